From an optimization exercise on the open Yosys and OpenROAD flow, aimed at small area, a short achievable clock period and few clock cycles; shortcuts taken in it are not production practice. Only simulation tests tie the RTL to the original design; equivalence was not proved. The runs stand in the order in which they began. Some may have run side by side, so a run need not build on the results above it, and the first need not be the original design. Not every run is shown, and edits may drop behaviour that the tests do not exercise. Power and IR drop assume default switching activity.

==> design/flow/design.v <==
module ADD4 (
    input [31:0] pc,
    output reg [31:0] pc4 
);
    always @(*) begin
        pc4 = pc + 4;
    end
endmodule
module ALU(
    input [3:0] ALUop,
    input [31:0] A,
    input [31:0] B,
    output reg [31:0] AO
);
    always @(*) begin
        case(ALUop) 
			4'b0000: AO = A + B;
            4'b0001: AO = A - B;
            4'b0010: AO = A | B; 
            4'b0011: AO = A & B;
            4'b0100: AO = ($signed(A) < $signed(B)) ? $signed(1) : $signed(0);
            4'b0101: AO = ({1'b0, A} < {1'b0,B}) ? 32'd1 : 32'd0;
            default: AO = 0;
        endcase
    end
endmodule
module CMP(
    input [31:0] A,
    input [31:0] B,
    output reg nequal,
    output reg equal
);
    always @(*) begin
        equal = (A == B);
        nequal = (A != B);
    end
endmodule
module CTRL(																																															
    input [5:0] op,
    input [5:0] funct,
    input [4:0] a1,
    input [4:0] a2,
	input busy,
	input start_i,
    input [1:0] E_Tnew,
    input [4:0] E_a3,
    input  E_we,
    input [1:0] M_Tnew,
	input [4:0] M_a3,
	input M_we,
    output reg useImm,
    output reg [1:0] EXTop,
    output reg [3:0] ALUop,
	output reg [1:0] WBHop,
    output reg RegWE,
    output reg [1:0] a3_sel,
    output reg MemWE,
    output reg [1:0] Tnew,
    output reg [1:0] wd_sel,
    output reg stall,
	output reg [3:0] HILOop,
	output reg start_o,
	output reg [1:0] readHL,
	output reg [1:0] writeHL
);
    reg [1:0] Tuse_rs;
    reg [1:0] Tuse_rt;
    always @(*) begin
		useImm=0;
		EXTop=0;
		ALUop=0;
		WBHop=0;
		RegWE=0;
		a3_sel=0;
		MemWE=0;
		Tnew=0;
		wd_sel=0;
		Tuse_rs = 3;
		Tuse_rt = 3;
		WBHop = 0;
		HILOop=0;
		start_o=0;
		readHL=0;
		writeHL=0;
        case(op)
            6'b00_0000: begin
                case(funct)
                6'b10_0000 : begin
					useImm=0;
					EXTop=0;
					ALUop=4'b0000;
					WBHop=0;
					RegWE=1;
					a3_sel=1;
					MemWE=0;
					Tnew=1;
					wd_sel=0;
					Tuse_rs = 1;
					Tuse_rt = 1;
					wd_sel=1;
				end
                6'b10_0010 : begin
					useImm=0;
					EXTop=0;
					ALUop=4'b0001;
					WBHop=0;
					RegWE=1;
					a3_sel=1;
					MemWE=0;
					Tnew=1;
					wd_sel=0;
					Tuse_rs = 1;
					Tuse_rt = 1;
					wd_sel=1;
				end
				6'b00_1000 : begin
					useImm=0;
					EXTop=0;
					ALUop=0;
					WBHop = 0;
					RegWE=0;
					a3_sel=0;
					MemWE=0;
					Tnew=0;
					wd_sel=0;
					Tuse_rs = 0;
					Tuse_rt = 3;
					wd_sel=0;
				end
				6'b10_0100 : begin
					useImm=0;
					EXTop=0;
					ALUop=4'b0011;
					WBHop=0;
					RegWE=1;
					a3_sel=1;
					MemWE=0;
					Tnew=1;
					wd_sel=0;
					Tuse_rs = 1;
					Tuse_rt = 1;
					wd_sel=1;
				end
				6'b10_0101 : begin
					useImm=0;
					EXTop=0;
					ALUop=4'b0010;
					WBHop=0;
					RegWE=1;
					a3_sel=1;
					MemWE=0;
					Tnew=1;
					wd_sel=0;
					Tuse_rs = 1;
					Tuse_rt = 1;
					wd_sel=1;
				end
				6'b10_1010 : begin
					useImm=0;
					EXTop=0;
					ALUop=4'b0100;
					WBHop=0;
					RegWE=1;
					a3_sel=1;
					MemWE=0;
					Tnew=1;
					wd_sel=0;
					Tuse_rs = 1;
					Tuse_rt = 1;
					wd_sel=1;
				end
				6'b10_1011 : begin
					useImm=0;
					EXTop=0;
					ALUop=4'b0101;
					WBHop=0;
					RegWE=1;
					a3_sel=1;
					MemWE=0;
					Tnew=1;
					wd_sel=0;
					Tuse_rs = 1;
					Tuse_rt = 1;
					wd_sel=1;
				end
				6'b01_1000 : begin
					useImm=0;
					EXTop=0;
					ALUop=0;
					WBHop=0;
					RegWE=0;
					a3_sel=1;
					MemWE=0;
					Tnew=0;
					wd_sel=0;
					Tuse_rs = 1;
					Tuse_rt = 1;
					wd_sel=1;
					start_o=1;
					HILOop=4'b0000;
				end
				6'b01_1001 : begin
					useImm=0;
					EXTop=0;
					ALUop=0;
					WBHop=0;
					RegWE=0;
					a3_sel=1;
					MemWE=0;
					Tnew=0;
					wd_sel=0;
					Tuse_rs = 1;
					Tuse_rt = 1;
					wd_sel=1;
					start_o=1;
					HILOop=4'b0001;
				end
				6'b01_1010 : begin
					useImm=0;
					EXTop=0;
					ALUop=0;
					WBHop=0;
					RegWE=0;
					a3_sel=1;
					MemWE=0;
					Tnew=0;
					wd_sel=0;
					Tuse_rs = 1;
					Tuse_rt = 1;
					wd_sel=1;
					start_o=1;
					HILOop=4'b0010;
				end
				6'b01_1011 : begin
					useImm=0;
					EXTop=0;
					ALUop=0;
					WBHop=0;
					RegWE=0;
					a3_sel=1;
					MemWE=0;
					Tnew=0;
					wd_sel=0;
					Tuse_rs = 1;
					Tuse_rt = 1;
					wd_sel=1;
					start_o=1;
					HILOop=4'b0011;
				end
				6'b01_0000 : begin  
					useImm=0;
					EXTop=0;
					ALUop=0;
					WBHop=0;
					RegWE=1;
					a3_sel=1;
					MemWE=0;
					Tnew=1;
					Tuse_rs=1;
					Tuse_rt=3;
					wd_sel=1;
					start_o=0;
					HILOop=0;
					readHL=2'b01;
				end
				6'b01_0010 : begin  
					useImm=0;
					EXTop=0;
					ALUop=0;
					WBHop=0;
					RegWE=1;
					a3_sel=1;
					MemWE=0;
					Tnew=1;
					Tuse_rs=1;
					Tuse_rt=3;
					wd_sel=1;
					start_o=0;
					HILOop=0;
					readHL=2'b11;
				end
				6'b01_0001 : begin  
					useImm=0;
					EXTop=0;
					ALUop=0;
					WBHop=0;
					RegWE=0;
					a3_sel=0;
					MemWE=0;
					Tnew=0;
					wd_sel=0;
					Tuse_rs = 1;
					Tuse_rt = 3;
					start_o=0;
					HILOop=0;
					writeHL=2'b01;
				end
				6'b01_0011 : begin  
					useImm=0;
					EXTop=0;
					ALUop=0;
					WBHop=0;
					RegWE=0;
					a3_sel=1;
					MemWE=0;
					Tnew=0;
					wd_sel=0;
					Tuse_rs = 1;
					Tuse_rt = 3;
					wd_sel=1;
					start_o=0;
					HILOop=0;
					writeHL=2'b11;
				end
				default: begin
					useImm=0;
					EXTop=0;
					ALUop=0;
					WBHop=0;
					RegWE=0;
					a3_sel=0;
					MemWE=0;
					Tnew=0;
					wd_sel=0;
					Tuse_rs = 3;
					Tuse_rt = 3;
					WBHop = 0;
					HILOop=0;
					start_o=0;
					readHL=0;
					writeHL=0;
				end								
                endcase
            end
            6'b00_1101 : begin
				useImm=1;
				EXTop=2'b00;
				ALUop=4'b0010;
				WBHop = 0;
				RegWE=1;
				a3_sel=0;
				MemWE=0;
				Tnew=1;
				Tuse_rs = 1;
				Tuse_rt = 3;
				wd_sel=1;
			end
            6'b00_1111 : begin
				useImm=1;
				EXTop=2'b10;
				ALUop=4'b0000;
				WBHop = 0;
				RegWE=1;
				a3_sel=0;
				MemWE=0;
				Tnew=1;
				Tuse_rs = 3;
				Tuse_rt = 3;
				wd_sel=1;
			end
            6'b00_1000 : begin
				useImm=1;
				EXTop=2'b01;
				ALUop=4'b0000;
				WBHop = 0;
				RegWE=1;
				a3_sel=0;
				MemWE=0;
				Tnew=1;
				Tuse_rs = 1;
				Tuse_rt = 3;
				wd_sel=1;
			end			
            6'b00_1100 : begin
				useImm=1;
				EXTop=2'b00;
				ALUop=4'b0011;
				WBHop=0;
				RegWE=1;
				a3_sel=0;
				MemWE=0;
				Tnew=1;
				Tuse_rs = 1;
				Tuse_rt = 3;
				wd_sel=1;
			end				
            6'b10_0011 : begin
				useImm=1;
				EXTop=2'b01;
				ALUop=4'b0000;
				WBHop = 2'b00;
				RegWE=1;
				a3_sel=0;
				MemWE=0;
				Tnew=2;
				Tuse_rs = 1;
				Tuse_rt = 3;
				wd_sel=0;
			end
            6'b10_1011 : begin
				useImm=1;
				EXTop=2'b01;
				ALUop=4'b0000;
				WBHop=2'b00;
				RegWE=0;
				a3_sel=0;
				MemWE=1;
				Tnew=0;
				Tuse_rs = 1;
				Tuse_rt = 2;
				wd_sel=0;
			end
            6'b10_0000 : begin
				useImm=1;
				EXTop=2'b01;
				ALUop=4'b0000;
				WBHop = 2'b01;
				RegWE=1;
				a3_sel=0;
				MemWE=0;
				Tnew=2;
				Tuse_rs = 1;
				Tuse_rt = 3;
				wd_sel=0;
			end
			6'b10_1000 : begin
				useImm=1;
				EXTop=2'b01;
				ALUop=4'b0000;
				WBHop = 2'b01;
				RegWE=0;
				a3_sel=0;
				MemWE=1;
				Tnew=0;
				Tuse_rs = 1;
				Tuse_rt = 2;
				wd_sel=0;
			end
            6'b10_0001 : begin
				useImm=1;
				EXTop=2'b01;
				ALUop=4'b0000;
				WBHop = 2'b10;
				RegWE=1;
				a3_sel=0;
				MemWE=0;
				Tnew=2;
				Tuse_rs = 1;
				Tuse_rt = 3;
				wd_sel=0;
			end
			6'b10_1001 : begin
				useImm=1;
				EXTop=2'b01;
				ALUop=4'b0000;
				WBHop = 2'b10;
				RegWE=0;
				a3_sel=0;
				MemWE=1;
				Tnew=0;
				Tuse_rs = 1;
				Tuse_rt = 2;
				wd_sel=0;
			end
            6'b00_0100 : begin
				useImm=0;
				EXTop=0;
				ALUop=0;
				WBHop=0;
				RegWE=0;
				a3_sel=0;
				MemWE=0;
				Tnew=0;
				Tuse_rs=0;
				Tuse_rt=0;
				wd_sel=1;
			end
			6'b00_0101 : begin
				useImm=0;
				EXTop=0;
				ALUop=0;
				WBHop=0;
				RegWE=0;
				a3_sel=0;
				MemWE=0;
				Tnew=0;
				Tuse_rs=0;
				Tuse_rt=0;
				wd_sel=1;
			end
            6'b00_0011 : begin
				useImm=0;
				EXTop=0;
				ALUop=0;
				RegWE=1;
				a3_sel=2'b10;
				MemWE=0;
				Tnew=2;
				Tuse_rs = 3;
				Tuse_rt = 3;
				wd_sel=2'b10;
			end
			default: begin
				useImm=0;
				EXTop=0;
				ALUop=0;
				WBHop=0;
				RegWE=0;
				a3_sel=0;
				MemWE=0;
				Tnew=0;
				wd_sel=0;
				Tuse_rs = 3;
				Tuse_rt = 3;
				WBHop = 0;
				HILOop=0;
				start_o=0;
				readHL=0;
				writeHL=0;
			end
        endcase
    end
    always @(*) begin
        if ((Tuse_rs == 2'b00 && (E_Tnew == 2'b01 || E_Tnew == 2'b10) || Tuse_rs == 2'b01 && E_Tnew == 2'b10) && E_we == 1 && a1 == E_a3 && a1 != 0) begin
            stall = 1;
		end else if ((Tuse_rs == 2'b00 && (M_Tnew == 2'b01 || M_Tnew == 2'b10) || Tuse_rs == 2'b01 && M_Tnew == 2'b10) && M_we == 1 && a1 == M_a3 && a1 != 0) begin
			stall = 1;
		end else if ((Tuse_rt == 2'b00 && (E_Tnew == 2'b01 || E_Tnew == 2'b10) || Tuse_rt == 2'b01 && E_Tnew == 2'b10) && E_we == 1 && a2 == E_a3 && a2 != 0) begin
            stall = 1;
        end else if ((Tuse_rt == 2'b00 && (M_Tnew == 2'b01 || M_Tnew == 2'b10) || Tuse_rt == 2'b01 && M_Tnew == 2'b10) && M_we == 1 && a2 == M_a3 && a2 != 0) begin
            stall = 1;
        end else if ((busy == 1 || start_i == 1) && (op == 6'b00_0000 && (funct == 6'b01_1000 || funct == 6'b01_1001 || funct == 6'b01_1010 || funct == 6'b01_1011 || funct == 6'b01_0000 || funct == 6'b01_0010 || funct == 6'b01_0001 || funct == 6'b01_0011))) begin
			stall = 1;
		end else begin
            stall = 0;
        end
    end
endmodule
module D(
	input [31:0] pc_i,
    input clk,
    input reset,
    input Dstall,
    input Dclear,
    input [31:0] instr_i,
    input [31:0] pc4_i,
	output reg [31:0] pc_o,
    output reg [31:0] instr_o,
    output reg [31:0] pc4_o
);
    always @(posedge clk) begin
        if (reset == 1) begin
            instr_o <= 0;
            pc4_o <= 0;
			pc_o <= 0;
        end else begin
            if (Dstall == 1) begin
                instr_o <= instr_o;
                pc4_o <= pc4_o;
				pc_o <= pc_o;
            end else if (Dclear == 1) begin
                instr_o <= 0;
                pc4_o <= 0;
				pc_o <= 0;
            end else begin
                instr_o <= instr_i;
                pc4_o <= pc4_i;
				pc_o <= pc_i;
            end
        end
    end
endmodule
module DATAEXT(
    input [1:0] A,
    input [31:0] Din,
    input [2:0] Op,
    output reg [31:0] Dout
);
    always @(*) begin
        if (Op == 3'b000) begin
            Dout = Din;
        end else if (Op == 3'b001) begin  
            if (A[1] == 1'b1) begin
                Dout = {{16{Din[31]}}, Din[31:16]};
            end else begin
                Dout = {{16{Din[15]}}, Din[15:0]};
            end
        end else if (Op == 3'b010) begin  
            if (A == 2'b00) begin
                Dout = {{24{Din[7]}}, Din[7:0]};
            end else if (A == 2'b01) begin
                Dout = {{24{Din[15]}}, Din[15:8]};
            end else if (A == 2'b10) begin
                Dout = {{24{Din[23]}}, Din[23:16]};
            end else begin
                Dout = {{24{Din[31]}}, Din[31:24]};
            end
        end else begin
            Dout = Din;
        end
    end
endmodule
module E(
    input Eclear,
	input [31:0] pc_i,
    input [4:0] a1_i,
    input [4:0] a2_i,
    input clk,
    input reset,
    input useImm_i,
    input [3:0] ALUop_i,
	input [1:0] WBHop_i,
    input RegWE_i,
    input [1:0] a3_sel_i,
    input MemWE_i,
    input [1:0] Tnew_i,
    input [31:0] RD1_i,
    input [31:0] RD2_i,
    input [1:0] wd_sel_i,
    input [31:0] ext32_i,
    input [4:0] rt_i,
    input [4:0] rd_i,
    input [31:0] pc8_i,
    input [3:0] HILOop_i,
    input start_i,
    input [1:0] readHL_i,
    input [1:0] writeHL_i,
	output reg [31:0] pc_o,
    output reg [4:0] a1_o,
    output reg [4:0] a2_o,
    output reg useImm_o,
    output reg [3:0] ALUop_o,
	output reg [1:0] WBHop_o,
    output reg RegWE_o,
    output reg [1:0] a3_sel_o,
    output reg MemWE_o,
    output reg [1:0] Tnew_o,
    output reg [31:0] RD1_o,
    output reg [31:0] RD2_o,
    output reg [1:0] wd_sel_o,
    output reg [31:0] ext32_o,
    output reg [4:0] rt_o,
    output reg [4:0] rd_o,
    output reg [31:0] pc8_o,
    output reg [3:0] HILOop_o,
    output reg start_o,
    output reg [1:0] readHL_o,
    output reg [1:0] writeHL_o
);
always @(posedge clk) begin
    if (reset == 1 || Eclear == 1) begin
        useImm_o <= 0;
        ALUop_o <= 0;
        RegWE_o <= 0;
        a3_sel_o <= 0;
        MemWE_o <= 0;
        Tnew_o <= 0;
        RD1_o <= 0;
        RD2_o <= 0;
        wd_sel_o <= 0;
        ext32_o <= 0;
        rt_o <= 0;
        rd_o <= 0;
        pc8_o <= 0;
		pc_o <= 0;
        a1_o <= 0;
        a2_o <= 0;
		WBHop_o <= 0;
        HILOop_o <= 0;
        start_o <= 0;
        readHL_o <= 0;
        writeHL_o <= 0;
    end else begin
            useImm_o <= useImm_i;
            ALUop_o <= ALUop_i;
			WBHop_o <= WBHop_i;
            RegWE_o <= RegWE_i;
            a3_sel_o <= a3_sel_i;
            MemWE_o <= MemWE_i;
            Tnew_o <= Tnew_i;
            RD1_o <= RD1_i;
            RD2_o <= RD2_i;
            wd_sel_o <= wd_sel_i;
            ext32_o <= ext32_i;
            rt_o <= rt_i;
            rd_o <= rd_i;
            pc8_o <= pc8_i;
			pc_o <= pc_i;
            a1_o <= a1_i;
            a2_o <= a2_i;
            HILOop_o <= HILOop_i;
            start_o <= start_i;
            readHL_o <= readHL_i;
            writeHL_o <= writeHL_i;
    end
end
endmodule
module EXT(
    input [15:0] imm16,
    input [1:0] extop,
    output reg [31:0] ext32
); 
    always @(*) begin
        case(extop)
            2'b00 : ext32 = {{16{1'b0}}, imm16};
            2'b01 : ext32 = {{16{imm16[15]}}, imm16};
            2'b10  : ext32 = {imm16, {16{1'b0}}};
            default : ext32 = 0;
        endcase
    end
endmodule
module FWD(
    input [4:0] a1,
    input [4:0] a2,
	input [4:0] M_a3,
	input M_we,
	input [4:0] W_a3,
	input W_we,
    output reg [1:0] v1_sel,
    output reg [1:0] v2_sel
);
    always @(*) begin
        if (a1 == M_a3 && M_we == 1 && M_a3 != 0 && a1 != 0) begin
            v1_sel = 2;
        end else if (a1 == W_a3 && W_we == 1 && W_a3 != 0 && a1 != 0) begin
            v1_sel = 1;
        end else begin
            v1_sel = 0;
        end
    end
     always @(*) begin
        if (a2 == M_a3 && M_we == 1 && M_a3 != 0 && a2 != 0) begin
            v2_sel = 2;
        end else if (a2 == W_a3 && W_we == 1 && W_a3 != 0 && a2 != 0) begin
            v2_sel = 1;
        end else begin
            v2_sel = 0;
        end
    end
endmodule
module GRF(
	input [31:0] pc,
    input clk,
    input reset,
    input [4:0] a1,
    input [4:0] a2,
    input [4:0] a3,
    input [31:0]wd,
    input we,
    output reg [31:0] RD1,
    output reg [31:0] RD2
);
    reg [31:0] regs [0:31];
    always @(*) begin
        if (a1 == a3 && we == 1 && a1 != 0) begin
            RD1 = wd;
        end else begin
            RD1 = regs[a1];
        end
        if (a2 == a3 && we == 1 && a2 != 0) begin
            RD2 = wd;
        end else begin
            RD2 = regs[a2];
        end
    end
    integer i;
    always @(posedge clk) begin
        if (reset == 1) begin
            for (i = 0 ; i < 32; i = i + 1) begin
                regs[i] <= 0;
            end
        end else begin
            if (we == 1 && a3 != 0) begin
                regs[a3] <= wd;
            end else begin
                regs[a3] <= regs[a3];
            end
        end
    end
endmodule
module HILO(
    input clk,
    input reset,
    input start_i,
    input [3:0] op,
    input [31:0] D1,
    input [31:0] D2,
    input [1:0] we,
    input [31:0] wd,
    output reg [31:0] HI,
    output reg [31:0] LO,
    output reg busy,
    output reg start_o
);
    reg [3:0] timer;
    reg [63:0] temp;
    always @(*) begin
        start_o=start_i;
    end
    always @(posedge clk) begin
        if (reset == 1) begin
            HI <= 0;
            LO <= 0;
            busy <= 0;
            timer <= 0;
            temp <= 0;
        end else begin
            if (timer == 0) begin
                if (start_i == 1) begin
                    busy <= 1;
                    if (op == 4'b0000) begin
                        temp <= $signed(D1) * $signed(D2);
                        timer <= 5;
                    end else if (op == 4'b0001) begin
                        temp <= D1 *  D2;    
                        timer <= 5;       
                    end else if (op == 4'b0010) begin
                        temp[63:32] <= $signed(D1) % $signed(D2);
                        temp[31:0] <= $signed(D1) / $signed(D2);
                        timer <= 10;
                    end else if (op == 4'b0011) begin
                        temp[63:32] <= D1 % D2;
                        temp[31:0] <= D1 / D2;           
                        timer <= 10;       
                    end
                end else if (we[0] == 1) begin
                    if  (we[1] == 1) begin 
                        LO <= wd; 
                    end else begin 
                        HI <= wd; 
                    end
                end else begin
                    timer <= 0;
                end
            end else begin
                if (timer == 1) begin
                    HI <= temp[63:32];
                    LO <= temp[31:0];
                    busy <= 1'b0;
                    timer <= 1'b0;
                end else begin
                    HI <= HI;
                    LO <= LO;
                    timer <= timer - 1;
                end
            end
        end
    end
endmodule
module M(
	input [31:0] pc_i,
    input clk,
    input reset,
    input [31:0] AO_i,
    input [31:0] RD2_i,
    input [4:0] a2_i,
    input [4:0] a3_i, 
    input RegWE_i,
    input [1:0] Tnew_i,
    input [31:0] pc8_i,
    input MemWE_i,
    input [1:0] wd_sel_i,
	input [1:0] WBHop_i,
	output reg [31:0] pc_o,
    output reg [31:0] AO_o,  
    output reg [31:0] RD2_o,
    output reg [4:0] a2_o,
    output reg [4:0] a3_o,  
    output reg RegWE_o,  
    output reg [1:0] Tnew_o,  
    output reg [31:0] pc8_o,
    output reg MemWE_o,
    output reg [1:0] wd_sel_o,
	output reg [1:0] WBHop_o
);
    always @(posedge clk) begin
        if (reset == 1) begin
            AO_o <= 0;
            RD2_o <= 0;
            a3_o <= 0;
            RegWE_o <= 0;
            Tnew_o <= 0;
            pc8_o <= 0;
            MemWE_o <= 0;
            wd_sel_o <= 0;
			pc_o <= 0;
            a2_o <= 0;
			WBHop_o <=0 ;
        end else begin
            AO_o <= AO_i;
            RD2_o <= RD2_i;
            a3_o <= a3_i;
            RegWE_o <= RegWE_i;
            Tnew_o <= Tnew_i - 2'd1;
            pc8_o <= pc8_i;
            MemWE_o <= MemWE_i;
            wd_sel_o <= wd_sel_i;
			pc_o <= pc_i;
            a2_o <= a2_i;
			WBHop_o <= WBHop_i;
		end
    end
endmodule
module NPC(
    input equal,
    input nequal,
    input [5:0] op,
    input [5:0] funct,
    input [31:0] pc4,
    input [25:0] dst,
    input [31:0] regdst,
    input [15:0] offset,
    output reg [31:0] npc,
    output reg Dclear,
    output reg [31:0] pc8,
    output reg branch
);
    wire [31:0] beq;
    wire [31:0] j;
	wire [31:0] pc;
    assign beq = {{14{offset[15]}}, offset, {2{1'b0}}} + pc4;
    assign pc = pc4-32'd4;
	assign j = {pc[31:28], dst, 1'b0, 1'b0};
    always @(*) begin
        Dclear = 0;
        pc8 = pc4 + 4;
        branch = 0;
        npc =  32'h00003000;
        case (op)
        6'b00_0000 : begin
            case (funct)
                6'b00_1000 : begin
                    Dclear = 0;
                    npc = regdst;
                    branch = 1;
                end
            endcase
        end
        6'b00_0100 : begin
            if (equal == 1) begin
                Dclear = 0;
                npc = beq;
                branch =  1;
            end
        end
        6'b00_0011 : begin
            Dclear = 0;
            npc = j;
            branch = 1;
        end
        6'b00_0101 : begin
            if (nequal == 1) begin
                Dclear = 0;
                npc = beq;
                branch =  1;
            end
        end
        default : begin
            Dclear = 0;
            npc = 0;
            branch =  0;
        end
        endcase
    end
endmodule
module PC(
    input clk,
    input reset,
    input PCstall,
    input [31:0] npc,
    output reg [31:0] pc
);
    always @(posedge clk) begin
        if (reset == 1) begin
            pc <= 32'h00003000;
        end else begin 
            if (PCstall == 1) begin
                pc <= pc;
            end else begin
                pc <= npc;
            end    
        end
    end
endmodule
module W(
	input [31:0] pc_i,
    input clk,
    input reset,
    input [1:0]  Tnew_i,
    input [31:0] mrd_i,
    input [31:0] ao_i,
    input [31:0] pc8_i,
    input RegWE_i,
    input [1:0] wd_sel_i,
    input [4:0] a3_i,
	output reg [31:0] pc_o,
    output reg RegWE_o,  
    output reg [31:0] wd_o,
    output reg [4:0] a3_o  
);
    always @(posedge clk) begin
        if (reset == 1) begin
            RegWE_o <= 0;
            wd_o <= 0;
            a3_o <= 0;
			pc_o <= 0;
        end else begin
            RegWE_o <= RegWE_i;
            a3_o <= a3_i;
			pc_o <= pc_i;
            case(wd_sel_i) 
                2'b00: wd_o <= mrd_i;
                2'b01: wd_o <= ao_i;
                2'b10: wd_o <= pc8_i;
                default : wd_o <= 0;
            endcase
        end
    end
endmodule
module mips(
    input clk,
    input reset,
    input [31:0] i_inst_rdata,
    input [31:0] m_data_rdata,
    output [31:0] i_inst_addr,
    output [31:0] m_data_addr,
    output [31:0] m_data_wdata,
    output [3 :0] m_data_byteen,
    output [31:0] m_inst_addr,
    output w_grf_we,
    output [4:0] w_grf_addr,
    output [31:0] w_grf_wdata,
    output [31:0] w_inst_addr
);
    assign i_inst_addr = PC_pc;
    assign m_data_addr = M_AO;
    assign m_data_wdata =  (M_MemWE == 1 && M_WBHop == 2'b00)                       ?  RD2 : 
                           (M_MemWE == 1 && M_WBHop == 2'b10 && M_AO[1] == 1'b1)    ? {RD2[15:0],RD2[15:0]} :
						   (M_MemWE == 1 && M_WBHop == 2'b10 && M_AO[1] == 1'b0)    ? {RD2[15:0],RD2[15:0]} : 
                           (M_MemWE == 1 && M_WBHop == 2'b01 && M_AO[1:0] == 2'b00) ? {RD2[7:0],RD2[7:0],RD2[7:0],RD2[7:0]} :
                           (M_MemWE == 1 && M_WBHop == 2'b01 && M_AO[1:0] == 2'b01) ? {RD2[7:0],RD2[7:0],RD2[7:0],RD2[7:0]} :
                           (M_MemWE == 1 && M_WBHop == 2'b01 && M_AO[1:0] == 2'b10) ? {RD2[7:0],RD2[7:0],RD2[7:0],RD2[7:0]} :
                           (M_MemWE == 1 && M_WBHop == 2'b01 && M_AO[1:0] == 2'b11) ? {RD2[7:0],RD2[7:0],RD2[7:0],RD2[7:0]} : 0;
    assign m_data_byteen = (M_MemWE == 1 && M_WBHop == 2'b00)                       ? 4'b1111 : 
                           (M_MemWE == 1 && M_WBHop == 2'b10 && M_AO[1] == 1'b1)    ? 4'b1100 :
						   (M_MemWE == 1 && M_WBHop == 2'b10 && M_AO[1] == 1'b0)    ? 4'b0011 : 
                           (M_MemWE == 1 && M_WBHop == 2'b01 && M_AO[1:0] == 2'b00) ? 4'b0001 :
                           (M_MemWE == 1 && M_WBHop == 2'b01 && M_AO[1:0] == 2'b01) ? 4'b0010 :
                           (M_MemWE == 1 && M_WBHop == 2'b01 && M_AO[1:0] == 2'b10) ? 4'b0100 :
                           (M_MemWE == 1 && M_WBHop == 2'b01 && M_AO[1:0] == 2'b11) ? 4'b1000 : 4'd0;
    assign m_inst_addr = M_pc;
    assign w_grf_we = W_RegWE;
    assign w_grf_addr = W_a3;
    assign w_grf_wdata = W_wd;
    assign w_inst_addr = W_pc;
	wire stall;
    wire [31:0] PC_pc, IM_instr, ADD4_pc4, D_instr, D_pc4, GRF_RD1_0, GRF_RD2_0, EXT_ext32, 
                E_RD1, E_RD2, E_ext32, ALU_AO, M_AO, M_RD2, M_pc8, DM_RD, W_wd, NPC_npc, NPC_pc8, 
                E_pc8, D_pc, E_pc, M_pc, W_pc, GRF_RD1, GRF_RD2, HILO_HI, HILO_LO, next_pc, A, B, 
                AO, RD2_0, RD2, rdata;
    wire CTRL_useimm, CTRL_RegWE, CTRL_MemWE, E_useImm, E_RegWE, E_MemWE, M_RegWE, M_MemWE, 
         W_RegWE, CMP_equal, CMP_nequal, NPC_Dclear, HILO_busy, HILO_start_o, CTRL_start, NPC_branch;
    wire [1:0] CTRL_EXTop, CTRL_a3_sel, CTRL_Tnew, FWD_v1_sel, FWD_v2_sel, CTRL_wd_sel, E_a3_sel, 
               E_Tnew, E_wd_sel, M_Tnew, M_wd_sel, grf_v1_sel, grf_v2_sel, dm_v2_sel, 
               CTRL_WBHop, E_WBHop, M_WBHop, CTRL_writeHL, CTRL_readHL, E_writeHL, E_readHL;
    wire [3:0] CTRL_ALUop, E_ALUop, CTRL_HILOop, E_HILOop;
    wire [4:0] E_rt, E_rd, M_a3, W_a3, E_a1, E_a2, M_a2, a3;
    wire [2:0] deop;
    assign next_pc = (NPC_branch == 1) ? NPC_npc : ADD4_pc4;
    PC pc0(
        .clk(clk),
        .reset(reset),
        .PCstall(stall),
        .npc(next_pc),
        .pc(PC_pc)
    );
    ADD4 add4(
        .pc(PC_pc),
        .pc4(ADD4_pc4)
    );
    D d0(
        .pc_i(PC_pc),
        .clk(clk),
        .reset(reset),
        .Dstall(stall),
        .Dclear(NPC_Dclear),
        .instr_i(i_inst_rdata),
        .pc4_i(ADD4_pc4),
        .instr_o(D_instr),
        .pc4_o(D_pc4),
        .pc_o(D_pc)
    );
    CTRL ctrl0(
        .op(D_instr[31:26]),
        .funct(D_instr[5:0]),
        .a1(D_instr[25:21]),
        .a2(D_instr[20:16]),
        .busy(HILO_busy),
        .start_i(HILO_start_o),
        .E_Tnew(E_Tnew),
        .E_a3(a3),
        .E_we(E_RegWE),
        .M_Tnew(M_Tnew),
        .M_a3(M_a3),
        .M_we(M_RegWE),
        .useImm(CTRL_useimm),
        .EXTop(CTRL_EXTop),
        .ALUop(CTRL_ALUop),
        .WBHop(CTRL_WBHop),
        .RegWE(CTRL_RegWE),
        .a3_sel(CTRL_a3_sel),
        .MemWE(CTRL_MemWE),
        .Tnew(CTRL_Tnew),
        .wd_sel(CTRL_wd_sel),
        .stall(stall),
        .HILOop(CTRL_HILOop),
        .start_o(CTRL_start),
        .readHL(CTRL_readHL),
        .writeHL(CTRL_writeHL)
    );
    GRF grf0(
        .pc(W_pc),
        .clk(clk),
        .reset(reset),
        .a1(D_instr[25:21]),
        .a2(D_instr[20:16]),
        .a3(W_a3),
        .wd(W_wd),
        .we(W_RegWE),
        .RD1(GRF_RD1_0),
        .RD2(GRF_RD2_0)
    );
    FWD fwd0(
        .a1(D_instr[25:21]),
        .a2(D_instr[20:16]),
        .M_a3(M_a3),
        .M_we(M_RegWE),
        .W_a3(W_a3),
        .W_we(W_RegWE),
        .v1_sel(grf_v1_sel),
        .v2_sel(grf_v2_sel)
    );
    assign GRF_RD1 = (grf_v1_sel == 2'b00) ? GRF_RD1_0 :
                     (grf_v1_sel == 2'b01) ? W_wd      :
                     (grf_v1_sel == 2'b10) ? M_AO      : 0 ;
    assign GRF_RD2 = (grf_v2_sel == 2'b00) ? GRF_RD2_0 :
                     (grf_v2_sel == 2'b01) ? W_wd      :
                     (grf_v2_sel == 2'b10) ? M_AO      : 0 ;
    EXT ext0(
        .imm16(D_instr[15:0]),
        .extop(CTRL_EXTop),
        .ext32(EXT_ext32)
    );
    CMP cmp0(
        .A(GRF_RD1),
        .B(GRF_RD2),
        .equal(CMP_equal),
        .nequal(CMP_nequal)
    );
    NPC npc0(
        .equal(CMP_equal),
        .nequal(CMP_nequal),
        .op(D_instr[31:26]),
        .funct(D_instr[5:0]),
        .pc4(D_pc4),
        .dst(D_instr[25:0]),
        .offset(D_instr[15:0]),
        .npc(NPC_npc),
        .Dclear(NPC_Dclear),
        .pc8(NPC_pc8),
        .branch(NPC_branch),
        .regdst(GRF_RD1)
    );
    E e0(
        .Eclear(stall),
        .a1_i(D_instr[25:21]),
        .a2_i(D_instr[20:16]),
        .pc_i(D_pc),
        .clk(clk),
        .reset(reset),
        .useImm_i(CTRL_useimm),
        .ALUop_i(CTRL_ALUop),
        .WBHop_i(CTRL_WBHop),
        .RegWE_i(CTRL_RegWE),
        .a3_sel_i(CTRL_a3_sel),
        .MemWE_i(CTRL_MemWE),
        .Tnew_i(CTRL_Tnew),
        .RD1_i(GRF_RD1),
        .RD2_i(GRF_RD2),
        .wd_sel_i(CTRL_wd_sel),
        .ext32_i(EXT_ext32),
        .rt_i(D_instr[20:16]),
        .rd_i(D_instr[15:11]),
        .pc8_i(NPC_pc8),
        .HILOop_i(CTRL_HILOop),
        .start_i(CTRL_start),
        .readHL_i(CTRL_readHL),
        .writeHL_i(CTRL_writeHL),
        .a1_o(E_a1),
        .a2_o(E_a2),
        .useImm_o(E_useImm),
        .ALUop_o(E_ALUop),
        .WBHop_o(E_WBHop),
        .RegWE_o(E_RegWE),
        .a3_sel_o(E_a3_sel),
        .MemWE_o(E_MemWE),
        .Tnew_o(E_Tnew),
        .RD1_o(E_RD1),
        .RD2_o(E_RD2),
        .wd_sel_o(E_wd_sel),
        .ext32_o(E_ext32),
        .rt_o(E_rt),
        .rd_o(E_rd),
        .pc8_o(E_pc8),
        .pc_o(E_pc),
        .HILOop_o(E_HILOop),
        .start_o(E_start),
        .readHL_o(E_readHL),
        .writeHL_o(E_writeHL)
    );
    FWD fwd1(
        .a1(E_a1),
        .a2(E_a2),
        .M_a3(M_a3),
        .M_we(M_RegWE),
        .W_a3(W_a3),
        .W_we(W_RegWE),
        .v1_sel(FWD_v1_sel),
        .v2_sel(FWD_v2_sel)
    );
    assign A = (FWD_v1_sel == 2'b00) ? E_RD1 :
               (FWD_v1_sel == 2'b01) ? W_wd  :
               (FWD_v1_sel == 2'b10) ? M_AO  : 0 ;
    assign B = (E_useImm == 1'b1)  ? E_ext32 : 
               (E_useImm == 0 && FWD_v2_sel == 2'b00) ? E_RD2 :
               (E_useImm == 0 && FWD_v2_sel == 2'b01) ? W_wd  :
               (E_useImm == 0 && FWD_v2_sel == 2'b10) ? M_AO: 0 ;
    HILO hilo0(
        .clk(clk),
        .reset(reset),
        .start_i(E_start),
        .op(E_HILOop),
        .D1(A),
        .D2(B),
        .we(E_writeHL),
        .wd(A),
        .HI(HILO_HI),
        .LO(HILO_LO),
        .busy(HILO_busy),
        .start_o(HILO_start_o)
    );
    ALU alu0(
        .ALUop(E_ALUop),
        .A(A),
        .B(B),
        .AO(ALU_AO)
    );
    assign AO = (E_readHL == 2'b00)   ? ALU_AO  :
                (E_readHL == 2'b01) ? HILO_HI :
                (E_readHL == 2'b11) ? HILO_LO : 0 ;
    assign a3 = (E_a3_sel == 2'b00) ? E_rt :
                (E_a3_sel == 2'b01) ? E_rd :
                (E_a3_sel == 2'b10) ? 5'd31 : 5'd0;
    assign RD2_0 = (FWD_v2_sel == 2'b00) ? E_RD2 :
                    (FWD_v2_sel == 2'b01)    ? W_wd  :
                    (FWD_v2_sel == 2'b10)    ? M_AO  : 0 ;
    M m0(
        .pc_i(E_pc),
        .clk(clk),
        .reset(reset),
        .a2_i(E_a2),
        .AO_i(AO),
        .RD2_i(RD2_0),
        .a3_i(a3),
        .WBHop_i(E_WBHop),
        .RegWE_i(E_RegWE),
        .Tnew_i(E_Tnew),
        .pc8_i(E_pc8),
        .MemWE_i(E_MemWE),
        .wd_sel_i(E_wd_sel),
        .WBHop_o(M_WBHop),
        .a2_o(M_a2),
        .AO_o(M_AO),  
        .RD2_o(M_RD2),
        .a3_o(M_a3),  
        .RegWE_o(M_RegWE),  
        .Tnew_o(M_Tnew),  
        .pc8_o(M_pc8),
        .MemWE_o(M_MemWE),
        .wd_sel_o(M_wd_sel),
        .pc_o(M_pc)
    );
    assign RD2 = (dm_v2_sel == 2'b00) ? M_RD2 : 
                 (dm_v2_sel == 2'b10) ? M_AO  :                 
                 (dm_v2_sel == 2'b01) ? W_wd  : 0 ;
    FWD fwd2(
        .a1(5'd0),
        .a2(M_a2),
        .M_a3(5'd0),
        .M_we(1'd0),
        .W_a3(W_a3),
        .W_we(W_RegWE),
        .v2_sel(dm_v2_sel)
    );
    assign deop = (M_WBHop == 2'b00) ?  3'b000 : 
                  (M_WBHop == 2'b10) ?  3'b001 :
                  (M_WBHop == 2'b01) ?  3'b010 : 3'd0 ;
    DATAEXT dataext(
        .A(M_AO[1:0]),
        .Din(m_data_rdata),
        .Op(deop),
        .Dout(rdata)
    );
    W w0(
        .pc_i(M_pc),
        .clk(clk),
        .reset(reset),
        .Tnew_i(M_Tnew),
        .mrd_i(rdata),
        .ao_i(M_AO),
        .pc8_i(M_pc8),
        .RegWE_i(M_RegWE),
        .wd_sel_i(M_wd_sel),
        .a3_i(M_a3),
        .RegWE_o(W_RegWE),  
        .wd_o(W_wd),  
        .a3_o(W_a3),  
        .pc_o(W_pc)
    );
endmodule
==> design/flow/run.sh <==
#!/bin/bash
# synth_recipe.tcl (not shown) runs the flow's synth.tcl, then flattens the netlist and writes it again
# the make line also repeats each setting of config.mk as NAME=value (left out here)
make -C /OpenROAD-flow-scripts/flow DESIGN_CONFIG=/design/flow/config.mk WORK_HOME=/design/flow/orfs CLKGATE_MAP_FILE= SYNTH_SCRIPT=/design/flow/synth_recipe.tcl finish
==> design/flow/config.mk <==
export PLATFORM = sky130hd
export DESIGN_NAME = mips
export DESIGN_NICKNAME = mips
export VERILOG_FILES = /design/flow/design.v
export SDC_FILE = /design/flow/constraint.sdc
export NUM_CORES = 4
export LEC_CHECK = 0
export CAP_MARGIN = 20
export CORE_MARGIN = 2
export CORE_UTILIZATION = 40
export SLEW_MARGIN = 20
==> design/flow/constraint.sdc <==
create_clock -name core_clock -period 100.0 [get_ports {clk}]
set_input_delay 20.0000 -clock core_clock [delete_from_list [all_inputs] [get_ports {clk}]]
set_output_delay 20.0000 -clock core_clock [all_outputs]
set_load 0.01 [all_outputs]
==> reports/results.md, run 1 <==
| Step | Quantity | Value |
|:---|:---|:---|
| outcome | Run status | complete, no violations |
| layout | Count of placed standard cells in the final layout, fillers left out | 30500 |
| place | Count of buffers inserted at the top-level ports | 267 |
| synthesis | Dominant cells by area after synthesis | sky130_fd_sc_hd__edfxtp_1 (15%), sky130_fd_sc_hd__fa_1 (15%), sky130_fd_sc_hd__ha_1 (10%) |
| place | Pre-CTS setup slack | 0.0159 ns |
| layout | Number of inserted filler cells in the final layout | 47900 |
| synthesis | Largest area contributor in the netlist | sky130_fd_sc_hd__edfxtp_1 |
| route | Antenna Violating Nets Remaining | 0 |
| setup path | Type of the worst setup path | flop to flop |
| route | Routed via count | 190000 |
| synthesis | Async set-or-reset flop fraction in the synthesized netlist | 0% |
| timing | Shortest period the worst path allows | 95.49 ns |
| layout | Register with the most flip-flops | grf0.regs |
| synthesis | Post-synth top area share | 15.4% |
| setup path | Required time reported for the critical path endpoint | 100.77 ns |
| synthesis | Cell with the most instances after synthesis | sky130_fd_sc_hd__nand2_1 |
| grt | Wire length of the first global-routing pass | 1360000 µm |
| timing | Final hold viol count | 0 |
| place | Routability Congestion | 1.07 |
| route | First-pass iteration count of the detailed router | 24 |
| setup path | Sort of element at the end of the critical path | flop |
| cts | Hold-fix buffers, CTS | 0 |
| layout | Nets | 26800 |
| timing | Worst rel slew slack | 11.3% |
| cts | CTS tree | built |
| timing | Final worst clock skew | 0.121 ns |
| layout | Area Overhead vs Synth | 15.8% |
| setup path | CP startpoint kind | flop |
| grt | Gr usage total | 37.7% |
| synthesis | FF+latch count, synth | 1716 |
| floorplan | Number of core rows | 259 |
| route | Sum of routed wire length over all layers | 977000 µm |
| floorplan | Number of top-level pins | 268 |
| timing | Ratio of final minimum period to clock period | 95.5% |
| setup path | Register-to-register setup slack | 4.51 ns |
| setup path | Cell family contributing the most delay on the critical path | compound AO/OA/AOI/OAI gates |
| grt | Via count of the first global-routing pass | 182000 |
| cts | Clk sink count | 1716 |
| cts | Maximum number of buffers from clock root to sink | 4 |
| route | Final routed DRC violation total | 0 |
| synthesis | Number of library cell types mapped by synthesis | 111 |
| setup path | Crit path top cell by count | sky130_fd_sc_hd__buf_4 |
| setup path | Worst Path Max Fanout | 25 |
| cts | Clock buffers created by TritonCTS | 191 |
| timing | Worst slew pin tran | 1.32 ns |
| cts | Master cell of the clock root buffer | sky130_fd_sc_hd__clkbuf_16 |
| layout | Layout cells sized above 1 | 16.5% |
| floorplan | Die width | 710 µm |
| timing | Fmax | 10.5 MHz |
| synthesis | Post-synthesis cell count | 22200 |
| layout | Max reg flops | 1024 |
| timing | Total Neg Setup Slack | 0 ns |
| synthesis | Portion of the post-synthesis area used by sequential elements | 22.4% |
| cts | Later-pin clock latency in the skew report | 0.92 ns |
| synthesis | Mean Syn Cell Area | 8.97 µm² |
| job | Maximum capacitance violations | 0 |
| timing | Endpoints failing setup | 0 |
| min path | Class of the worst hold path | flop to flop |
| grt | Pin count of the biggest net entering global routing | 143 |
| cts | Clk pin slew, worst setup/hold paths | 0.07 ns |
| floorplan | Vert. Die Dim | 710 µm |
| route | Detail-routed net length per standard cell | 32.0 µm |
| setup path | Max stage delay cell, worst path | sky130_fd_sc_hd__xnor2_1 |
| synthesis | Number of warnings reported in the yosys synthesis log | 16 |
| setup path | Count of buffering cells on the critical path with inverters included | 62 |
| place | HPWL after detailed placement | 737000 µm |
| timing | Max-slew violation count | 0 |
| layout | Register Area | 44700 µm² |
| floorplan | Initial Util | 40.1% |
| setup path | Critical path data arrival time | 96.26 ns |
| synthesis | EDFF count, synth | 1024 |
| route | Vias per inst | 6.21 |
| route | Number of violations reported at the end of detailed-routing iteration 0 | 23600 |
| timing | Smallest setup slack after layout | 4.51 ns |
| place | Inst Count DP | 30100 |
| layout | Largest registers ranked by flip-flop count | grf0.regs (1024), hilo0.temp (64) |
| floorplan | Core footprint | 497000 µm² |
| synthesis | Most frequent cells after synthesis | sky130_fd_sc_hd__nand2_1 (2218), sky130_fd_sc_hd__nor2_1 (2059), sky130_fd_sc_hd__inv_1 (1888) |
| grt | Initial antenna violation count | 92 |
| floorplan | Area enclosed by the die boundary | 505000 µm² |
| synthesis | Top flip-flop cell by instance count after synthesis | sky130_fd_sc_hd__edfxtp_1 |
| layout | Area occupied by multi-input gates | 145000 µm² |
| grt | Overflow left after global routing | 0 |
| setup path | Stage delay of the slowest cell on the critical path | 0.73 ns |
| synthesis | Synthesized cell area | 200000 µm² |
| cts | # H-tree levels | 4 |
-- area by class of cell --
class                      count  share of cell area (%)
antenna                       75                  0.0812
clock buffer                 264                    2.33
inverter                    1915                    3.11
tap                         6655                    3.60
sequential                  1716                    19.3
clock inverter                81                   0.328
multi-input combinational  17300                    62.7
timing repair buffer        2503                    8.53
-- cell families (layout without fill, tap and decap cells) --
group / Yosys count / count (layout) / synth area share (%)
DFF: 1716 / 1716 / 22.4
adders and majority gates: 3072 / 3072 / 24.8
xor gates and xnor gates: 1057 / 1057 / 4.64
other: 1 / 107 / 0.00188
and+or+nand+nor: 7599 / 7601 / 17.9
buffers and inverters: 3228 / 4763 / 6.13
AOI/OAI and AO/OA: 4529 / 4531 / 14.8
muxes: 1040 / 1040 / 9.34
-- cells in the final DEF, fill, tap and decap left out, types with 103 or more instances in the layout --
master,netlist,final
sky130_fd_sc_hd__a211oi_1,231,214
sky130_fd_sc_hd__a21o_1,388,385
sky130_fd_sc_hd__a21oi_1,1308,1280
sky130_fd_sc_hd__a31oi_1,200,181
sky130_fd_sc_hd__and2_1,760,759
sky130_fd_sc_hd__and3_1,159,156
sky130_fd_sc_hd__buf_4,8,2210
sky130_fd_sc_hd__clkbuf_16,0,194
sky130_fd_sc_hd__clkdlybuf4s50_1,0,266
sky130_fd_sc_hd__dfxtp_1,692,654
sky130_fd_sc_hd__edfxtp_1,1024,1024
sky130_fd_sc_hd__fa_1,1477,1476
sky130_fd_sc_hd__ha_1,1595,1592
sky130_fd_sc_hd__inv_1,1888,1873
sky130_fd_sc_hd__mux2_2,153,153
sky130_fd_sc_hd__mux2i_1,244,242
sky130_fd_sc_hd__mux4_2,641,641
sky130_fd_sc_hd__nand2_1,2218,2213
sky130_fd_sc_hd__nand2b_1,134,133
sky130_fd_sc_hd__nand3_1,304,296
sky130_fd_sc_hd__nand4_1,165,165
sky130_fd_sc_hd__nor2_1,2059,2029
sky130_fd_sc_hd__nor2b_1,283,282
sky130_fd_sc_hd__nor3_1,905,882
sky130_fd_sc_hd__nor4_1,127,110
sky130_fd_sc_hd__o211ai_1,107,107
sky130_fd_sc_hd__o21a_1,386,375
sky130_fd_sc_hd__o21ai_0,774,735
sky130_fd_sc_hd__o31ai_1,120,103
sky130_fd_sc_hd__or2_2,138,139
sky130_fd_sc_hd__or3_1,153,146
sky130_fd_sc_hd__xnor2_1,667,644
sky130_fd_sc_hd__xor2_1,390,389
-- final timing paths --
kind | from | endpoint | cells past startpoint
worst max-delay path | m0.a3_o[3] | hilo0.temp[63] | 445
worst min-delay path | e0.Tnew_o[0] | m0.Tnew_o[0] | 1
worst max register to register | m0.a3_o[3] | hilo0.temp[63] | 445
worst min register to register | e0.Tnew_o[0] | m0.Tnew_o[0] | 1
-- per-layer routing --
| layer | vias to the layer above | GRT usage, % | share of wire (%) |
|---|---|---|---|
| li1 | 81100 | - | - |
| met1 | 93100 | 46.2 | 37 |
| met2 | 12200 | 56.3 | 42 |
| met3 | 3131 | 11.6 | 12 |
| met4 | 57 | 27.0 | 9.0 |
| met5 | - | 0.190 | 0.069 |
-- stage by stage --
stage / cell area, µm² / hold slack [ns] / util [%]
floorplan: 200000 / 0.393 / -
global placement: 223000 / 0.416 / 44.9
detailed placement: 223000 / 0.412 / 44.9
CTS: 230000 / 0.418 / 46.2
global route: 231000 / 0.441 / 46.4
finish: 231000 / 0.417 / 46.5
-- timing repair --
action,in CTS,in global routing
gates cloned,0,4
buffers inserted,0,28
pin swaps,0,36
setup endpoints to repair,21,64
resized for setup,4,229
Testbench counts, summed over its fixed seeds: cycles 125,233.
Power of run 1 is not shown: default switching activity piles up to over one toggle a cycle in this logic, so the estimate is an artifact.
==> run 2, diff against run 1 <==
==> design/flow/design.v (replaced) <==
module mips(
    input clk,
    input reset,
    input [31:0] i_inst_rdata,
    input [31:0] m_data_rdata,
    output [31:0] i_inst_addr,
    output [31:0] m_data_addr,
    output [31:0] m_data_wdata,
    output [3 :0] m_data_byteen,
    output [31:0] m_inst_addr,
    output w_grf_we,
    output [4:0] w_grf_addr,
    output [31:0] w_grf_wdata,
    output [31:0] w_inst_addr
);
    reg [31:0] pc;                        
    reg [31:0] ir, x_pc;                  
    reg [31:0] m_pc, m_res, m_wd;         
    reg [3:0]  m_be;
    reg [4:0]  m_rd;
    reg        m_we, m_ld;
    reg [1:0]  m_lt;                      
    reg [31:0] w_pc, w_wd;                
    reg [4:0]  w_rd;
    reg        w_we;
    assign i_inst_addr   = pc;
    assign m_data_addr   = m_res;
    assign m_data_wdata  = m_wd;
    assign m_data_byteen = m_be;
    assign m_inst_addr   = m_pc;
    assign w_grf_we      = w_we;
    assign w_grf_addr    = w_rd;
    assign w_grf_wdata   = w_wd;
    assign w_inst_addr   = w_pc;
    wire [5:0]  op = ir[31:26];
    wire [5:0]  fn = ir[5:0];
    wire [4:0]  rs = ir[25:21];
    wire [4:0]  rt = ir[20:16];
    wire [4:0]  rd = ir[15:11];
    wire [15:0] imm = ir[15:0];
    wire rtype  = (op == 6'h00);
    wire i_add  = rtype & (fn == 6'h20);
    wire i_sub  = rtype & (fn == 6'h22);
    wire i_and  = rtype & (fn == 6'h24);
    wire i_or   = rtype & (fn == 6'h25);
    wire i_slt  = rtype & (fn == 6'h2a);
    wire i_sltu = rtype & (fn == 6'h2b);
    wire i_jr   = rtype & (fn == 6'h08);
    wire i_mult = rtype & (fn == 6'h18);
    wire i_multu= rtype & (fn == 6'h19);
    wire i_div  = rtype & (fn == 6'h1a);
    wire i_divu = rtype & (fn == 6'h1b);
    wire i_mfhi = rtype & (fn == 6'h10);
    wire i_mthi = rtype & (fn == 6'h11);
    wire i_mflo = rtype & (fn == 6'h12);
    wire i_mtlo = rtype & (fn == 6'h13);
    wire i_ori  = (op == 6'h0d);
    wire i_andi = (op == 6'h0c);
    wire i_addi = (op == 6'h08);
    wire i_lui  = (op == 6'h0f);
    wire i_lw   = (op == 6'h23);
    wire i_lh   = (op == 6'h21);
    wire i_lb   = (op == 6'h20);
    wire i_sw   = (op == 6'h2b);
    wire i_sh   = (op == 6'h29);
    wire i_sb   = (op == 6'h28);
    wire i_beq  = (op == 6'h04);
    wire i_bne  = (op == 6'h05);
    wire i_jal  = (op == 6'h03);
    wire r_alu  = i_add | i_sub | i_and | i_or | i_slt | i_sltu;
    wire load   = i_lw | i_lh | i_lb;
    wire store  = i_sw | i_sh | i_sb;
    wire md_op  = i_mult | i_multu | i_div | i_divu;
    wire hl_op  = md_op | i_mfhi | i_mflo | i_mthi | i_mtlo;
    wire use_rs = r_alu | i_jr | md_op | i_mthi | i_mtlo | i_ori | i_andi | i_addi |
                  load | store | i_beq | i_bne;
    wire use_rt = r_alu | md_op | store | i_beq | i_bne;
    wire [4:0] dst = (r_alu | i_mfhi | i_mflo) ? rd :
                     (i_ori | i_andi | i_addi | i_lui | load) ? rt :
                     i_jal ? 5'd31 : 5'd0;
    wire [31:0] rf_rs, rf_rt;
    reg reset_q;
    always @(posedge clk) reset_q <= reset;
    regfile rf (.clk(clk), .reset(reset_q), .ra1(rs), .ra2(rt),
                .we(w_we), .wa(w_rd), .wd(w_wd), .rd1(rf_rs), .rd2(rf_rt));
    wire m_fwd_rs = m_we & (m_rd != 5'd0) & (m_rd == rs);
    wire m_fwd_rt = m_we & (m_rd != 5'd0) & (m_rd == rt);
    wire w_fwd_rs = w_we & (w_rd != 5'd0) & (w_rd == rs);
    wire w_fwd_rt = w_we & (w_rd != 5'd0) & (w_rd == rt);
    wire [31:0] vs = m_fwd_rs ? m_res : w_fwd_rs ? w_wd : rf_rs;
    wire [31:0] vt = m_fwd_rt ? m_res : w_fwd_rt ? w_wd : rf_rt;
    wire md_busy;
    wire ld_haz = m_ld & ((use_rs & m_fwd_rs) | (use_rt & m_fwd_rt));
    wire stall  = ld_haz | ((i_mfhi | i_mflo | i_mthi | i_mtlo) & md_busy);
    wire        imm_z = i_ori | i_andi;
    wire [31:0] ext   = {{16{imm[15] & ~imm_z}}, imm};
    wire [31:0] b     = (r_alu | store & 1'b0) ? vt : ext;
    wire        sub   = i_sub | i_slt | i_sltu;
    wire [32:0] sum   = {1'b0, vs} + {1'b0, sub ? ~b : b} + {32'd0, sub};
    wire        lt_s  = (vs[31] ^ b[31]) ? vs[31] : sum[31];
    wire        lt_u  = ~sum[32];
    wire [31:0] hl_val;
    wire [31:0] res = (i_and | i_andi) ? (vs & b) :
                      (i_or  | i_ori)  ? (vs | b) :
                      i_slt  ? {31'd0, lt_s} :
                      i_sltu ? {31'd0, lt_u} :
                      i_lui  ? {imm, 16'd0} :
                      (i_mfhi | i_mflo) ? hl_val :
                      i_jal  ? pc4 :
                      sum[31:0];
    wire        eq     = (vs == vt);
    wire        taken  = (i_beq & eq) | (i_bne & ~eq) | i_jal | i_jr;
    wire [31:0] pc4, btgt;
    wire        pc4_co, btgt_co;
    assign pc4[1:0]  = pc[1:0];
    assign btgt[1:0] = pc[1:0];
    rc_add #(.W(30)) pc_inc (.a(pc[31:2]), .b(30'd0), .ci(1'b1), .s(pc4[31:2]), .co(pc4_co));
    rc_add #(.W(30)) br_add (.a(pc[31:2]), .b({{14{imm[15]}}, imm}), .ci(1'b0), .s(btgt[31:2]), .co(btgt_co));
    wire [31:0] target = i_jr ? vs : i_jal ? {x_pc[31:28], ir[25:0], 2'b00} : btgt;
    wire go = ~stall;
    muldiv md (.clk(clk), .reset(reset_q),
               .start_mul(go & (i_mult | i_multu)), .start_div(go & (i_div | i_divu)),
               .sgn(i_mult | i_div), .a(vs), .b(vt),
               .wr_hi(go & i_mthi), .wr_lo(go & i_mtlo),
               .rd_hi(i_mfhi), .busy(md_busy), .rdata(hl_val));
    wire [1:0] al = sum[1:0];
    wire [3:0] be = i_sw ? 4'b1111 :
                    i_sh ? (al[1] ? 4'b1100 : 4'b0011) :
                    i_sb ? (4'b0001 << al) : 4'b0000;
    wire [31:0] sdat = i_sw ? vt : i_sh ? {2{vt[15:0]}} : {4{vt[7:0]}};
    reg [31:0] ldat;
    always @(*) begin
        case (m_lt)
            2'd1: ldat = m_res[1] ? {{16{m_data_rdata[31]}}, m_data_rdata[31:16]}
                                  : {{16{m_data_rdata[15]}}, m_data_rdata[15:0]};
            2'd2: case (m_res[1:0])
                      2'd0: ldat = {{24{m_data_rdata[7]}},  m_data_rdata[7:0]};
                      2'd1: ldat = {{24{m_data_rdata[15]}}, m_data_rdata[15:8]};
                      2'd2: ldat = {{24{m_data_rdata[23]}}, m_data_rdata[23:16]};
                      default: ldat = {{24{m_data_rdata[31]}}, m_data_rdata[31:24]};
                  endcase
            default: ldat = m_data_rdata;
        endcase
    end
    always @(posedge clk) begin
        if (reset) begin
            pc <= 32'h00003000;
            ir[31:26] <= 6'd0;
            ir[5:0] <= 6'd0;
            m_we <= 1'b0; m_ld <= 1'b0; m_be <= 4'd0;
            w_we <= 1'b0;
        end else begin
            if (!stall) begin
                pc   <= taken ? target : pc4;
                ir   <= i_inst_rdata;
                x_pc <= pc;
            end
            m_we <= ~stall & (dst != 5'd0);
            m_ld <= ~stall & load;
            m_be <= stall ? 4'd0 : be;
            w_we <= m_we;
        end
        m_pc  <= x_pc;
        m_res <= res;
        m_wd  <= sdat;
        m_rd  <= dst;
        m_lt  <= i_lh ? 2'd1 : i_lb ? 2'd2 : 2'd0;
        w_pc  <= m_pc;
        w_rd  <= m_rd;
        w_wd  <= m_ld ? ldat : m_res;
    end
endmodule
module regfile(
    input clk,
    input reset,
    input [4:0] ra1,
    input [4:0] ra2,
    input we,
    input [4:0] wa,
    input [31:0] wd,
    output [31:0] rd1,
    output [31:0] rd2
);
    wire [31:0] q [0:31];
    wire [31:0] wdz = reset ? 32'd0 : wd;
    assign q[0] = 32'd0;
    genvar i;
    generate for (i = 1; i < 32; i = i + 1) begin : r
        reg [31:0] v;
        always @(posedge clk)
            if (reset | (we & (wa == i))) v <= wdz;
        assign q[i] = v;
    end endgenerate
    assign rd1 = q[ra1];
    assign rd2 = q[ra2];
endmodule
module muldiv #(parameter MW = 8) (
    input clk,
    input reset,
    input start_mul,
    input start_div,
    input sgn,
    input [31:0] a,
    input [31:0] b,
    input wr_hi,
    input wr_lo,
    input rd_hi,
    output busy,
    output [31:0] rdata
);
    reg [31:0] hi, lo, ma, mb;
    reg neg_hi, neg_lo, msgn, mfirst, mbusy, dbusy;
    reg [4:0] mk;
    reg [4:0] dcnt;
    assign busy = mbusy | dbusy;
    wire [31:0] rv = rd_hi ? hi : lo;
    wire        rn = rd_hi ? neg_hi : neg_lo;
    cneg rneg (.x(rv), .n(rn), .y(rdata));
    localparam NC = 32 / MW;
    function [4:0] nch(input [31:0] x, input s);
        integer c;
        reg [31:0] hs, hz;
        begin
            nch = NC - 1;
            for (c = NC - 2; c >= 0; c = c - 1) begin
                hs = $signed(x) >>> (MW * (c + 1) - 1);
                hz = x >> (MW * (c + 1));
                if (s ? (&hs | ~|hs) : ~|hz) nch = c;
            end
        end
    endfunction
    wire [4:0] na = nch(a, sgn);
    wire [4:0] nb = nch(b, sgn);
    wire       swp = na < nb;
    wire [MW-1:0] ch = mb[mk*MW +: MW];
    wire        cs = msgn & mfirst;
    wire signed [32:0] sma = {msgn & ma[31], ma};
    wire signed [MW:0] sch = {cs & ch[MW-1], ch};
    wire signed [63:0] sma64 = sma;
    wire signed [63:0] sch64 = sch;
    wire [63:0] acc_in = mfirst ? 64'd0 : {hi, lo};
    wire [63:0] acc    = (acc_in << MW) + sma64 * sch64;
    wire sn = sgn & a[31];
    wire sd = sgn & b[31];
    wire [31:0] an, ad;
    cneg aneg (.x(a), .n(sn), .y(an));
    cneg bneg (.x(b), .n(sd), .y(ad));
    function [5:0] clz(input [31:0] x);
        integer i;
        begin
            clz = 6'd32;
            for (i = 0; i < 32; i = i + 1)
                if (x[i]) clz = 6'd31 - i;
        end
    endfunction
    wire [6:0] sh   = {1'b0, clz(ad)} - {1'b0, clz(an)};
    wire       dnow = sh[6];                   
    wire       bz   = ~|b;
    wire [31:0] dsh = ad << sh[4:0];
    wire [31:0] df;
    wire        dge;                           
    rc_add #(.W(32)) dsub (.a(hi), .b(~ma), .ci(1'b1), .s(df), .co(dge));
    always @(posedge clk) begin
        if (reset) begin
            hi <= 32'd0; lo <= 32'd0;
            neg_hi <= 1'b0; neg_lo <= 1'b0;
            mbusy <= 1'b0; dbusy <= 1'b0;
        end else if (start_mul) begin
            ma <= swp ? b : a;
            mb <= swp ? a : b;
            mk <= swp ? na : nb;
            msgn <= sgn; mfirst <= 1'b1; mbusy <= 1'b1; dbusy <= 1'b0;
            neg_hi <= 1'b0; neg_lo <= 1'b0;
        end else if (start_div) begin
            if (dnow | bz) begin
                hi <= bz ? 32'd0 : a; lo <= 32'd0;
                mbusy <= 1'b0; dbusy <= 1'b0;
                neg_hi <= 1'b0; neg_lo <= 1'b0;
            end else begin
                hi <= an; lo <= 32'd0;
                ma <= dsh;
                dcnt <= sh[4:0];
                dbusy <= 1'b1; mbusy <= 1'b0;
                neg_hi <= sn; neg_lo <= sn ^ sd;
            end
        end else if (mbusy) begin
            {hi, lo} <= acc;
            mfirst <= 1'b0;
            mk <= mk - 5'd1;
            if (mk == 5'd0) mbusy <= 1'b0;
        end else if (dbusy) begin
            if (dge) hi <= df;
            lo <= {lo[30:0], dge};
            ma <= {1'b0, ma[31:1]};
            dcnt <= dcnt - 5'd1;
            if (dcnt == 5'd0) dbusy <= 1'b0;
        end else begin
            if (wr_hi) begin hi <= a; neg_hi <= 1'b0; end
            if (wr_lo) begin lo <= a; neg_lo <= 1'b0; end
        end
    end
endmodule
module rc_add #(parameter W = 32) (
    input [W-1:0] a,
    input [W-1:0] b,
    input ci,
    output [W-1:0] s,
    output co
);
    wire [W:0] c;
    assign c[0] = ci;
    genvar i;
    generate for (i = 0; i < W; i = i + 1) begin : gb
        assign s[i]   = a[i] ^ b[i] ^ c[i];
        assign c[i+1] = (a[i] & b[i]) | (c[i] & (a[i] ^ b[i]));
    end endgenerate
    assign co = c[W];
endmodule
module cneg (
    input [31:0] x,
    input n,
    output [31:0] y
);
    wire [31:0] low;
    assign low[0] = 1'b0;
    genvar i;
    generate for (i = 1; i < 32; i = i + 1) begin : gb
        assign low[i] = low[i-1] | x[i-1];
    end endgenerate
    assign y = x ^ ({32{n}} & low);
endmodule
==> design/flow/flow/run.sh (new file) <==
#!/bin/bash
# The standard layout (standard.sh, standard synthesis), except that
# the input and output ports are buffered with buf_2 cells rather than the
# placer's default choice. Each tool's output is in standard_flow.log.
set -euo pipefail
export BUFFER_PORTS_ARGS="-buffer_cell sky130_fd_sc_hd__buf_2"
bash standard.sh "BUFFER_PORTS_ARGS=-buffer_cell sky130_fd_sc_hd__buf_2" finish > standard_flow.log 2>&1
==> design/flow/standard.sh (new file) <==
#!/bin/bash
# synth_recipe.tcl (not shown) runs the flow's synth.tcl, then flattens the netlist and writes it again
# the make line also repeats each setting of config.mk as NAME=value (left out here)
make -C /OpenROAD-flow-scripts/flow DESIGN_CONFIG=/design/flow/config.mk WORK_HOME=/design/flow/orfs CLKGATE_MAP_FILE= SYNTH_SCRIPT=/design/flow/synth_recipe.tcl "${@:-finish}"
--- a/design/flow/config.mk
+++ b/design/flow/config.mk
@@ -7,5 +7,9 @@
 export LEC_CHECK = 0
-export CAP_MARGIN = 20
+export CAP_MARGIN = 30
+export CELL_PAD_IN_SITES_DETAIL_PLACEMENT = 1
+export CELL_PAD_IN_SITES_GLOBAL_PLACEMENT = 2
 export CORE_MARGIN = 2
 export CORE_UTILIZATION = 40
-export SLEW_MARGIN = 20
+export CTS_CLUSTER_DIAMETER = 100
+export CTS_CLUSTER_SIZE = 16
+export SLEW_MARGIN = 40
removed: design/flow/run.sh
==> run 2 against run 1 <==
Against the previous run:
- sequential share of layout area grew 21 points
- via count shrank 56%
- first-iteration DRC count shrank 46%
- non-clock buffer count shrank 1830
- fmax grew to 4.3 times the previous value
- design area shrank 58%
- critical path depth shrank 444
- sequential cell count shrank 304
- count of clock-buffer cells in the layout shrank 123
- critical path type is now flop to primary output
==> reports/results.md, run 2 <==
| Step | Quantity | Value |
|:---|:---|:---|
| layout | Top library cells by usage in the layout, fill and taps aside | sky130_fd_sc_hd__edfxtp_1 (1120), sky130_fd_sc_hd__nand3_1 (657), sky130_fd_sc_hd__nand2_1 (563) |
| floorplan | Vert. Die Dim | 471 µm |
| pwr | Leakage dissipation | 37.7 nW |
| synthesis | Number of library cell types mapped by synthesis | 101 |
| route | Sum of routed wire length over all layers | 509000 µm |
| cts | Clk pin slew, worst setup/hold paths | 0.08 ns |
| place | Count of buffers inserted at the top-level ports | 267 |
| cts | # H-tree levels | 3 |
| route | Antenna Violating Nets Remaining | 0 |
| synthesis | Async set-or-reset flop fraction in the synthesized netlist | 0% |
| synthesis | Mean Syn Cell Area | 10.2 µm² |
| timing | Shortest period the worst path allows | 22.05 ns |
| pwr | Part of the total power dissipated in combinational logic | 34.9% |
| cts | Clock buffers created by TritonCTS | 108 |
| pwr | Total power consumption of the routed design | 0.00197 W |
| cts | CTS-repair resized insts | 0 |
| grt | Pin count of the biggest net entering global routing | 77 |
| route | Routed via count | 83000 |
| grt | Wire length of the first global-routing pass | 689000 µm |
| setup path | Path depth of the worst reg2reg path | 43 |
| setup path | Origin of the critical flop-to-flop path | md.ma[0] |
| setup path | Required time reported for the critical path endpoint | 80.00 ns |
| min path | Cell depth of the worst hold path | 0 |
| floorplan | Die width | 471 µm |
| grt | Overflow left after global routing | 0 |
| route | First-pass iteration count of the detailed router | 7 |
| min path | Worst hold path endpoint | m_pc[13] |
| layout | Max reg flops | 992 |
| timing | Final worst clock skew | 0.0915 ns |
| synthesis | Most frequent cells after synthesis | sky130_fd_sc_hd__edfxtp_1 (1120), sky130_fd_sc_hd__nand3_1 (659), sky130_fd_sc_hd__nor2_1 (602) |
| place | Routability Congestion | 0.982 |
| floorplan | Initial Util | 40.2% |
| floorplan | Core footprint | 217000 µm² |
| route | Number of violations reported at the end of detailed-routing iteration 0 | 12700 |
| setup path | Sort of element at the end of the critical path | primary output |
| setup path | Launching instance or port of the critical path | w_wd[9] |
| timing | Worst rel slew slack | 33.4% |
| pwr | Sequential power share | 42.5% |
| layout | Number of inserted filler cells in the final layout | 23700 |
| floorplan | Area enclosed by the die boundary | 222000 µm² |
| cts | Post-CTS Setup Inserts | 0 |
| pwr | Pint | 0.00116 W |
| outcome | Run status | complete, no violations |
| synthesis | Post-synth top area share | 38.5% |
| floorplan | Number of core rows | 171 |
| setup path | Max stage delay cell, worst path | sky130_fd_sc_hd__dfxtp_1 |
| cts | Hold-fix buffers, CTS | 0 |
| layout | Register Area | 39500 µm² |
| route | Detail-routed net length per standard cell | 43.8 µm |
| grt | Gr usage total | 44.6% |
| setup path | Worst Path Max Fanout | 6 |
| cts | Master cell of the clock root buffer | sky130_fd_sc_hd__clkbuf_16 |
| pwr | Power density relative to cell area | 20.2 nW/µm² |
| setup path | Register-to-register setup slack | 85.24 ns |
| layout | Layout cells sized above 1 | 13.3% |
| cts | Later-pin clock latency in the skew report | 0.89 ns |
| grt | Initial antenna violation count | 62 |
| place | HPWL after detailed placement | 335000 µm |
| layout | Nets | 9278 |
| setup path | Cell family contributing the most delay on the critical path | flip-flops |
| layout | Register with the most flip-flops | rf.r.v |
| pwr | Net switching component of the power | 0.000807 W |
| setup path | Count of buffering cells on the critical path with inverters included | 1 |
| cts | Clk sink count | 1412 |
| synthesis | Dominant cells by area after synthesis | sky130_fd_sc_hd__edfxtp_1 (39%), sky130_fd_sc_hd__fa_1 (6.9%), sky130_fd_sc_hd__dfxtp_1 (6.7%) |
| timing | Fmax | 45.4 MHz |
| timing | Final hold viol count | 0 |
| timing | Worst slew pin tran | 0.998 ns |
| setup path | Worst reg2reg endpoint | md.hi[31] |
| min path | Worst Hold Launch | x_pc[13] |
| synthesis | Number of warnings reported in the yosys synthesis log | 3 |
| job | Maximum capacitance violations | 0 |
| timing | Ratio of final minimum period to clock period | 22.0% |
| pwr | Share of total power in the clock network | 22.6% |
| route | Vias per inst | 7.13 |
| cts | Maximum number of buffers from clock root to sink | 3 |
| layout | Area occupied by multi-input gates | 44900 µm² |
| route | Final routed DRC violation total | 0 |
| synthesis | Top flip-flop cell by instance count after synthesis | sky130_fd_sc_hd__edfxtp_1 |
| place | Placement Cell Area | 93900 µm² |
| layout | Non-Filler Cell Area, Final | 97300 µm² |
| layout | Most common cell after layout, fill and taps aside | sky130_fd_sc_hd__edfxtp_1 |
| pwr | Worst ir drop on vdd | 19.0 µV |
| setup path | Stage delay of the slowest cell on the critical path | 0.92 ns |
| timing | Endpoints failing setup | 0 |
| synthesis | Post-synthesis cell count | 8591 |
| synthesis | EDFF count, synth | 1120 |
| timing | Max-slew violation count | 0 |
| grt | Via count of the first global-routing pass | 80900 |
| synthesis | Portion of the post-synthesis area used by sequential elements | 45.2% |
| floorplan | Number of top-level pins | 268 |
| min path | Class of the worst hold path | flop to flop |
| synthesis | Largest area contributor in the netlist | sky130_fd_sc_hd__edfxtp_1 |
| timing | Setup repair after global routing missed its margin | no |
| layout | Area Overhead vs Synth | 11.5% |
| setup path | CP startpoint kind | flop |
| timing | Total Neg Setup Slack | 0 ns |
| synthesis | Cell with the most instances after synthesis | sky130_fd_sc_hd__edfxtp_1 |
| cts | CTS tree | built |
| setup path | Critical path data arrival time | 2.05 ns |
| synthesis | FF+latch count, synth | 1412 |
| pwr | Switching share of total power | 41.0% |
| synthesis | Synthesized cell area | 87300 µm² |
| setup path | Type of the worst setup path | flop to primary output |
| setup path | Crit path cell chain | buf_2 |
## run 2: cell count changes after synthesis, moves of 479 or more
cell	before	now
sky130_fd_sc_hd__clkbuf_1	1016	502
sky130_fd_sc_hd__o21ai_0	774	217
sky130_fd_sc_hd__fa_1	1477	301
sky130_fd_sc_hd__a21oi_1	1308	426
sky130_fd_sc_hd__nor2_1	2059	602
sky130_fd_sc_hd__nor3_1	905	177
sky130_fd_sc_hd__inv_1	1888	349
sky130_fd_sc_hd__nand2_1	2218	564
sky130_fd_sc_hd__and2_1	760	42
sky130_fd_sc_hd__ha_1	1595	216
sky130_fd_sc_hd__mux4_2	641	25
sky130_fd_sc_hd__xnor2_1	667	188
## run 2: cell families (layout without fill, tap and decap cells)
logic type                 after synthesis  count (layout)  share of synthesized area (%)
buffers and inverters                 1051            1210                           4.73
other                                    0              36                              0
DFF                                   1412            1412                           45.2
muxes                                  177             177                           2.42
and+or+nand+nor                       3071            3071                           17.9
adders and majority gates              517             517                           10.0
AOI/OAI and AO/OA                     2058            2058                           16.7
xor gates and xnor gates               305             305                           3.06
## run 2: how the worst max path moves through the flow
stage	end	slack [ns]	depth (start not counted)
floorplan	ir[10]	78.19	3
global placement	ir[10]	77.82	5
detailed placement	ir[6]	77.74	5
CTS	w_grf_wdata[9]	78.01	1
global route	w_grf_wdata[9]	77.98	1
finish	w_grf_wdata[9]	77.95	1
## run 2: cell type report
class | instances | area share [%]
Timing Repair Buffer | 673 | 4.82
Clock inverter | 24 | 0.356
Sequential cell | 1412 | 40.6
Inverter | 372 | 1.44
Clock buffer | 141 | 2.95
Antenna cell | 36 | 0.0926
Multi-Input combinational cell | 6128 | 46.1
Tap cell | 2854 | 3.67
## run 2: power groups by stage
stage | registers, W | logic (W) | clock network [W]
3_3_place_gp | 0.000838 | 0.000650 | 0
3_5_place_dp | 0.000842 | 0.000658 | 0
5_1_grt | 0.000840 | 0.000703 | 0.000462
6_report | 0.000836 | 0.000687 | 0.000446
4_1_cts | 0.000829 | 0.000661 | 0.000445
2_1_floorplan | 0.000817 | 0.000336 | 0
## run 2: metrics by stage
stage | setup slack (ns) | cells | utilization (%) | hold slack, ns
after floorplan | 78.19 | 8591 | - | 0.323
after detailed placement | 77.74 | 11400 | 43.3 | 0.330
final | 77.95 | 11600 | 44.9 | 0.347
after CTS | 78.01 | 11600 | 44.8 | 0.346
after global placement | 77.82 | 11400 | 43.0 | 0.329
after global routing | 77.98 | 11600 | 44.8 | 0.353
## run 2: per-layer routing
metal	GRT usage [%]	part of all wire, %
met5	0.368	0.075
met3	12.5	11
met4	35.2	9.6
met2	67.2	43
met1	53.6	36
Testbench counts for the RTL of run 2, summed over its fixed seeds: cycles 98,879.
==> run 3, diff against run 2 <==
--- a/design/flow/design.v
+++ b/design/flow/design.v
@@ -25,4 +25,7 @@
     reg        w_we;
-    assign i_inst_addr   = pc;
-    assign m_data_addr   = m_res;
+    reg [31:0] pc_o, m_res_o, w_wd_o;
+    reg [4:0]  w_rd_o;
+    reg        w_we_o;
+    assign i_inst_addr   = pc_o;
+    assign m_data_addr   = m_res_o;
     assign m_data_wdata  = m_wd;
@@ -30,5 +33,5 @@
     assign m_inst_addr   = m_pc;
-    assign w_grf_we      = w_we;
-    assign w_grf_addr    = w_rd;
-    assign w_grf_wdata   = w_wd;
+    assign w_grf_we      = w_we_o;
+    assign w_grf_addr    = w_rd_o;
+    assign w_grf_wdata   = w_wd_o;
     assign w_inst_addr   = w_pc;
@@ -147,2 +150,3 @@
             pc <= 32'h00003000;
+            pc_o <= 32'h00003000;
             ir[31:26] <= 6'd0;
@@ -151,5 +155,7 @@
             w_we <= 1'b0;
+            w_we_o <= 1'b0;
         end else begin
+            pc   <= stall ? pc_o : taken ? target : pc4;
+            pc_o <= stall ? pc   : taken ? target : pc4;
             if (!stall) begin
-                pc   <= taken ? target : pc4;
                 ir   <= i_inst_rdata;
@@ -160,3 +166,4 @@
             m_be <= stall ? 4'd0 : be;
-            w_we <= m_we;
+            w_we <= m_we & (m_rd != 5'd0);
+            w_we_o <= m_we;
         end
@@ -164,2 +171,3 @@
         m_res <= res;
+        if (!stall & (load | store)) m_res_o <= res;
         m_wd  <= sdat;
@@ -169,3 +177,5 @@
         w_rd  <= m_rd;
+        if (m_we) w_rd_o <= m_rd;
         w_wd  <= m_ld ? ldat : m_res;
+        if (m_we) w_wd_o <= m_ld ? ldat : m_res;
     end
==> design/flow/run.sh (new file) <==
#!/bin/bash
# synth_recipe.tcl (not shown) runs the flow's synth.tcl, then flattens the netlist and writes it again
# the make line also repeats each setting of config.mk as NAME=value (left out here)
make -C /OpenROAD-flow-scripts/flow DESIGN_CONFIG=/design/flow/config.mk WORK_HOME=/design/flow/orfs CLKGATE_MAP_FILE= SYNTH_SCRIPT=/design/flow/synth_recipe.tcl finish
removed: design/flow/flow/run.sh
removed: design/flow/standard.sh
==> run 3 against run 2 <==
Against the previous run:
- still clean on timing, DRC and antenna
- global-route usage is 0.94 points lower
- cell count is 2.1% higher
- non-clock buffer count is 24 lower
- count of clock-buffer cells in the layout is 4 higher
- combinational power is 27% higher
- worst setup slack better by 0.21 ns
- synthesized cell count is 1.1% higher
- worst hold slack worse by 0.0035 ns
- critical endpoint is now i_inst_addr[27]
- highest routed layer unchanged
==> reports/results.md, run 3 <==
| Step | Quantity | Value |
|:---|:---|:---|
| outcome | Run status | complete, no violations |
| route | Final routed DRC violation total | 0 |
| timing | Total Neg Setup Slack | 0 ns |
| layout | Max reg flops | 992 |
| layout | Nets | 9363 |
| synthesis | FF+latch count, synth | 1514 |
| floorplan | Initial Util | 40.2% |
| layout | Most common cell after layout, fill and taps aside | sky130_fd_sc_hd__edfxtp_1 |
| pwr | Net switching component of the power | 0.000971 W |
| pwr | Share of total power in the clock network | 20.4% |
| cts | Clk sink count | 1514 |
| pwr | Part of the total power dissipated in combinational logic | 38.8% |
| timing | Worst slew pin tran | 1.07 ns |
| timing | Max-slew violation count | 0 |
| synthesis | Mean Syn Cell Area | 10.4 µm² |
| place | HPWL after detailed placement | 341000 µm |
| route | First-pass iteration count of the detailed router | 8 |
| pwr | Worst ir drop on vdd | 30.7 µV |
| cts | Clk pin slew, worst setup/hold paths | 0.08 ns |
| cts | Hold-fix buffers, CTS | 0 |
| setup path | Critical path data arrival time | 1.83 ns |
| setup path | Crit path cell chain | clkdlybuf4s50_1 |
| synthesis | Async set-or-reset flop fraction in the synthesized netlist | 0% |
| pwr | Sequential power share | 40.8% |
| setup path | CP startpoint kind | flop |
| setup path | Max stage delay cell, worst path | sky130_fd_sc_hd__clkdlybuf4s50_1 |
| pwr | Power density relative to cell area | 22.0 nW/µm² |
| floorplan | Vert. Die Dim | 479 µm |
| route | Length of routed met3 wiring | 58100 µm |
| synthesis | Number of warnings reported in the yosys synthesis log | 3 |
| timing | Fmax | 45.8 MHz |
| min path | Cell depth of the worst hold path | 0 |
| setup path | Sort of element at the end of the critical path | primary output |
| timing | Ratio of final minimum period to clock period | 21.8% |
| place | Count of buffers inserted at the top-level ports | 267 |
| route | Top Metal Used | met5 |
| grt | Overflow left after global routing | 0 |
| pwr | Leakage dissipation | 39.6 nW |
| synthesis | Cell with the most instances after synthesis | sky130_fd_sc_hd__edfxtp_1 |
| route | Number of violations reported at the end of detailed-routing iteration 0 | 13300 |
| floorplan | Core footprint | 225000 µm² |
| grt | Initial antenna violation count | 78 |
| setup path | Type of the worst setup path | flop to primary output |
| layout | Area Overhead vs Synth | 13.1% |
| route | Antenna Violating Nets Remaining | 0 |
| route | Routed via count | 84400 |
| timing | Final worst clock skew | 0.146 ns |
| setup path | Cell family contributing the most delay on the critical path | buffers and inverters |
| timing | Worst rel slew slack | 28.4% |
| grt | Pin count of the biggest net entering global routing | 83 |
| min path | Class of the worst hold path | flop to flop |
| setup path | Register-to-register setup slack | 85.53 ns |
| timing | Endpoints failing setup | 0 |
| timing | Smallest setup slack after layout | 78.17 ns |
| timing | Shortest period the worst path allows | 21.83 ns |
| grt | Gr usage total | 43.7% |
| route | Sum of routed wire length over all layers | 516000 µm |
| cts | Master cell of the clock root buffer | sky130_fd_sc_hd__clkbuf_16 |
| cts | Post-CTS Setup Inserts | 0 |
| timing | Final hold viol count | 0 |
| pwr | Total power consumption of the routed design | 0.00224 W |
| setup path | Stage delay of the slowest cell on the critical path | 0.66 ns |
| synthesis | Post-synthesis cell count | 8686 |
| grt | Via count of the first global-routing pass | 82400 |
| setup path | Path depth of the worst reg2reg path | 42 |
| layout | Register with the most flip-flops | rf.r.v |
| route | Vias per inst | 7.10 |
| route | Detail-routed net length per standard cell | 43.4 µm |
| layout | Top library cells by usage in the layout, fill and taps aside | sky130_fd_sc_hd__edfxtp_1 (1189), sky130_fd_sc_hd__and3_1 (700), sky130_fd_sc_hd__nor2_1 (596) |
| cts | CTS-repair resized insts | 0 |
| synthesis | Dominant cells by area after synthesis | sky130_fd_sc_hd__edfxtp_1 (40%), sky130_fd_sc_hd__dfxtp_1 (7.2%), sky130_fd_sc_hd__fa_1 (6.7%) |
| setup path | Required time reported for the critical path endpoint | 80.00 ns |
| synthesis | Portion of the post-synthesis area used by sequential elements | 46.7% |
| floorplan | Die width | 479 µm |
| min path | Worst hold path endpoint | m_pc[6] |
| place | Pre-CTS setup slack | 77.96 ns |
| synthesis | Post-synth top area share | 39.5% |
| place | Routability Congestion | 0.947 |
| synthesis | Synthesized cell area | 90300 µm² |
| cts | # H-tree levels | 3 |
| route | Length of routed met2 wiring | 227000 µm |
| setup path | Count of buffering cells on the critical path with inverters included | 1 |
| setup path | Origin of the critical flop-to-flop path | md.ma[1] |
| min path | Worst Hold Launch | x_pc[6] |
| grt | Wire length of the first global-routing pass | 698000 µm |
| synthesis | Most frequent cells after synthesis | sky130_fd_sc_hd__edfxtp_1 (1189), sky130_fd_sc_hd__and3_1 (703), sky130_fd_sc_hd__nor2_1 (673) |
| synthesis | Number of library cell types mapped by synthesis | 102 |
| synthesis | Largest area contributor in the netlist | sky130_fd_sc_hd__edfxtp_1 |
| route | Routed metal-1 wirelength | 184000 µm |
| floorplan | Area enclosed by the die boundary | 230000 µm² |
| timing | Setup repair after global routing missed its margin | no |
| cts | Maximum number of buffers from clock root to sink | 3 |
| pwr | Switching share of total power | 43.3% |
| cts | Clock buffers created by TritonCTS | 111 |
| floorplan | Number of core rows | 174 |
| job | Maximum capacitance violations | 0 |
| pwr | Pint | 0.00127 W |
| cts | CTS tree | built |
| synthesis | Top flip-flop cell by instance count after synthesis | sky130_fd_sc_hd__edfxtp_1 |
| layout | Layout cells sized above 1 | 10.1% |
| cts | Later-pin clock latency in the skew report | 0.91 ns |
| synthesis | EDFF count, synth | 1189 |
| floorplan | Number of top-level pins | 268 |
| setup path | Worst Path Max Fanout | 2 |
| setup path | Worst reg2reg endpoint | md.hi[30] |
-- run 3: cell types whose count changed after synthesis, sizes merged, moves of 32 or more --
cell / delta
xnor2: +46
a22o: -90
a211oi: +32
and3: +348
nand4: -92
nor2: +72
edfxtp: +69
a2111oi: +101
nand3: -462
xor2: -43
a31oi: -35
a22oi: +157
dfxtp: +33
a21oi: +34
-- run 3: worst max-delay path by stage --
| stage | startpoint | to | slack (ns) | cells past startpoint |
|---|---|---|---|---|
| 3_3_place_gp | m_data_rdata[7] | w_wd_o[11] | 77.98 | 6 |
| 6_report | pc_o[27] | i_inst_addr[27] | 78.17 | 1 |
| 3_5_place_dp | m_data_rdata[7] | w_wd_o[10] | 77.96 | 6 |
| 4_1_cts | pc_o[25] | i_inst_addr[25] | 78.16 | 1 |
| 5_1_grt | pc_o[27] | i_inst_addr[27] | 78.10 | 1 |
| 2_1_floorplan | reset | ir[10] | 77.31 | 1 |
-- run 3: power by group through the flow --
| stage | Combinational, W | Clock (W) | Sequential, W |
|---|---|---|---|
| floorplan | 0.000434 | 0 | 0.000871 |
| global placement | 0.000812 | 0 | 0.000920 |
| detailed placement | 0.000827 | 0 | 0.000920 |
| CTS | 0.000831 | 0.000458 | 0.000908 |
| global route | 0.000891 | 0.000476 | 0.000917 |
| finish | 0.000871 | 0.000457 | 0.000917 |
-- run 3: metrics by stage --
| stage | hold WS, ns | cell area (µm²) | std cells | util [%] |
|---|---|---|---|---|
| after floorplan | 0.323 | 90300 | 8686 | - |
| after global placement | 0.326 | 98000 | 11600 | 43.6 |
| after detailed placement | 0.329 | 98700 | 11700 | 43.9 |
| after CTS | 0.344 | 102000 | 11800 | 45.4 |
| after global routing | 0.359 | 102000 | 11800 | 45.4 |
| final | 0.343 | 102000 | 11900 | 45.5 |
-- run 3: cell type report --
class                           instances  area [µm²]
Fill cell                           24300      122000
Tap cell                             2992        3740
Sequential cell                      1514       42200
Clock inverter                         21         380
Inverter                              382        1430
Clock buffer                          145        2910
Timing Repair Buffer                  649        5750
Multi-Input combinational cell       6122       45600
Antenna cell                           55         138
-- run 3: logic make-up after synthesis --
| kind of cell | count (synthesis) | share of synthesized area (%) |
|---|---|---|
| adders and majority gates | 517 | 9.66 |
| DFF | 1514 | 46.7 |
| buffers and inverters | 1050 | 4.55 |
| muxes | 158 | 1.92 |
| AOI/OAI and AO/OA | 2260 | 17.7 |
| xor gates and xnor gates | 308 | 2.99 |
| and+or+nand+nor | 2879 | 16.4 |
-- run 3: routing by layer --
metal	up-vias	global-route usage, %
met3	1969	12.0
met5	-	0
met4	30	31.5
met2	6518	67.1
li1	33000	-
met1	42900	52.8
Testbench counts for the RTL of run 3, summed over its fixed seeds: cycles 98,879.
==> run 4, diff against run 3 <==
--- a/design/flow/design.v
+++ b/design/flow/design.v
@@ -25,7 +25,4 @@
     reg        w_we;
-    reg [31:0] pc_o, m_res_o, w_wd_o;
-    reg [4:0]  w_rd_o;
-    reg        w_we_o;
-    assign i_inst_addr   = pc_o;
-    assign m_data_addr   = m_res_o;
+    assign i_inst_addr   = pc;
+    assign m_data_addr   = m_res;
     assign m_data_wdata  = m_wd;
@@ -33,5 +30,5 @@
     assign m_inst_addr   = m_pc;
-    assign w_grf_we      = w_we_o;
-    assign w_grf_addr    = w_rd_o;
-    assign w_grf_wdata   = w_wd_o;
+    assign w_grf_we      = w_we;
+    assign w_grf_addr    = w_rd;
+    assign w_grf_wdata   = w_wd;
     assign w_inst_addr   = w_pc;
@@ -150,3 +147,2 @@
             pc <= 32'h00003000;
-            pc_o <= 32'h00003000;
             ir[31:26] <= 6'd0;
@@ -155,7 +151,5 @@
             w_we <= 1'b0;
-            w_we_o <= 1'b0;
         end else begin
-            pc   <= stall ? pc_o : taken ? target : pc4;
-            pc_o <= stall ? pc   : taken ? target : pc4;
             if (!stall) begin
+                pc   <= taken ? target : pc4;
                 ir   <= i_inst_rdata;
@@ -166,4 +160,3 @@
             m_be <= stall ? 4'd0 : be;
-            w_we <= m_we & (m_rd != 5'd0);
-            w_we_o <= m_we;
+            w_we <= m_we;
         end
@@ -171,3 +164,2 @@
         m_res <= res;
-        if (!stall & (load | store)) m_res_o <= res;
         m_wd  <= sdat;
@@ -177,5 +169,3 @@
         w_rd  <= m_rd;
-        if (m_we) w_rd_o <= m_rd;
         w_wd  <= m_ld ? ldat : m_res;
-        if (m_we) w_wd_o <= m_ld ? ldat : m_res;
     end
==> design/flow/flow/run.sh (new file) <==
#!/bin/bash
# The standard layout (standard.sh, standard synthesis) with two
# changes to how it is made, none to the constraints:
#  - the input and output ports are buffered with buf_2 cells rather than
#    the placer's default choice;
#  - ORFS's timing repair aims for 78.4 ns of setup slack at the design's
#    100 ns clock (a 21.6 ns path), so that it sizes up and buffers the
#    paths to and from the ports; gate cloning is off, so every register
#    stays as synthesis made it (only its drive strength may change).
# Each tool's full output is in standard_flow.log (and ORFS's own logs).
set -euo pipefail
export BUFFER_PORTS_ARGS="-buffer_cell sky130_fd_sc_hd__buf_2"
export SETUP_SLACK_MARGIN=78.4
export SKIP_GATE_CLONING=1
bash standard.sh "BUFFER_PORTS_ARGS=-buffer_cell sky130_fd_sc_hd__buf_2" \
  "SETUP_SLACK_MARGIN=78.4" "SKIP_GATE_CLONING=1" finish > standard_flow.log 2>&1
==> design/flow/standard.sh (new file) <==
#!/bin/bash
# synth_recipe.tcl (not shown) runs the flow's synth.tcl, then flattens the netlist and writes it again
# the make line also repeats each setting of config.mk as NAME=value (left out here)
make -C /OpenROAD-flow-scripts/flow DESIGN_CONFIG=/design/flow/config.mk WORK_HOME=/design/flow/orfs CLKGATE_MAP_FILE= SYNTH_SCRIPT=/design/flow/synth_recipe.tcl "${@:-finish}"
removed: design/flow/run.sh
==> run 4 against run 3 <==
Against the previous run:
- cell count is 2.0% lower
- total power is 12% lower
- largest cell class unchanged
- clock power is 3% lower
- worst hold slack hardly changed
- still clean
- non-clock buffer count is 30 higher
- first-iteration DRC count is 1.5% lower
- highest routed layer unchanged
- sequential power is 8.9% lower
==> reports/results.md, run 4 <==
| Step | Quantity | Value |
|:---|:---|:---|
| layout | Max reg flops | 992 |
| pwr | Leakage dissipation | 37.7 nW |
| setup path | Required time reported for the critical path endpoint | 80.00 ns |
| layout | Count of placed standard cells in the final layout, fillers left out | 11600 |
| synthesis | Share of synthesized cell area in full adder, half adder and majority cells | 10.0% |
| cts | Maximum number of buffers from clock root to sink | 3 |
| synthesis | Share of cell area taken by muxes after synthesis | 2.42% |
| setup path | Register-to-register setup slack | 85.20 ns |
| timing | Total Neg Setup Slack | 0 ns |
| place | HPWL after detailed placement | 335000 µm |
| setup path | Origin of the critical flop-to-flop path | md.ma[0] |
| timing | Fmax | 46.3 MHz |
| outcome | Run status | complete, no violations |
| setup path | Max stage delay cell, worst path | sky130_fd_sc_hd__dfxtp_2 |
| layout | Number of inserted filler cells in the final layout | 23700 |
| place | Inst Count DP | 11400 |
| pwr | Power density relative to cell area | 20.3 nW/µm² |
| place | Routability Congestion | 0.974 |
| timing | Final hold viol count | 0 |
| route | Final routed DRC violation total | 0 |
| place | Count of buffers inserted at the top-level ports | 267 |
| pwr | Total power consumption of the routed design | 0.00198 W |
| job | Maximum capacitance violations | 0 |
| route | Sum of routed wire length over all layers | 512000 µm |
| synthesis | Compound-Gate Fraction of Synth Area | 16.7% |
| synthesis | Dominant cells by area after synthesis | sky130_fd_sc_hd__edfxtp_1 (39%), sky130_fd_sc_hd__fa_1 (6.9%), sky130_fd_sc_hd__dfxtp_1 (6.7%) |
| synthesis | Number of warnings reported in the yosys synthesis log | 3 |
| synthesis | Top flip-flop cell by instance count after synthesis | sky130_fd_sc_hd__edfxtp_1 |
| timing | Ratio of final minimum period to clock period | 21.6% |
| route | Number of violations reported at the end of detailed-routing iteration 0 | 13100 |
| layout | Area occupied by multi-input gates | 44800 µm² |
| min path | Worst hold path endpoint | w_pc[2] |
| cts | Clk pin slew, worst setup/hold paths | 0.08 ns |
| min path | Worst Hold Launch | m_pc[2] |
| timing | Worst rel slew slack | 30.7% |
| synthesis | Most frequent cells after synthesis | sky130_fd_sc_hd__edfxtp_1 (1120), sky130_fd_sc_hd__nand3_1 (659), sky130_fd_sc_hd__nor2_1 (602) |
| synthesis | FF+latch count, synth | 1412 |
| synthesis | Synthesized cell area | 87300 µm² |
| setup path | Cell family contributing the most delay on the critical path | flip-flops |
| cts | Master cell of the clock root buffer | sky130_fd_sc_hd__clkbuf_16 |
| grt | Pin count of the biggest net entering global routing | 92 |
| layout | Nets | 9281 |
| setup path | Path depth of the worst reg2reg path | 43 |
| grt | Via count of the first global-routing pass | 81300 |
| setup path | Type of the worst setup path | flop to primary output |
| cts | Clock buffers created by TritonCTS | 105 |
| synthesis | Post-synth top area share | 38.5% |
| grt | Wire length of the first global-routing pass | 690000 µm |
| setup path | Count of buffering cells on the critical path with inverters included | 1 |
| cts | CTS tree | built |
| grt | Initial antenna violation count | 56 |
| synthesis | Post-synthesis cell count | 8591 |
| floorplan | Die width | 471 µm |
| synthesis | EDFF count, synth | 1120 |
| setup path | Worst reg2reg endpoint | md.hi[31] |
| synthesis | Dominant combinational cell family by area after synthesis | simple AND/OR/NAND/NOR gates |
| grt | Overflow left after global routing | 0 |
| layout | Area Overhead vs Synth | 11.5% |
| pwr | Worst ir drop on vdd | 22.1 µV |
| min path | Cell depth of the worst hold path | 0 |
| timing | Endpoints failing setup | 0 |
| route | Antenna Violating Nets Remaining | 0 |
| synthesis | Post-Synth XOR/XNOR Area | 3.06% |
| setup path | Stage delay of the slowest cell on the critical path | 0.54 ns |
| route | Routed via count | 83300 |
| layout | Layout cells sized above 1 | 13.4% |
| route | First-pass iteration count of the detailed router | 7 |
| synthesis | Simple-gate area share of the yosys netlist | 17.9% |
| route | Vias per inst | 7.16 |
| cts | Clk sink count | 1412 |
| cts | Later-pin clock latency in the skew report | 0.86 ns |
| cts | # H-tree levels | 3 |
| timing | Worst slew pin tran | 1.03 ns |
| synthesis | Cell with the most instances after synthesis | sky130_fd_sc_hd__edfxtp_1 |
| layout | Register with the most flip-flops | rf.r.v |
| floorplan | Vert. Die Dim | 471 µm |
| timing | Setup repair after global routing missed its margin | no |
| layout | Top library cells by usage in the layout, fill and taps aside | sky130_fd_sc_hd__edfxtp_1 (1120), sky130_fd_sc_hd__nand3_1 (657), sky130_fd_sc_hd__nand2_1 (563) |
| layout | Core utilization of the finished layout | 44.9% |
| layout | Register Area | 39500 µm² |
| setup path | Sort of element at the end of the critical path | primary output |
| synthesis | Largest area contributor in the netlist | sky130_fd_sc_hd__edfxtp_1 |
| setup path | Stages on the worst setup path | 1 |
| timing | Max-slew violation count | 0 |
| floorplan | Area enclosed by the die boundary | 222000 µm² |
| min path | Class of the worst hold path | flop to flop |
| setup path | Crit path cell chain | buf_2 |
| route | Detail-routed net length per standard cell | 44.0 µm |
| floorplan | Number of top-level pins | 268 |
| synthesis | Portion of the post-synthesis area used by sequential elements | 45.2% |
| grt | Gr usage total | 44.7% |
| synthesis | Number of library cell types mapped by synthesis | 101 |
| setup path | Worst Path Max Fanout | 4 |
| timing | Final worst clock skew | 0.0869 ns |
| timing | Shortest period the worst path allows | 21.59 ns |
| synthesis | Async set-or-reset flop fraction in the synthesized netlist | 0% |
| setup path | CP startpoint kind | flop |
| floorplan | Initial Util | 40.2% |
| setup path | Critical path data arrival time | 1.59 ns |
| synthesis | Mean Syn Cell Area | 10.2 µm² |
| layout | Most common cell after layout, fill and taps aside | sky130_fd_sc_hd__edfxtp_1 |
| floorplan | Core footprint | 217000 µm² |
| floorplan | Number of core rows | 171 |
==> run 4: how the worst max path moves through the flow <==
stage          startpoint             end  slack, ns
6_report          w_wd[1]  w_grf_wdata[1]      78.41
5_1_grt           w_wd[3]  w_grf_wdata[3]      78.41
4_1_cts           w_wd[5]  w_grf_wdata[5]      78.33
3_5_place_dp        reset           ir[6]      77.75
3_3_place_gp        reset           ir[6]      77.80
2_1_floorplan       reset          ir[10]      78.44
==> run 4: logic make-up after synthesis <==
group	Yosys count
multiplexers	177
buffers and inverters	1051
AO/OA/AOI/OAI	2058
AND/OR/NAND/NOR	3071
adder cells (fa/ha/maj)	517
flip-flops	1412
XOR/XNOR	305
==> run 4: power breakdown <==
part           internal (W)  switching, W
clock network      0.000208      0.000236
registers          0.000760     0.0000757
logic              0.000199      0.000497
total               0.00117      0.000809
==> run 4: per-stage QoR <==
step / setup WS [ns] / hold WS [ns] / cell area [µm²]
2_1_floorplan: 78.44 / 0.323 / 87300
3_3_place_gp: 77.80 / 0.329 / 93300
3_5_place_dp: 77.75 / 0.331 / 93800
4_1_cts: 78.33 / 0.347 / 97000
5_1_grt: 78.41 / 0.351 / 97300
6_report: 78.41 / 0.344 / 97300
==> run 4: timing repair <==
action                     4_1_cts  5_1_grt
pin swaps                        0        0
setup buffers                    0        1
setup endpoints to repair       24        5
hold endpoints to repair         0        0
hold buffers                     0        0
resized for setup               26        4
cloned                           0        0
==> run 4: cell type report <==
type	count	share of cell area, %
diodes	33	0.0848
clock buffers	138	2.87
clock inverters	23	0.399
inverters	372	1.44
multi-input cells	6128	46.1
flip-flops and latches	1412	40.6
well taps	2854	3.67
repair buffers	679	4.88
==> run 4: routing by layer <==
metal / vias to the layer above / track usage, % / share of wire [%]
met3: 2071 / 12.7 / 12
met4: 42 / 36.1 / 9.8
met5: - / 0 / 0.060
met2: 6417 / 67.1 / 43
li1: 32600 / - / -
met1: 42200 / 53.6 / 36
Testbench counts for the RTL of run 4, summed over its fixed seeds: cycles 98,879.
==> run 5, diff against run 4 <==
--- a/design/flow/design.v
+++ b/design/flow/design.v
@@ -196,3 +196,3 @@
 endmodule
-module muldiv #(parameter MW = 8) (
+module muldiv #(parameter MW = 4) (
     input clk,
==> run 5 against run 4 <==
Against the previous run:
- worst hold slack improved by 0.0027 ns
- fmax is essentially flat
- clock power is 3% lower
- still clean
- largest cell class unchanged
- global-route usage up 0.76 points
- sequential cell count unchanged
- first-iteration DRC count down 5.7%
- synthesized cell count is 0.98% lower
- design area fell by 2.2%
- sequential share of layout area grew 0.91 points
- combinational power is 2% higher
- critical path type unchanged
==> reports/results.md, run 5 <==
| Step | Quantity | Value |
|:---|:---|:---|
| outcome | Run status | complete, no violations |
| synthesis | Largest area contributor in the netlist | sky130_fd_sc_hd__edfxtp_1 |
| floorplan | Vert. Die Dim | 467 µm |
| job | Maximum capacitance violations | 0 |
| setup path | Cell family contributing the most delay on the critical path | flip-flops |
| pwr | Total power consumption of the routed design | 0.00198 W |
| setup path | Required time reported for the critical path endpoint | 80.00 ns |
| timing | Fmax | 46.3 MHz |
| cts | Later-pin clock latency in the skew report | 0.83 ns |
| floorplan | Area enclosed by the die boundary | 218000 µm² |
| grt | Gr usage total | 45.5% |
| setup path | Type of the worst setup path | flop to primary output |
| pwr | Switching share of total power | 41.5% |
| setup path | Sort of element at the end of the critical path | primary output |
| floorplan | Initial Util | 40.3% |
| route | Antenna Violating Nets Remaining | 0 |
| place | Count of buffers inserted at the top-level ports | 267 |
| timing | Worst slew pin tran | 1.02 ns |
| layout | Layout cells sized above 1 | 13.8% |
| place | HPWL after detailed placement | 346000 µm |
| setup path | Worst Path Max Fanout | 7 |
| synthesis | Post-synthesis cell count | 8507 |
| synthesis | Synthesized cell area | 85600 µm² |
| grt | Via count of the first global-routing pass | 80500 |
| grt | Initial antenna violation count | 51 |
| cts | Clock buffers created by TritonCTS | 104 |
| cts | Maximum number of buffers from clock root to sink | 3 |
| synthesis | Async set-or-reset flop fraction in the synthesized netlist | 0% |
| synthesis | Mean Syn Cell Area | 10.1 µm² |
| grt | Wire length of the first global-routing pass | 687000 µm |
| pwr | Share of total power in the clock network | 21.8% |
| layout | Area Overhead vs Synth | 11.2% |
| floorplan | Core footprint | 212000 µm² |
| place | Routability Congestion | 0.982 |
| synthesis | FF+latch count, synth | 1412 |
| route | Routed via count | 82400 |
| pwr | Power density relative to cell area | 20.8 nW/µm² |
| route | Final routed DRC violation total | 0 |
| synthesis | Number of library cell types mapped by synthesis | 112 |
| setup path | Max stage delay cell, worst path | sky130_fd_sc_hd__dfxtp_2 |
| min path | Class of the worst hold path | flop to flop |
| place | Placement Cell Area | 92000 µm² |
| floorplan | Die width | 467 µm |
| timing | Total Neg Setup Slack | 0 ns |
| synthesis | Top flip-flop cell by instance count after synthesis | sky130_fd_sc_hd__edfxtp_1 |
| pwr | Leakage dissipation | 35.8 nW |
| setup path | Crit path cell chain | buf_2 |
| layout | Register with the most flip-flops | rf.r.v |
| grt | Pin count of the biggest net entering global routing | 83 |
| synthesis | EDFF count, synth | 1120 |
| synthesis | Number of warnings reported in the yosys synthesis log | 3 |
| timing | Final hold viol count | 0 |
| min path | Worst Hold Launch | x_pc[7] |
| cts | # H-tree levels | 3 |
| layout | Nets | 9071 |
| grt | Overflow left after global routing | 0 |
| setup path | Launching instance or port of the critical path | w_wd[13] |
| pwr | Net switching component of the power | 0.000822 W |
| cts | Clk pin slew, worst setup/hold paths | 0.08 ns |
| cts | Clk sink count | 1412 |
| route | First-pass iteration count of the detailed router | 9 |
| pwr | Worst ir drop on vdd | 19.4 µV |
| cts | Master cell of the clock root buffer | sky130_fd_sc_hd__clkbuf_16 |
| layout | Non-Filler Cell Area, Final | 95200 µm² |
| route | Vias per inst | 7.14 |
| timing | Setup repair after global routing missed its margin | no |
| setup path | Critical path data arrival time | 1.61 ns |
| setup path | Origin of the critical flop-to-flop path | md.ma[0] |
| timing | Final worst clock skew | 0.0572 ns |
| synthesis | Post-synth top area share | 39.3% |
| setup path | Stage delay of the slowest cell on the critical path | 0.56 ns |
| layout | Top library cells by usage in the layout, fill and taps aside | sky130_fd_sc_hd__edfxtp_1 (1120), sky130_fd_sc_hd__nand3_1 (951), sky130_fd_sc_hd__nor2_1 (524) |
| floorplan | Number of top-level pins | 268 |
| route | Number of violations reported at the end of detailed-routing iteration 0 | 12400 |
| route | Sum of routed wire length over all layers | 509000 µm |
| cts | CTS tree | built |
| synthesis | Most frequent cells after synthesis | sky130_fd_sc_hd__edfxtp_1 (1120), sky130_fd_sc_hd__nand3_1 (953), sky130_fd_sc_hd__nor2_1 (563) |
| timing | Worst rel slew slack | 32.3% |
| floorplan | Number of core rows | 169 |
| timing | Shortest period the worst path allows | 21.61 ns |
| layout | Core utilization of the finished layout | 44.8% |
| layout | Most common cell after layout, fill and taps aside | sky130_fd_sc_hd__edfxtp_1 |
| layout | Max reg flops | 992 |
| synthesis | Portion of the post-synthesis area used by sequential elements | 46.1% |
| pwr | Pint | 0.00116 W |
| timing | Endpoints failing setup | 0 |
| setup path | Count of buffering cells on the critical path with inverters included | 1 |
| synthesis | Dominant cells by area after synthesis | sky130_fd_sc_hd__edfxtp_1 (39%), sky130_fd_sc_hd__dfxtp_1 (6.8%), sky130_fd_sc_hd__nand3_1 (5.6%) |
| timing | Ratio of final minimum period to clock period | 21.6% |
| timing | Max-slew violation count | 0 |
| pwr | Sequential power share | 42.2% |
| pwr | Part of the total power dissipated in combinational logic | 35.9% |
| setup path | CP startpoint kind | flop |
| synthesis | Cell with the most instances after synthesis | sky130_fd_sc_hd__edfxtp_1 |
| timing | WHS | 0.346 ns |
| route | Detail-routed net length per standard cell | 44.1 µm |
-- run 5: changes by cell type after synthesis, sizes merged, moves of 40 or more --
cell / delta
a22oi: -132
nand2b: +54
inv: -101
nand2: -104
fa: -137
clkbuf: -156
a21oi: +56
and3: -143
buf: +137
o21ai: +40
nand3: +292
nand4: +72
and2: +102
-- run 5: metrics by stage --
stage                     instances  setup WS [ns]
after floorplan                8507          78.55
after global placement        11300          78.00
after detailed placement      11300          77.96
after CTS                     11500          78.38
after global routing          11500          78.40
final                         11500          78.39
-- run 5: final cells by class --
type,count,area [µm²]
Fill cell,23400,117000
Clock inverter,17,211
Tap cell,2821,3530
Sequential cell,1412,39500
Timing Repair Buffer,682,4880
Inverter,264,991
Antenna cell,32,80.1
Multi-Input combinational cell,6171,43200
Clock buffer,137,2790
-- run 5: cell families (layout without fill, tap and decap cells) --
kind of cell | count (synthesis) | count (layout) | synth area share (%)
muxes | 195 | 195 | 2.57
and+or+nand+nor | 3288 | 3288 | 20.0
buffers and inverters | 924 | 1100 | 4.83
xor gates and xnor gates | 311 | 311 | 3.18
other | 0 | 32 | 0
DFF | 1412 | 1412 | 46.1
adders and majority gates | 370 | 370 | 6.85
AOI/OAI and AO/OA | 2007 | 2007 | 16.5
-- run 5: worst paths after layout --
kind | to | slack, ns | cells after the start
setup / recovery | w_grf_wdata[13] | 78.39 | 1
hold / removal | m_pc[7] | 0.35 | 0
setup reg to reg | md.hi[26] | 85.59 | 42
hold reg to reg | m_pc[7] | 0.35 | 0
-- run 5: what timing repair did --
action	in CTS	in global routing
endpoints found under the setup margin	17	3
hold buffers	0	0
setup buffers	0	0
gates resized for setup	18	3
pin swaps	0	0
-- run 5: per-layer routing --
layer | global-route usage (%) | up-vias | part of all wire (%)
met5 | 0 | - | 0.026
met4 | 38.6 | 20 | 10
met3 | 12.1 | 1993 | 11
met2 | 69.3 | 6036 | 44
met1 | 53.3 | 41800 | 35
li1 | - | 32500 | -
-- run 5: power by group through the flow --
stage | clock [W] | sequential [W] | combinational (W)
6_report | 0.000432 | 0.000836 | 0.000711
5_1_grt | 0.000448 | 0.000842 | 0.000724
4_1_cts | 0.000430 | 0.000830 | 0.000681
3_5_place_dp | 0 | 0.000842 | 0.000677
3_3_place_gp | 0 | 0.000838 | 0.000666
2_1_floorplan | 0 | 0.000818 | 0.000353
Testbench counts for the RTL of run 5, summed over its fixed seeds: cycles 100,997.

afterwards: timing with drivers on the ports:
The flow's constraints put no driver on any port. The routed layouts listed below were extracted and timed again, unchanged, in two steps. Step 1 (the two cells are an assumption about what drives the block):
set clk [get_ports {clk}]
set_driving_cell -lib_cell sky130_fd_sc_hd__clkbuf_16 $clk
set_driving_cell -lib_cell sky130_fd_sc_hd__buf_2 [delete_from_list [all_inputs] $clk]
Step 2 adds t to the input delays and takes it off the output delays; t is the mean of the earliest and latest rising clock arrival at the registers after step 1. Input paths then give back, and output paths get back, about the clock's delay inside the block. a / b / c = ideal / step 1 / step 2; a / b = the first two.
run	t (ns)	slack for setup (ns)	slew at the worst register clock pin (ns)	worst slew at a driven data input, ns	cell pins on the clock port's net
run 1	0.951	4.514 / 4.514 / 4.514	0.08 / 0.08	0.16	1
run 2	0.931	77.955 / 77.868 / 77.632	0.09 / 0.09	0.09	1
run 3	0.942	78.166 / 78.064 / 77.925	0.09 / 0.09	0.10	1
run 4	0.919	78.407 / 78.304 / 77.713	0.09 / 0.09	0.09	1
run 5	0.904	78.387 / 78.287 / 77.930	0.09 / 0.09	0.09	1
After both steps setup and hold are still met in every run listed. The setup slack of run 4, which loses most, moves by -0.103 ns with the drivers and by -0.694 ns with both steps.
